From an optimization exercise on the open Yosys and OpenROAD flow, aimed at small area; shortcuts taken in it are not production practice. Function was checked by simulation only, so behaviour that the tests miss may differ from the original. Order is by start time. A run may have started before the one above it ended, and the first run may already hold edits. Not every run is shown, and edits may drop behaviour that the tests do not exercise. In runs 9, 10, 12 and 13 the design's own scripts or RTL, not TritonCTS, make the clock network. The clock input has no modelled driver; a real chip could not lean on it and would need a root buffer or a full tree. Power is estimated from default activity; no workload was simulated.

## design/flow/config.mk

```make
export PLATFORM = sky130hd
export DESIGN_NAME = bist_link
export DESIGN_NICKNAME = bist_link
export VERILOG_FILES = /design/flow/design.v
export SDC_FILE = /design/flow/constraint.sdc
export NUM_CORES = 4
export LEC_CHECK = 0
export CAP_MARGIN = 20
export CORE_AREA = 5 5 165 165
export DIE_AREA = 0 0 170 170
export SLEW_MARGIN = 20
```

## design/flow/constraint.sdc

```tcl
create_clock -name core_clock -period 5.0 [get_ports {clk}]
set_input_delay 1.0000 -clock core_clock [delete_from_list [all_inputs] [get_ports {clk}]]
set_output_delay 1.0000 -clock core_clock [all_outputs]
set_load 0.01 [all_outputs]
```

## design/flow/design.v

```verilog
module lfsr32#(
    parameter SEED = 32'hdeadbeef
) (
    input  logic        clk,
    input  logic        reset,
    output logic [31:0] n
);
logic new_bit;
assign new_bit = n[7] ^ n[6] ^ n[2] ^ n[0];
always_ff @(posedge reset or posedge clk) begin
    if (reset) begin
        n <= SEED;
    end else begin
        n <= (n >> 1) | {new_bit, 31'b0};         
    end
end
endmodule
module bist_sender#(
    parameter int TEST_CHANNELS = 70,
    parameter SEED = 32'hdeadbeef,
    parameter int TEST_CASES = 1000
) (
    input  logic clk,
    input  logic reset,
    input  logic [TEST_CHANNELS-1:0] input_channels,
    output logic busy,
    output logic [TEST_CHANNELS-1:0] output_channels
);
logic [31:0] cases;
logic [31:0] rng_out;
logic [TEST_CHANNELS-1:0] test_output;
assign busy = cases != TEST_CASES;
lfsr32#(
    .SEED(SEED)
) rng (
    .clk(clk),
    .reset(reset),
    .n(rng_out)
);
always_ff @(posedge clk or posedge reset) begin
    if (reset) begin
        cases <= '0;
        test_output <= '0;
    end else begin
        if (busy) begin
            cases <= cases + 32'b1;
            test_output <= (test_output << 32) | rng_out;
        end
    end
end
always_comb begin
    if (busy)
        output_channels = test_output;
    else
        output_channels = input_channels;
end
endmodule
module bist_receiver#(
    parameter int TEST_CHANNELS = 70,
    parameter SEED = 32'hdeadbeef,
    parameter int TEST_CASES = 1000
) (
    input  logic clk,
    input  logic reset,
    input  logic [TEST_CHANNELS-1:0] input_channels,
    output logic busy,
    output logic failed
);
logic [31:0] cases;
logic [31:0] rng_out;
logic [TEST_CHANNELS-1:0] expected_input;
assign busy = cases != TEST_CASES;
lfsr32#(
    .SEED(SEED)
) rng (
    .clk(clk),
    .reset(reset),
    .n(rng_out)
);
always_ff @(posedge clk or posedge reset) begin
    if (reset) begin
        cases <= '0;
        expected_input <= '0;
        failed <= '0;
    end else begin
        if (busy) begin
            cases <= cases + 32'b1;
            expected_input <= (expected_input << 32) | rng_out;
            failed <= failed | (input_channels != expected_input);
        end
    end
end
endmodule
module bist_link (
    input  logic        clk,
    input  logic        reset,
    input  logic [69:0] sender_in,
    output logic        sender_busy,
    output logic [69:0] sender_out,
    input  logic [69:0] receiver_in,
    output logic        receiver_busy,
    output logic        receiver_failed
);
bist_sender#(
    .TEST_CHANNELS(70),
    .SEED(32'hdeadbeef),
    .TEST_CASES(1000)
) sender (
    .clk(clk),
    .reset(reset),
    .input_channels(sender_in),
    .busy(sender_busy),
    .output_channels(sender_out)
);
bist_receiver#(
    .TEST_CHANNELS(70),
    .SEED(32'hdeadbeef),
    .TEST_CASES(1000)
) receiver (
    .clk(clk),
    .reset(reset),
    .input_channels(receiver_in),
    .busy(receiver_busy),
    .failed(receiver_failed)
);
endmodule
```

## design/flow/run.sh

```bash
#!/bin/bash
# synth_recipe.tcl (not shown) runs the flow's synth.tcl, then flattens the netlist and writes it again
# the make line also repeats each setting of config.mk as NAME=value (left out here)
make -C /OpenROAD-flow-scripts/flow DESIGN_CONFIG=/design/flow/config.mk WORK_HOME=/design/flow/orfs CLKGATE_MAP_FILE= SYNTH_SCRIPT=/design/flow/synth_recipe.tcl finish
```

==> flow_summary.yaml, run 1 <==
worst_hold_path:
  min_to: "sender.rng.n[30]$_DFF_PP1_"
  worstHoldPathType: "flop to flop"
  worstHoldPathCells: 0
  min_from: "sender.rng.n[31]$_DFF_PP1_"
global_route:
  grt_first_pass_wirelength_um: 42100
  global_route_usage_sum: 0.179
  grt_overflow: 0
  vias_in_the_first_global_route: 7995
  grt_antenna_before_repair: 0
  pin_count_of_the_biggest_net_entering_global_routing: 142
  gr-usage-met3: 0.0386
  grtUsageMet2: 0.288
  grt_busiest_layer: "met2"
  grt_use_met1: 0.246
synth:
  post_synth_num_cell_types: 38
  synth_flop_type: "sky130_fd_sc_hd__dfrtp_1"
  synth_top_family_by_area: "simple AND/OR/NAND/NOR gates"
  synth-compound-area-share: 0.00416
  xor_xnor_portion_of_the_synthesized_cell_area: 0.102
  synth-seq-cells: 269
  synthCells: 1074
  post_synth_mux_area_share: 0.0707
  synthesis.yosys.warnings: 3
  fraction_of_the_mapped_netlist_area_in_adder_cells: 0.00438
  synthArstFlopShare: 1.00
  synth-simple-area-share: 0.202
  synthesis.nets: 1220
  synth.cell_area_um2: 11400
  postSynthAreaPerCell_um2: 10.6
  synth-seq-area-share: 0.594
  synth_enable_flop_cells: 0
clock_tree:
  post-cts-setup-buffer-count: 0
  cts_repair_resize_count: 0
  cts_max_path_buffers: 3
  cts_inserted_buffers: 28
  clk-insertion-delay-late_ns: 0.53
  cts_tree: "yes"
  cts.sink_count: 269
  cts-root-buf: "sky130_fd_sc_hd__clkbuf_16"
  cts_hold_buf: 0
  clk_pin_slew_ns: 0.06
  htreeDepth: 1
detailed_routing:
  vias_per_cell: 4.81
  routed_wl_per_cell_um: 15.8
  drt_pre_antenna_iters: 4
  drc: 0
  vias: 7889
  detailed_route_iter0_violations: 431
  postRouteWirelength_um: 25900
  route.antenna.remaining_nets: 0
timing:
  finalHoldViolCount: 0
  timing.setup.tns_ns: 0
  grt_setup_unrepaired: "false"
  timing_worst_slew_pin_value_ns: 0.988
  fmax_ghz: 0.238
  period_share: 0.842
  report.final.setup_viol: 0
  layout_min_cycle_time_ns: 4.21
  drv_slew: 0
  worst_max_slew_margin_expressed_relative_to_the_limit: 0.341
  clock-skew-final_ns: 0.00797
layout:
  finish.net_count: 1434
  drive_above_1_share: 0.101
  area_growth_syn_to_layout_pct: 30.6
  insertedDiodeCount: 0
  layout_common_cells: "sky130_fd_sc_hd__nand2_1, sky130_fd_sc_hd__dfrtp_1, sky130_fd_sc_hd__clkdlybuf4s50_1"
  layout_commonest_cell: "sky130_fd_sc_hd__nand2_1"
setup_path:
  reg2reg_path_depth: 7
  timing.critical_path.fanout_max: 141
  max_stage_delay_ns: 0.57
  timing.setup.critical_path_class: "flop to output port"
  critical_path_required_ns: 4.00
  timing.reg2reg.setup_slack_ns: 2.18
  worstPathArrival_ns: 3.21
  reg2reg_to: "receiver.expected_input[46]$_DFFE_PP0P_"
  timing.rr.start: "receiver.cases[0]$_DFFE_PP0P_"
  crit_path_frequent_cell: "sky130_fd_sc_hd__nand2_1"
  timing.critical_path.from: "sender.cases[0]$_DFFE_PP0N_"
  cell_chain_critical_path: "inv_1, ha_1, nor4b_1, nand3_1, nor3_4, buf_12, nand2_1, nand2_1, clkdlybuf4s50_1"
  critPathLaunchType: "flop"
  worst_path_max_delay_cell: "sky130_fd_sc_hd__clkdlybuf4s50_1"
  setup.worst_path.end_class: "output port"
power:
  total_power_per_unit_cell_area_nw_per_um2: 308
  internal_power_uw: 3690
  totalPowerFinal_uw: 4600
  p_seq_frac: 0.474
  power.combinational.fraction: 0.041
  netSwitchingFraction: 0.198
  net-switching-power_uw: 910
  ir_drop_mv: 0.260
  p_clk_frac: 0.485
  p_leak_uw: 0.00746
place:
  place.port_buffers: 214
  hpwlAfterDp_um: 18200
  gpl.final_weighted_congestion: 0.804
floorplan:
  die_width_um: 170
  floorplan.core_area_um2: 25200
  rows: 58
  total_die_area_um2: 28900
  die_h_um: 170
  ios: 215
  initial_utilization: 0.454
flow_run:
  max_capacitance_violation_count: 0
run_status:
  run_status: "complete, no violations"
-- critical path, delay by kind of cell (launching register included) --
family	cells	cell delay, ns
buffers and inverters	3	1.10
AND/OR/NAND/NOR	5	0.93
adder cells (fa/ha/maj)	1	0.13
flip-flops	1	0.43
-- power groups by stage --
stage / registers (µW) / clock network [µW] / logic [µW]
after floorplan: 2220 / 0 / 52.7
after global placement: 2220 / 0 / 193
after detailed placement: 2220 / 0 / 194
after CTS: 2180 / 2290 / 195
after global routing: 2180 / 2390 / 208
final: 2180 / 2230 / 190
-- routing by layer --
layer | share of wire | vias to the layer above
li1 | - | 3908
met1 | 0.45 | 3754
met2 | 0.47 | 177
met3 | 0.052 | 50
met4 | 0.031 | 0
met5 | 0 | -
-- worst max-delay path by stage --
stage	end	depth (start not counted)
2_1_floorplan	receiver.cases[0]$_DFFE_PP0P_	1
3_3_place_gp	sender_out[68]	9
3_5_place_dp	sender_out[68]	9
4_1_cts	sender_out[68]	9
5_1_grt	sender_out[68]	9
6_report	sender_out[68]	9
-- stage by stage --
stage                      util  setup WS [ns]  instances  hold slack [ns]  instance area (µm²)
after floorplan               -          0.486       1074            0.348                11400
after global placement    0.553           1.29       1588            0.353                13900
after detailed placement  0.553           1.32       1588            0.354                13900
after CTS                 0.593          0.735       1640            0.360                14900
after global routing      0.593          0.478       1640            0.363                14900
final                     0.593          0.790       1640            0.361                14900
-- synth_stat cells, types with 2 or more instances --
cell type | number | share of area
sky130_fd_sc_hd__nor4_1 | 24 | 0.013
sky130_fd_sc_hd__ha_1 | 4 | 0.0044
sky130_fd_sc_hd__dfstp_2 | 48 | 0.11
sky130_fd_sc_hd__clkbuf_1 | 15 | 0.0049
sky130_fd_sc_hd__and4_1 | 6 | 0.0046
sky130_fd_sc_hd__xor2_1 | 82 | 0.063
sky130_fd_sc_hd__inv_1 | 16 | 0.0053
sky130_fd_sc_hd__buf_6 | 5 | 0.0049
sky130_fd_sc_hd__nand2b_1 | 4 | 0.0022
sky130_fd_sc_hd__nand3_1 | 27 | 0.012
sky130_fd_sc_hd__nor2_1 | 19 | 0.0062
sky130_fd_sc_hd__o21ai_0 | 2 | 0.00088
sky130_fd_sc_hd__mux2_2 | 24 | 0.024
sky130_fd_sc_hd__nor4_2 | 3 | 0.0033
sky130_fd_sc_hd__xnor2_1 | 51 | 0.039
sky130_fd_sc_hd__buf_2 | 16 | 0.0070
sky130_fd_sc_hd__nor4b_1 | 3 | 0.0023
sky130_fd_sc_hd__dfrtp_1 | 221 | 0.48
sky130_fd_sc_hd__mux2_1 | 46 | 0.045
sky130_fd_sc_hd__nand4_1 | 15 | 0.0082
sky130_fd_sc_hd__nand2_1 | 411 | 0.13
sky130_fd_sc_hd__nor3_1 | 8 | 0.0035
sky130_fd_sc_hd__and3_1 | 8 | 0.0044
sky130_fd_sc_hd__mux2i_1 | 2 | 0.0018
-- flip-flops by register name (all words and copies together), names as in the netlist --
signal,cells
receiver.failed,1
sender.cases,32
sender.rng.n,32
sender.test_output,70
receiver.rng.n,32
receiver.cases,32
receiver.expected_input,70
-- area by class of cell --
class / count / area [µm²]
Timing Repair Buffer: 221 / 2260
Clock buffer: 42 / 825
Tap cell: 330 / 413
Multi-Input combinational cell: 751 / 4390
Clock inverter: 10 / 179
Inverter: 17 / 68.8
Fill cell: 2115 / 10300
Sequential cell: 269 / 6790
-- cells by family (layout without fill, tap and decap cells) --
group / Yosys count / after routing
flip-flops: 269 / 269
AO/OA/AOI/OAI: 6 / 6
buffers and inverters: 54 / 290
multiplexers: 72 / 72
adder cells (fa/ha/maj): 4 / 4
AND/OR/NAND/NOR: 536 / 536
XOR/XNOR: 133 / 133
==> run 2: changes to the inputs <==
==> design/flow/design.v (replaced) <==
module lfsr32#(
    parameter logic [31:0] RESET_WINDOW = 32'hf56df77b
) (
    input  logic        clk,
    input  logic        reset,
    output logic [31:0] r,       
    output logic [1:0]  next     
);
assign next[0] = r[7] ^ r[6] ^ r[2] ^ r[0];
assign next[1] = r[8] ^ r[7] ^ r[3] ^ r[1];
always_ff @(posedge reset or posedge clk) begin
    if (reset)
        r <= RESET_WINDOW;
    else
        r <= {next[0], r[31:1]};
end
endmodule
module bist_sender (
    input  logic [33:0] w,       
    input  logic [2:0]  en,      
    input  logic        busy,
    input  logic [69:0] input_channels,
    output logic [69:0] output_channels
);
logic [69:0] pattern;
assign pattern = {w[5:0]  & {6{en[2]}},
                  w[32:1] & {32{en[1]}},
                  w[33:2] & {32{en[0]}}};
assign output_channels = busy ? pattern : input_channels;
endmodule
module bist_receiver (
    input  logic        clk,
    input  logic        reset,
    input  logic        busy,
    input  logic [69:0] expected,
    input  logic [69:0] input_channels,
    output logic        failed
);
always_ff @(posedge clk or posedge reset) begin
    if (reset)
        failed <= 1'b0;
    else if (busy)
        failed <= failed | (input_channels != expected);
end
endmodule
module bist_link (
    input  logic        clk,
    input  logic        reset,
    input  logic [69:0] sender_in,
    output logic        sender_busy,
    output logic [69:0] sender_out,
    input  logic [69:0] receiver_in,
    output logic        receiver_busy,
    output logic        receiver_failed
);
logic [31:0] r;
logic [1:0]  next;
logic        done;
logic        busy;
logic [2:0]  en;
lfsr32 stream (
    .clk(clk),
    .reset(reset),
    .r(r),
    .next(next)
);
localparam logic [31:0] M_LAST = 32'h0020cd01, V_LAST = 32'h0000c401;  
localparam logic [31:0] M_S0   = 32'h04404089, V_S0   = 32'h04404009;  
localparam logic [31:0] M_S1   = 32'h22020c08, V_S1   = 32'h22020808;  
localparam logic [31:0] M_S2   = 32'h15010204, V_S2   = 32'h15010004;  
logic at_last, at0, at1, at2;
assign at_last = (r & M_LAST) == V_LAST;
assign at0     = (r & M_S0) == V_S0;
assign at1     = (r & M_S1) == V_S1;
assign at2     = (r & M_S2) == V_S2;
always_ff @(posedge clk or posedge reset) begin
    if (reset)
        done <= 1'b0;
    else if (at_last)
        done <= 1'b1;
end
assign busy = !done;
assign en[0] = !at0;
assign en[1] = !(at0 | at1);
assign en[2] = !(at0 | at1 | at2);
bist_sender sender (
    .w({next, r}),
    .en(en),
    .busy(busy),
    .input_channels(sender_in),
    .output_channels(sender_out)
);
bist_receiver receiver (
    .clk(clk),
    .reset(reset),
    .busy(busy),
    .expected(sender_out),
    .input_channels(receiver_in),
    .failed(receiver_failed)
);
assign sender_busy = busy;
assign receiver_busy = busy;
endmodule
==> run 2 against run 1 <==
  * Via count decreased by 47%
  * Count of clock-buffer cells in the layout shrank 37
  * Cell area down 59%
  * Synthesized cell count is 61% lower
  * Clock power fell by 82%
  * Hold slack improved by 0.032 ns
  * Final cell count is 41% lower
  * Clock skew decreased by 0.0037 ns
  * Routed wire length fell by 22%
  * Critical endpoint is now sender_out[69]
  * Setup slack improved by 0.38 ns
  * Register-to-register slack worse by 0.78 ns
==> flow_summary.yaml, run 2 <==
run_status:
  run_status: "complete, no violations"
layout:
  layout_common_cells: "sky130_fd_sc_hd__clkdlybuf4s50_1, sky130_fd_sc_hd__xnor2_1, sky130_fd_sc_hd__inv_1, sky130_fd_sc_hd__nand2_1, sky130_fd_sc_hd__nor2_1"
  design_area_um2: 6150
  finish.net_count: 768
  largest-register: "stream.r"
  fillCellCount: 2750
  number_of_non_filler_instances_in_the_completed_layout: 960
  layout.area.seq_um2: 885
  max_ffs_per_register: 32
  area_growth_syn_to_layout_pct: 76.7
  top_regs: "stream.r: 32 flops, done: 1 flops, receiver.failed: 1 flops"
  multi_input_area_um2: 2340
  drive_above_1_share: 0.0861
  layout_commonest_cell: "sky130_fd_sc_hd__clkdlybuf4s50_1"
detailed_routing:
  detailed_route_iter0_violations: 306
  route.antenna.remaining_nets: 0
  drc: 0
  routed_wl_per_cell_um: 20.9
  postRouteWirelength_um: 20100
  vias_per_cell: 4.38
  vias: 4202
  drt_pre_antenna_iters: 4
timing:
  finalHoldViolCount: 0
  layout_min_cycle_time_ns: 3.83
  report.final.setup_viol: 0
  worst_max_slew_margin_expressed_relative_to_the_limit: 0.455
  drv_slew: 0
  period_share: 0.767
  timing.setup.tns_ns: 0
  timing_worst_slew_pin_value_ns: 0.817
  clock-skew-final_ns: 0.00425
  fmax_ghz: 0.261
  grt_setup_unrepaired: "false"
floorplan:
  total_die_area_um2: 28900
  rows: 58
  floorplan.core_area_um2: 25200
  die_h_um: 170
  die_width_um: 170
  ios: 215
  initial_utilization: 0.138
synth:
  synth_largest_area_cell: "sky130_fd_sc_hd__dfstp_2"
  synth_enable_flop_cells: 0
  synthesis.nets: 563
  synth.cells.most_frequent: "sky130_fd_sc_hd__xnor2_1, sky130_fd_sc_hd__inv_1, sky130_fd_sc_hd__nand2_1, sky130_fd_sc_hd__nor2_1, sky130_fd_sc_hd__a22o_1"
  synthArstFlopShare: 1.00
  yosysTopAreaCellShare: 0.181
  postSynthAreaPerCell_um2: 8.27
  most_used_standard_cell_by_instance_count_after_synthesis: "sky130_fd_sc_hd__xnor2_1"
  synth-seq-area-share: 0.253
  synth_flop_type: "sky130_fd_sc_hd__dfstp_2"
  synth.cell_area_um2: 3480
  post_synth_num_cell_types: 63
  synth.top_cells.by_area: "sky130_fd_sc_hd__dfstp_2, sky130_fd_sc_hd__xnor2_1, sky130_fd_sc_hd__dfrtp_1"
  synthesis.yosys.warnings: 3
  synthCells: 421
  synth-seq-cells: 34
place:
  hpwlAfterDp_um: 17200
  gpl.final_weighted_congestion: 0.871
  postPlaceCellArea_um2: 5950
  cell_count_after_placement: 949
  place.port_buffers: 214
global_route:
  pin_count_of_the_biggest_net_entering_global_routing: 63
  grt_overflow: 0
  grt_first_pass_wirelength_um: 28000
  global_route_usage_sum: 0.131
  grt_antenna_before_repair: 4
  vias_in_the_first_global_route: 4246
clock_tree:
  cts.sink_count: 34
  cts_repair_resize_count: 0
  cts_tree: "yes"
  clk-insertion-delay-late_ns: 0.28
  clk_pin_slew_ns: 0.05
  cts_hold_buf: 0
  post-cts-setup-buffer-count: 0
  cts_max_path_buffers: 2
  cts_inserted_buffers: 5
  htreeDepth: 2
  cts-root-buf: "sky130_fd_sc_hd__clkbuf_16"
setup_path:
  timing.reg2reg.setup_slack_ns: 1.40
  reg2reg_path_depth: 9
  timing.critical_path.to: "sender_out[69]"
  worstPathArrival_ns: 2.83
  critical_path_required_ns: 4.00
  reg2reg_to: "receiver.failed$_DFFE_PP0N_"
  timing.rr.start: "done$_DFFE_PP0N_"
  timing.critical_path.from: "stream.r[7]$_DFF_PP0_"
  setup.worst_path.end_class: "output port"
  timing.setup.critical_path_class: "flop to output port"
  timing.critical_path.fanout_max: 7
  critPathLaunchType: "flop"
power:
  totalPowerFinal_uw: 859
  ir_drop_mv: 0.169
  p_leak_uw: 0.00217
  total_power_per_unit_cell_area_nw_per_um2: 140
flow_run:
  max_capacitance_violation_count: 0
worst_hold_path:
  worstHoldPathType: "flop to flop"
==> run 2: changes by cell type after synthesis, sizes merged, moves of 20 or more <==
cell	before	now
mux2i	2	23
dfrtp	221	10
nand2	411	35
a21oi	0	20
a22o	0	27
xor2	82	8
dfstp	48	24
nor4	28	4
mux2	70	1
==> run 2: how the worst min path moves through the flow <==
stage               cells after the start                endpoint              startpoint
finish                                  0  stream.r[29]$_DFF_PP1_  stream.r[30]$_DFF_PP1_
global route                            0  stream.r[18]$_DFF_PP1_  stream.r[19]$_DFF_PP1_
detailed placement                      0  stream.r[18]$_DFF_PP1_  stream.r[19]$_DFF_PP1_
CTS                                     0  stream.r[18]$_DFF_PP1_  stream.r[19]$_DFF_PP1_
global placement                        0  stream.r[18]$_DFF_PP1_  stream.r[19]$_DFF_PP1_
floorplan                               0   stream.r[1]$_DFF_PP1_   stream.r[2]$_DFF_PP0_
==> run 2: layer usage <==
layer  GRT usage  vias up  routed length [µm]
li1            -     1968                   -
met1       0.163     1989                8030
met2       0.219      212                9520
met3      0.0411       29                1990
met4      0.0340        4                 527
met5           0        -                  26
==> run 2: stage by stage <==
| step | utilization | hold WS, ns | setup slack [ns] |
|---|---|---|---|
| after floorplan | - | 0.353 | 2.21 |
| after global placement | 0.236 | 0.381 | 1.40 |
| after detailed placement | 0.236 | 0.383 | 1.36 |
| after CTS | 0.244 | 0.391 | 1.19 |
| after global routing | 0.244 | 0.397 | 1.04 |
| final | 0.244 | 0.393 | 1.17 |
==> run 2: cells by family after synthesis <==
group,count (synthesis),synth area share
AO/OA/AOI/OAI,126,0.264
XOR/XNOR,49,0.123
buffers and inverters,57,0.0779
flip-flops,34,0.253
multiplexers,24,0.0891
AND/OR/NAND/NOR,131,0.193
==> run 2: cell type report <==
cell class | instances | area share
well taps | 330 | 0.0671
inverters | 35 | 0.0214
flip-flops and latches | 34 | 0.144
diodes | 3 | 0.00122
clock buffers | 5 | 0.0203
clock inverters | 3 | 0.0112
repair buffers | 220 | 0.355
multi-input cells | 330 | 0.380
==> run 2: critical path, cell delays in order (launching register included) <==
cell                              delay [ns]
sky130_fd_sc_hd__dfrtp_1                0.47
sky130_fd_sc_hd__and3b_1                0.26
sky130_fd_sc_hd__and2_1                 0.19
sky130_fd_sc_hd__nor2_1                 0.53
sky130_fd_sc_hd__and3_1                 0.36
sky130_fd_sc_hd__a22o_1                 0.20
sky130_fd_sc_hd__clkdlybuf4s50_1        0.55
==> run 2: report_power, final <==
part	leakage [µW]	internal, µW	switching, µW	total [µW]
sequential	0.000380	276	0	276
combinational	0.00170	122	61.9	184
clock	0.0000940	286	113	399
total	0.00217	684	175	859
==> run 3: changes to the inputs <==
--- a/design/flow/design.v
+++ b/design/flow/design.v
@@ -17,16 +17,15 @@
 endmodule
 module bist_sender (
     input  logic [33:0] w,       
-    input  logic [2:0]  en,      
-    input  logic        busy,
+    input  logic [2:0]  sel,     
+    input  logic        idle,    
     input  logic [69:0] input_channels,
     output logic [69:0] output_channels
 );
-logic [69:0] pattern;
-assign pattern = {w[5:0]  & {6{en[2]}},
-                  w[32:1] & {32{en[1]}},
-                  w[33:2] & {32{en[0]}}};
-assign output_channels = busy ? pattern : input_channels;
+logic [69:0] pattern_sel;
+assign pattern_sel = {{6{sel[2]}}, {32{sel[1]}}, {32{sel[0]}}};
+assign output_channels = ({w[5:0], w[32:1], w[33:2]} & pattern_sel)
+                       | (input_channels & {70{idle}});
 endmodule
 module bist_receiver (
     input  logic        clk,
@@ -57,7 +56,7 @@
 logic [1:0]  next;
 logic        done;
 logic        busy;
-logic [2:0]  en;
+logic [2:0]  sel;
 lfsr32 stream (
     .clk(clk),
     .reset(reset),
@@ -80,13 +79,13 @@
         done <= 1'b1;
 end
 assign busy = !done;
-assign en[0] = !at0;
-assign en[1] = !(at0 | at1);
-assign en[2] = !(at0 | at1 | at2);
+assign sel[0] = busy & !at0;
+assign sel[1] = busy & !(at0 | at1);
+assign sel[2] = busy & !(at0 | at1 | at2);
 bist_sender sender (
     .w({next, r}),
-    .en(en),
-    .busy(busy),
+    .sel(sel),
+    .idle(done),
     .input_channels(sender_in),
     .output_channels(sender_out)
 );
==> design/flow/flow/run.sh (new file) <==
#!/bin/bash
# The standard layout (standard.sh: the standard flow's synthesis, floorplan, power grid,
# placement, CTS and routing), with the port buffers inserted at placement
# made from the smallest buffer cell.
set -euo pipefail
export BUFFER_PORTS_ARGS="-buffer_cell sky130_fd_sc_hd__buf_1"
bash standard.sh finish > standard_flow.log 2>&1
==> design/flow/standard.sh (new file) <==
#!/bin/bash
# synth_recipe.tcl (not shown) runs the flow's synth.tcl, then flattens the netlist and writes it again
# the make line also repeats each setting of config.mk as NAME=value (left out here)
make -C /OpenROAD-flow-scripts/flow DESIGN_CONFIG=/design/flow/config.mk WORK_HOME=/design/flow/orfs CLKGATE_MAP_FILE= SYNTH_SCRIPT=/design/flow/synth_recipe.tcl "${@:-finish}"
--- a/design/flow/config.mk
+++ b/design/flow/config.mk
@@ -6,6 +6,9 @@
 export NUM_CORES = 4
 export LEC_CHECK = 0
 export CAP_MARGIN = 20
-export CORE_AREA = 5 5 165 165
-export DIE_AREA = 0 0 170 170
+export CORE_MARGIN = 2
+export CORE_UTILIZATION = 60
+export PLACE_DENSITY = 0.75
 export SLEW_MARGIN = 20
+export SYNTH_HIERARCHICAL = 1
+export SYNTH_MINIMUM_KEEP_SIZE = 0
removed: design/flow/run.sh
==> run 3 against run 2 <==
  * Still clean on timing, DRC and antenna
  * Core utilization rose by 56 points
  * Setup slack improved by 0.47 ns
  * Power fell by 34%
  * Die area fell by 83%
  * Register-to-register slack improved by 0.24 ns
  * Clock power fell by 48%
  * Critical endpoint is now receiver.failed$_DFFE_PP0P_
  * Largest power group is now registers
  * Highest routed layer is now met4
==> flow_summary.yaml, run 3 <==
timing:
  report.final.setup_viol: 0
  clock-skew-final_ns: 0.00588
  finalHoldViolCount: 0
  layout_min_cycle_time_ns: 3.36
  drv_slew: 0
  grt_setup_unrepaired: "false"
  worst_max_slew_margin_expressed_relative_to_the_limit: 0.272
  fmax_ghz: 0.297
  period_share: 0.673
  timing_worst_slew_pin_value_ns: 1.09
  timing.setup.tns_ns: 0
layout:
  area_growth_syn_to_layout_pct: 30.9
  top_regs: "stream.r: 32 flops, done: 1 flops, receiver.failed: 1 flops"
  insertedDiodeCount: 0
  finish.net_count: 598
  layout_commonest_cell: "sky130_fd_sc_hd__buf_1"
  largest-register: "stream.r"
  max_ffs_per_register: 32
  layout_common_cells: "sky130_fd_sc_hd__buf_1, sky130_fd_sc_hd__a22o_1, sky130_fd_sc_hd__xnor2_1"
  postLayoutCoreUtil: 0.802
  drive_above_1_share: 0.0875
run_status:
  run_status: "complete, no violations"
synth:
  xor_xnor_portion_of_the_synthesized_cell_area: 0.223
  synth_largest_area_cell: "sky130_fd_sc_hd__dfstp_2"
  synthArstFlopShare: 1.00
  synthesis.yosys.warnings: 9
  fraction_of_the_mapped_netlist_area_in_adder_cells: 0
  postSynthAreaPerCell_um2: 10.6
  post_synth_mux_area_share: 0
  most_used_standard_cell_by_instance_count_after_synthesis: "sky130_fd_sc_hd__a22o_1"
  synth.top_cells.by_area: "sky130_fd_sc_hd__dfstp_2, sky130_fd_sc_hd__a22o_1, sky130_fd_sc_hd__xnor2_1"
  synth-seq-cells: 34
  synth-seq-area-share: 0.335
  synth.cell_area_um2: 2630
  synth-compound-area-share: 0.272
  synth_flop_type: "sky130_fd_sc_hd__dfstp_2"
  synth_top_family_by_area: "compound AO/OA/AOI/OAI gates"
  synth.cells.most_frequent: "sky130_fd_sc_hd__a22o_1, sky130_fd_sc_hd__xnor2_1, sky130_fd_sc_hd__xor2_1, sky130_fd_sc_hd__dfstp_2"
  synthCells: 248
  synth-simple-area-share: 0.0871
  yosysTopAreaCellShare: 0.240
  synth_enable_flop_cells: 0
  synthesis.nets: 390
  post_synth_num_cell_types: 26
setup_path:
  cp_top_family: "compound AO/OA/AOI/OAI gates"
  worst_path_max_delay_cell: "sky130_fd_sc_hd__a2111oi_0"
  crit_path_frequent_cell: "sky130_fd_sc_hd__inv_1"
  critPathLaunchType: "flop"
  critical_path_required_ns: 5.17
  max_stage_delay_ns: 0.69
  timing.setup.critical_path_class: "flop to flop"
  critical_path.n_buffers_inverters: 2
  setup.worst_path.end_class: "flop"
  timing.critical_path.fanout_max: 32
  cell_chain_critical_path: "nand4b_1, o21ai_2, inv_1, a22o_1, inv_1, o2111ai_1, a2111oi_0, nand3_1, o32a_1"
  worstPathArrival_ns: 3.54
place:
  gpl.final_weighted_congestion: 1.00
  hpwlAfterDp_um: 7720
  place.port_buffers: 214
floorplan:
  total_die_area_um2: 4930
  rows: 24
  initial_utilization: 0.612
  die_h_um: 70.2
  ios: 215
  floorplan.core_area_um2: 4290
  die_width_um: 70.2
global_route:
  vias_in_the_first_global_route: 2890
  grt_first_pass_wirelength_um: 14500
  grt_overflow: 0
  grt_antenna_before_repair: 0
  global_route_usage_sum: 0.383
  pin_count_of_the_biggest_net_entering_global_routing: 71
clock_tree:
  clk-insertion-delay-late_ns: 0.29
  cts_tree: "yes"
  post-cts-setup-buffer-count: 0
  cts_inserted_buffers: 5
  clk_pin_slew_ns: 0.07
  cts-root-buf: "sky130_fd_sc_hd__clkbuf_8"
  htreeDepth: 2
  cts_hold_buf: 0
  cts_repair_resize_count: 0
  cts.sink_count: 34
  cts_max_path_buffers: 2
power:
  p_leak_uw: 0.00125
  ir_drop_mv: 0.195
  totalPowerFinal_uw: 568
  total_power_per_unit_cell_area_nw_per_um2: 165
detailed_routing:
  routed_wl_per_cell_um: 18.9
  route.antenna.remaining_nets: 0
  drt_pre_antenna_iters: 5
  drc: 0
  postRouteWirelength_um: 9630
  detailed_route_iter0_violations: 198
  vias: 3034
  vias_per_cell: 5.96
flow_run:
  max_capacitance_violation_count: 0
worst_hold_path:
  worstHoldPathType: "flop to flop"
## run 3: cell types whose count changed in the layout (fill, tap and decap cells not counted), sizes merged, moves of 6 or more
cell and delta:
nand2 -32, a211oi -6, o32ai -9, inv -21, a22o +44, clkdlybuf4s50 -214
xor2 +17, o21ai -17, buf +210, a21oi -20, nor3 -9, nand3 -11
mux2i -23, nor2 -28
## run 3: cell families after synthesis
logic type / after synthesis
simple gates: 37
compound gates: 81
xor+xnor: 67
buf+inv: 29
flops: 34
## run 3: layout make-up
| cell class | instances | area (µm²) |
|---|---|---|
| Inverter | 14 | 52.6 |
| Clock inverter | 1 | 5.00 |
| Tap cell | 52 | 65.1 |
| Clock buffer | 7 | 86.3 |
| Multi-Input combinational cell | 185 | 1530 |
| Timing Repair Buffer | 216 | 818 |
| Fill cell | 336 | 852 |
| Sequential cell | 34 | 882 |
## run 3: worst paths after layout
check	startpoint	end	slack, ns	cells after the start
worst max-delay path	stream.r[3]$_DFF_PP1_	receiver.failed$_DFFE_PP0P_	1.64	9
worst min-delay path	stream.r[31]$_DFF_PP1_	stream.r[30]$_DFF_PP1_	0.38	0
worst max register to register	stream.r[3]$_DFF_PP1_	receiver.failed$_DFFE_PP0P_	1.64	9
worst min register to register	stream.r[31]$_DFF_PP1_	stream.r[30]$_DFF_PP1_	0.38	0
max in group asynchronous	reset	stream.r[23]$_DFF_PP0_	3.71	2
min in group asynchronous	reset	done$_DFFE_PP0N_	0.60	2
## run 3: Yosys stat by module (local to each module, per instance)
module	cells inside	cell area, µm²
lfsr32	39	887
bist_receiver	108	838
bist_sender	84	771
bist_link	17	133
## run 3: worst reg2reg max path: stages, from the launching register on
cell and delay (ns):
sky130_fd_sc_hd__dfstp_2 0.60, sky130_fd_sc_hd__nand4b_1 0.14, sky130_fd_sc_hd__o21ai_2 0.19, sky130_fd_sc_hd__inv_1 0.49
sky130_fd_sc_hd__a22o_1 0.44, sky130_fd_sc_hd__inv_1 0.09, sky130_fd_sc_hd__o2111ai_1 0.12, sky130_fd_sc_hd__a2111oi_0 0.69
sky130_fd_sc_hd__nand3_1 0.15, sky130_fd_sc_hd__o32a_1 0.32
## run 3: per-stage QoR
step	cell area (µm²)	worst slack, ns	hold slack, ns	instances
global placement	3350	1.76	0.368	501
finish	3440	1.64	0.379	509
CTS	3440	1.70	0.378	509
global route	3440	1.51	0.383	509
floorplan	2630	2.52	0.361	248
detailed placement	3350	1.72	0.368	501
## run 3: where the power goes
group          total (µW)  switching (µW)  internal (µW)  leakage, µW
Clock                 209            97.9            111    0.0000482
Combinational        83.5            41.7           41.8     0.000825
Sequential            276               0            276     0.000380
Total                 568             140            429      0.00125
## run 3: metal layers
layer  wire, µm  global-route usage  vias up
met5          0                   0        -
met4        246               0.118        0
li1           -                   -     1355
met1       3650               0.478     1448
met3        804              0.0707       29
met2       4930               0.671      202
==> run 4: changes to the inputs <==
==> design/flow/run.sh (new file) <==
#!/bin/bash
# synth_recipe.tcl (not shown) runs the flow's synth.tcl, then flattens the netlist and writes it again
# the make line also repeats each setting of config.mk as NAME=value (left out here)
make -C /OpenROAD-flow-scripts/flow DESIGN_CONFIG=/design/flow/config.mk WORK_HOME=/design/flow/orfs CLKGATE_MAP_FILE= SYNTH_SCRIPT=/design/flow/synth_recipe.tcl finish
removed: design/flow/flow/run.sh
removed: design/flow/standard.sh
==> run 4 against run 3 <==
  * The run now fails in global placement (3_3_place_gp)
  * Synthesized cell count unchanged
  * Synthesized area unchanged
==> flow_summary.yaml, run 4 <==
run_status:
  run_status: "stopped before the end"
  stage_at_which_the_flow_ended: "global placement (3_3_place_gp)"
  error: "[ERROR GPL-0301] Utilization 118.657 % exceeds 100%."
synth:
  synthesis.nets: 390
  synth_enable_flop_cells: 0
  synth-seq-cells: 34
  synth-seq-area-share: 0.335
  synthesis.yosys.warnings: 9
  yosysTopAreaCellShare: 0.240
  synthArstFlopShare: 1.00
  synthCells: 248
  synth_largest_area_cell: "sky130_fd_sc_hd__dfstp_2"
  synth.cell_area_um2: 2630
  post_synth_num_cell_types: 26
  postSynthAreaPerCell_um2: 10.6
  synth.cells.most_frequent: "sky130_fd_sc_hd__a22o_1, sky130_fd_sc_hd__xnor2_1, sky130_fd_sc_hd__xor2_1, sky130_fd_sc_hd__dfstp_2"
  synth_flop_type: "sky130_fd_sc_hd__dfstp_2"
  synth.top_cells.by_area: "sky130_fd_sc_hd__dfstp_2, sky130_fd_sc_hd__a22o_1, sky130_fd_sc_hd__xnor2_1"
  most_used_standard_cell_by_instance_count_after_synthesis: "sky130_fd_sc_hd__a22o_1"
floorplan:
  rows: 24
  ios: 215
  die_h_um: 70.2
  die_width_um: 70.2
  initial_utilization: 0.612
place:
  place.port_buffers: 214
-- run 4: cell counts after synthesis --
Identical to the previous run, type by type.
-- run 4: modules after synthesis (local to each module, per instance) --
module         times used  cell area [µm²]  flops+latches
bist_sender             1              771              0
bist_receiver           1              838              1
lfsr32                  1              887             32
bist_link               1              133              1
-- run 4: cells by family after synthesis --
logic type      after synthesis  synth area share
compound gates               81             0.272
xor+xnor                     67             0.223
buf+inv                      29            0.0828
flops                        34             0.335
simple gates                 37            0.0871
==> run 5: changes to the inputs <==
==> design/flow/flow/run.sh (new file) <==
#!/bin/bash
# The standard layout (standard.sh: the standard flow's synthesis, floorplan, power grid,
# placement, CTS and routing), with the port buffers inserted at placement
# made from the smallest buffer cell.
set -euo pipefail
export BUFFER_PORTS_ARGS="-buffer_cell sky130_fd_sc_hd__buf_1"
bash standard.sh finish > standard_flow.log 2>&1
==> design/flow/standard.sh (new file) <==
#!/bin/bash
# synth_recipe.tcl (not shown) runs the flow's synth.tcl, then flattens the netlist and writes it again
# the make line also repeats each setting of config.mk as NAME=value (left out here)
make -C /OpenROAD-flow-scripts/flow DESIGN_CONFIG=/design/flow/config.mk WORK_HOME=/design/flow/orfs CLKGATE_MAP_FILE= SYNTH_SCRIPT=/design/flow/synth_recipe.tcl "${@:-finish}"
--- a/design/flow/config.mk
+++ b/design/flow/config.mk
@@ -8,6 +8,9 @@
 export CAP_MARGIN = 20
 export CORE_MARGIN = 2
 export CORE_UTILIZATION = 60
+export CTS_BUF_LIST = sky130_fd_sc_hd__clkbuf_4
+export CTS_CLUSTER_DIAMETER = 200
+export CTS_CLUSTER_SIZE = 40
 export PLACE_DENSITY = 0.75
 export SLEW_MARGIN = 20
 export SYNTH_HIERARCHICAL = 1
removed: design/flow/run.sh
==> run 5 against run 4 <==
  * Now clean on timing, DRC and antenna
  * Synthesized cell count stayed put
  * Synthesized area is the same
==> flow_summary.yaml, run 5 <==
clock_tree:
  htreeDepth: 2
  cts.sink_count: 34
  cts_hold_buf: 0
  cts_repair_resize_count: 0
  cts_max_path_buffers: 2
  clk_pin_slew_ns: 0.10
  cts_inserted_buffers: 5
  clk-insertion-delay-late_ns: 0.34
  post-cts-setup-buffer-count: 0
  cts-root-buf: "sky130_fd_sc_hd__clkbuf_4"
  cts_tree: "yes"
setup_path:
  reg2reg_path_depth: 9
  cp_top_family: "compound AO/OA/AOI/OAI gates"
  timing.reg2reg.setup_slack_ns: 1.54
  timing.setup.critical_path_class: "flop to flop"
  crit_path_frequent_cell: "sky130_fd_sc_hd__inv_1"
  timing.rr.start: "stream.r[3]$_DFF_PP1_"
  critical_path.n_buffers_inverters: 2
  timing.critical_path.fanout_max: 32
  critical_path_required_ns: 5.23
  setup.worst_path.end_class: "flop"
  cell_chain_critical_path: "nand4b_1, o21ai_2, inv_1, a22o_1, inv_1, o2111ai_1, a2111oi_0, nand3_1, o32a_1"
  reg2reg_to: "receiver.failed$_DFFE_PP0P_"
  worstPathArrival_ns: 3.69
  max_stage_delay_ns: 0.74
  worst_path_max_delay_cell: "sky130_fd_sc_hd__a2111oi_0"
  critPathLaunchType: "flop"
synth:
  synth-simple-area-share: 0.0871
  synth.cell_area_um2: 2630
  synth_enable_flop_cells: 0
  synth_top_family_by_area: "compound AO/OA/AOI/OAI gates"
  synth_flop_type: "sky130_fd_sc_hd__dfstp_2"
  synthArstFlopShare: 1.00
  synth.top_cells.by_area: "sky130_fd_sc_hd__dfstp_2, sky130_fd_sc_hd__a22o_1, sky130_fd_sc_hd__xnor2_1"
  synthesis.yosys.warnings: 9
  post_synth_mux_area_share: 0
  synth_largest_area_cell: "sky130_fd_sc_hd__dfstp_2"
  post_synth_num_cell_types: 26
  xor_xnor_portion_of_the_synthesized_cell_area: 0.223
  most_used_standard_cell_by_instance_count_after_synthesis: "sky130_fd_sc_hd__a22o_1"
  synth-seq-cells: 34
  synthCells: 248
  synth-seq-area-share: 0.335
  synth.cells.most_frequent: "sky130_fd_sc_hd__a22o_1, sky130_fd_sc_hd__xnor2_1, sky130_fd_sc_hd__xor2_1, sky130_fd_sc_hd__dfstp_2"
  yosysTopAreaCellShare: 0.240
  synth-compound-area-share: 0.272
  fraction_of_the_mapped_netlist_area_in_adder_cells: 0
  postSynthAreaPerCell_um2: 10.6
  synthesis.nets: 390
detailed_routing:
  drt_pre_antenna_iters: 5
  vias: 3050
  vias_per_cell: 5.99
  detailed_route_iter0_violations: 202
  route.antenna.remaining_nets: 0
  routed_wl_per_cell_um: 18.8
  postRouteWirelength_um: 9570
  drc: 0
timing:
  report.final.setup_viol: 0
  finalHoldViolCount: 0
  grt_setup_unrepaired: "false"
  period_share: 0.691
  worst_max_slew_margin_expressed_relative_to_the_limit: 0.266
  layout_min_cycle_time_ns: 3.46
  drv_slew: 0
  hold-worst-slack_ns: 0.383
  timing.setup.tns_ns: 0
  fmax_ghz: 0.289
  final_critical_path_setup_slack_ns: 1.54
  timing_worst_slew_pin_value_ns: 1.10
  clock-skew-final_ns: 0.0108
worst_hold_path:
  min_to: "stream.r[30]$_DFF_PP1_"
  worstHoldPathCells: 0
  min_from: "stream.r[31]$_DFF_PP1_"
  worstHoldPathType: "flop to flop"
global_route:
  grt_first_pass_wirelength_um: 14400
  grt_overflow: 0
  pin_count_of_the_biggest_net_entering_global_routing: 71
  global_route_usage_sum: 0.380
  grt_antenna_before_repair: 0
  vias_in_the_first_global_route: 2896
floorplan:
  die_h_um: 70.2
  rows: 24
  floorplan.core_area_um2: 4290
  ios: 215
  die_width_um: 70.2
  total_die_area_um2: 4930
  initial_utilization: 0.612
place:
  place.port_buffers: 214
  gpl.final_weighted_congestion: 1.00
  hpwlAfterDp_um: 7720
  post-place-ws_ns: 1.72
layout:
  layout_commonest_cell: "sky130_fd_sc_hd__buf_1"
  max_ffs_per_register: 32
  drive_above_1_share: 0.0875
  layout_common_cells: "sky130_fd_sc_hd__buf_1, sky130_fd_sc_hd__a22o_1, sky130_fd_sc_hd__xnor2_1"
  area_growth_syn_to_layout_pct: 29.5
  finish.net_count: 598
  insertedDiodeCount: 0
  largest-register: "stream.r"
  top_regs: "stream.r: 32 flops, done: 1 flops, receiver.failed: 1 flops"
run_status:
  run_status: "complete, no violations"
power:
  ir_drop_mv: 0.190
  p_leak_uw: 0.00124
  totalPowerFinal_uw: 506
  total_power_per_unit_cell_area_nw_per_um2: 148
flow_run:
  max_capacitance_violation_count: 0
## run 5: cell counts after synthesis
Identical to the previous run, type by type.
## run 5: routing by layer
metal / vias to the layer above / global-route usage / share of wire
met3: 30 / 0.0736 / 0.094
li1: 1353 / - / -
met4: 0 / 0.141 / 0.032
met5: - / 0 / 0
met1: 1447 / 0.473 / 0.37
met2: 220 / 0.655 / 0.50
## run 5: logic make-up after synthesis
group | after synthesis
AO/OA/AOI/OAI | 81
XOR/XNOR | 67
buffers and inverters | 29
flip-flops | 34
AND/OR/NAND/NOR | 37
## run 5: worst reg2reg max path, stage by stage (launching register included)
cell                        delay (ns)
sky130_fd_sc_hd__dfstp_2          0.62
sky130_fd_sc_hd__nand4b_1         0.15
sky130_fd_sc_hd__o21ai_2          0.19
sky130_fd_sc_hd__inv_1            0.49
sky130_fd_sc_hd__a22o_1           0.45
sky130_fd_sc_hd__inv_1            0.09
sky130_fd_sc_hd__o2111ai_1        0.12
sky130_fd_sc_hd__a2111oi_0        0.74
sky130_fd_sc_hd__nand3_1          0.17
sky130_fd_sc_hd__o32a_1           0.33
## run 5: stage by stage
stage          utilization  area [µm²]  std cells
6_report             0.793        3400        509
5_1_grt              0.793        3400        509
4_1_cts              0.793        3400        509
3_5_place_dp         0.780        3350        501
3_3_place_gp         0.780        3350        501
2_1_floorplan            -        2630        248
## run 5: per-module statistics from Yosys, one instance, submodules excluded
module,area [µm²],copies in the design
bist_sender,771,1
bist_link,133,1
bist_receiver,838,1
lfsr32,887,1
## run 5: how the worst max path moves through the flow
stage	start	depth (start not counted)	slack, ns	end
floorplan	stream.r[3]$_DFF_PP1_	10	2.52	receiver.failed$_DFFE_PP0P_
global placement	stream.r[3]$_DFF_PP1_	9	1.76	receiver.failed$_DFFE_PP0P_
detailed placement	stream.r[3]$_DFF_PP1_	9	1.72	receiver.failed$_DFFE_PP0P_
CTS	stream.r[3]$_DFF_PP1_	5	1.64	sender_out[7]
global route	stream.r[7]$_DFF_PP0_	5	1.45	sender_out[20]
finish	stream.r[3]$_DFF_PP1_	9	1.54	receiver.failed$_DFFE_PP0P_
## run 5: layout make-up
cell class,count,area (µm²)
Tap cell,52,65.1
Fill cell,330,890
Multi-Input combinational cell,185,1530
Clock inverter,2,8.76
Clock buffer,6,45.0
Inverter,14,52.6
Sequential cell,34,882
Timing Repair Buffer,216,818
## run 5: power by group
part           switching [µW]  internal, µW
logic                    41.6          41.8
clock network            88.1          58.2
registers                   0           276
total                     130           376
==> run 6: changes to the inputs <==
--- a/design/flow/config.mk
+++ b/design/flow/config.mk
@@ -8,9 +8,9 @@
 export CAP_MARGIN = 20
 export CORE_MARGIN = 2
 export CORE_UTILIZATION = 60
-export CTS_BUF_LIST = sky130_fd_sc_hd__clkbuf_4
-export CTS_CLUSTER_DIAMETER = 200
-export CTS_CLUSTER_SIZE = 40
+export CTS_BUF_LIST = sky130_fd_sc_hd__clkbuf_2 sky130_fd_sc_hd__clkbuf_4
+export CTS_CLUSTER_DIAMETER = 100
+export CTS_CLUSTER_SIZE = 20
 export PLACE_DENSITY = 0.75
 export SLEW_MARGIN = 20
 export SYNTH_HIERARCHICAL = 1
==> run 6 against run 5 <==
  * Largest power group unchanged
  * Sequential power about the same
  * Power unchanged
  * Routed wire length unchanged
  * Core utilization unchanged
  * Global-route usage unchanged
  * Clock skew unchanged
  * Highest routed layer unchanged
==> flow_summary.yaml, run 6 <==
run_status:
  run_status: "complete, no violations"
setup_path:
  critPathLaunchType: "flop"
  worstPathArrival_ns: 3.69
  timing.critical_path.fanout_max: 32
  timing.rr.start: "stream.r[3]$_DFF_PP1_"
  critical_path_required_ns: 5.23
  timing.setup.critical_path_class: "flop to flop"
  setup.worst_path.end_class: "flop"
  timing.critical_path.from: "stream.r[3]$_DFF_PP1_"
synth:
  synth_largest_area_cell: "sky130_fd_sc_hd__dfstp_2"
  synth-simple-area-share: 0.0871
  synth_top_family_by_area: "compound AO/OA/AOI/OAI gates"
  yosysTopAreaCellShare: 0.240
  synth.top_cells.by_area: "sky130_fd_sc_hd__dfstp_2, sky130_fd_sc_hd__a22o_1, sky130_fd_sc_hd__xnor2_1"
  synthCells: 248
  synth-seq-cells: 34
  xor_xnor_portion_of_the_synthesized_cell_area: 0.223
  synthesis.nets: 390
  post_synth_mux_area_share: 0
  synth_enable_flop_cells: 0
  synth.cells.most_frequent: "sky130_fd_sc_hd__a22o_1, sky130_fd_sc_hd__xnor2_1, sky130_fd_sc_hd__xor2_1, sky130_fd_sc_hd__dfstp_2"
  synthesis.yosys.warnings: 9
  synth_flop_type: "sky130_fd_sc_hd__dfstp_2"
  fraction_of_the_mapped_netlist_area_in_adder_cells: 0
  synth-compound-area-share: 0.272
  post_synth_num_cell_types: 26
  most_used_standard_cell_by_instance_count_after_synthesis: "sky130_fd_sc_hd__a22o_1"
  synth-seq-area-share: 0.335
  postSynthAreaPerCell_um2: 10.6
  synthArstFlopShare: 1.00
  synth.cell_area_um2: 2630
layout:
  layout_commonest_cell: "sky130_fd_sc_hd__buf_1"
  layout_common_cells: "sky130_fd_sc_hd__buf_1, sky130_fd_sc_hd__a22o_1, sky130_fd_sc_hd__xnor2_1"
  area_growth_syn_to_layout_pct: 29.5
  top_regs: "stream.r: 32 flops, done: 1 flops, receiver.failed: 1 flops"
  max_ffs_per_register: 32
  drive_above_1_share: 0.0875
  postLayoutCoreUtil: 0.793
  finish.net_count: 598
  fillCellCount: 330
  insertedDiodeCount: 0
  largest-register: "stream.r"
detailed_routing:
  routed_wl_per_cell_um: 18.8
  drt_pre_antenna_iters: 5
  route.antenna.remaining_nets: 0
  drc: 0
  postRouteWirelength_um: 9570
  vias: 3050
  detailed_route_iter0_violations: 202
  vias_per_cell: 5.99
flow_run:
  max_capacitance_violation_count: 0
place:
  place.port_buffers: 214
  gpl.final_weighted_congestion: 1.00
  hpwlAfterDp_um: 7720
worst_hold_path:
  worstHoldPathType: "flop to flop"
  min_from: "stream.r[31]$_DFF_PP1_"
clock_tree:
  cts_inserted_buffers: 5
  cts_tree: "yes"
  cts_max_path_buffers: 2
  cts-root-buf: "sky130_fd_sc_hd__clkbuf_4"
  htreeDepth: 2
  cts_repair_resize_count: 0
  cts.sink_count: 34
  clk-insertion-delay-late_ns: 0.34
  cts_hold_buf: 0
  clk_pin_slew_ns: 0.10
  post-cts-setup-buffer-count: 0
global_route:
  grt_antenna_before_repair: 0
  vias_in_the_first_global_route: 2896
  global_route_usage_sum: 0.380
  grt_first_pass_wirelength_um: 14400
  pin_count_of_the_biggest_net_entering_global_routing: 71
  grt_overflow: 0
power:
  p_leak_uw: 0.00124
  ir_drop_mv: 0.190
  total_power_per_unit_cell_area_nw_per_um2: 148
timing:
  finalHoldViolCount: 0
  layout_min_cycle_time_ns: 3.46
  drv_slew: 0
  clock-skew-final_ns: 0.0108
  grt_setup_unrepaired: "false"
  report.final.setup_viol: 0
  worst_max_slew_margin_expressed_relative_to_the_limit: 0.266
  timing.setup.tns_ns: 0
  timing_worst_slew_pin_value_ns: 1.10
  fmax_ghz: 0.289
  period_share: 0.691
floorplan:
  die_h_um: 70.2
  initial_utilization: 0.612
  total_die_area_um2: 4930
  die_width_um: 70.2
  ios: 215
  floorplan.core_area_um2: 4290
  rows: 24
==> run 6: final cells by class <==
cell class                      count  area (µm²)  share of cell area
Multi-Input combinational cell    185        1530               0.450
Sequential cell                    34         882               0.259
Timing Repair Buffer              216         818               0.240
Tap cell                           52        65.1              0.0191
Inverter                           14        52.6              0.0154
Clock buffer                        6        45.0              0.0132
Clock inverter                      2        8.76             0.00257
==> run 6: power by group <==
part	total, µW	leakage (µW)	switching, µW	internal [µW]
combinational	83.4	0.000825	41.6	41.8
clock	146	0.0000331	88.1	58.2
sequential	276	0.000380	0	276
total	506	0.00124	130	376
==> run 6: metal layers <==
| metal | part of all wire | vias up | global-route usage |
|---|---|---|---|
| met3 | 0.094 | 30 | 0.0736 |
| met2 | 0.50 | 220 | 0.655 |
| li1 | - | 1353 | - |
| met5 | 0 | - | 0 |
| met1 | 0.37 | 1447 | 0.473 |
| met4 | 0.032 | 0 | 0.141 |
==> run 6: path summary, 6_finish.rpt <==
path,slack [ns],cells past startpoint,to
min,0.38,0,stream.r[30]$_DFF_PP1_
min in group asynchronous,0.53,2,done$_DFFE_PP0N_
max in group asynchronous,3.79,2,stream.r[17]$_DFF_PP0_
min reg2reg,0.38,0,stream.r[30]$_DFF_PP1_
max,1.54,9,receiver.failed$_DFFE_PP0P_
max reg2reg,1.54,9,receiver.failed$_DFFE_PP0P_
==> run 6: per-module statistics from Yosys (local to each module, per instance) <==
module | cells inside | area (µm²)
lfsr32 | 39 | 887
bist_link | 17 | 133
bist_sender | 84 | 771
bist_receiver | 108 | 838
==> run 6: cells by family (layout without fill, tap and decap cells) <==
kind of cell | count (synthesis) | count (layout)
buffers and inverters | 29 | 238
AO/OA/AOI/OAI | 81 | 81
AND/OR/NAND/NOR | 37 | 37
flip-flops | 34 | 34
XOR/XNOR | 67 | 67
==> run 6: per-stage QoR <==
step                total power (µW)  setup WS, ns  instances  hold WS [ns]  cell area (µm²)
floorplan                        310          2.52        248         0.361             2630
finish                           506          1.54        509         0.383             3400
global route                     531          1.45        509         0.389             3400
global placement                 363          1.76        501         0.368             3350
detailed placement               363          1.72        501         0.368             3350
CTS                              507          1.64        509         0.383             3400
==> run 6: critical path: stages (launching register included) <==
cell and delay [ns]:
sky130_fd_sc_hd__dfstp_2 0.62, sky130_fd_sc_hd__nand4b_1 0.14, sky130_fd_sc_hd__o21ai_2 0.19, sky130_fd_sc_hd__inv_1 0.49, sky130_fd_sc_hd__a22o_1 0.43, sky130_fd_sc_hd__inv_1 0.09
sky130_fd_sc_hd__o2111ai_1 0.12, sky130_fd_sc_hd__a2111oi_0 0.74, sky130_fd_sc_hd__nand3_1 0.17, sky130_fd_sc_hd__o32a_1 0.33
==> run 7: changes to the inputs <==
--- a/design/flow/design.v
+++ b/design/flow/design.v
@@ -20,26 +20,50 @@
     input  logic [2:0]  sel,     
     input  logic        idle,    
     input  logic [69:0] input_channels,
-    output logic [69:0] output_channels
+    output logic [69:0] output_channels,
+    input  logic [69:0] check_channels,
+    output logic [69:0] mismatch
 );
+logic [69:0] pattern;
 logic [69:0] pattern_sel;
+assign pattern     = {w[5:0], w[32:1], w[33:2]};
 assign pattern_sel = {{6{sel[2]}}, {32{sel[1]}}, {32{sel[0]}}};
-assign output_channels = ({w[5:0], w[32:1], w[33:2]} & pattern_sel)
-                       | (input_channels & {70{idle}});
+for (genvar i = 0; i < 70; i++) begin : lane
+    bist_lane u (
+        .pattern(pattern[i]),
+        .sel(pattern_sel[i]),
+        .idle(idle),
+        .data_in(input_channels[i]),
+        .data_out(output_channels[i]),
+        .check_in(check_channels[i]),
+        .mismatch(mismatch[i])
+    );
+end
+endmodule
+module bist_lane (
+    input  logic pattern,
+    input  logic sel,
+    input  logic idle,
+    input  logic data_in,
+    output logic data_out,
+    input  logic check_in,
+    output logic mismatch
+);
+assign data_out = (pattern & sel) | (data_in & idle);
+assign mismatch = check_in ^ data_out;
 endmodule
 module bist_receiver (
     input  logic        clk,
     input  logic        reset,
     input  logic        busy,
-    input  logic [69:0] expected,
-    input  logic [69:0] input_channels,
+    input  logic [69:0] mismatch,
     output logic        failed
 );
 always_ff @(posedge clk or posedge reset) begin
     if (reset)
         failed <= 1'b0;
     else if (busy)
-        failed <= failed | (input_channels != expected);
+        failed <= failed | (|mismatch);
 end
 endmodule
 module bist_link (
@@ -57,6 +81,7 @@
 logic        done;
 logic        busy;
 logic [2:0]  sel;
+logic [69:0] mismatch;
 lfsr32 stream (
     .clk(clk),
     .reset(reset),
@@ -87,14 +112,15 @@
     .sel(sel),
     .idle(done),
     .input_channels(sender_in),
-    .output_channels(sender_out)
+    .output_channels(sender_out),
+    .check_channels(receiver_in),
+    .mismatch(mismatch)
 );
 bist_receiver receiver (
     .clk(clk),
     .reset(reset),
     .busy(busy),
-    .expected(sender_out),
-    .input_channels(receiver_in),
+    .mismatch(mismatch),
     .failed(receiver_failed)
 );
 assign sender_busy = busy;
--- a/design/flow/config.mk
+++ b/design/flow/config.mk
@@ -8,9 +8,9 @@
 export CAP_MARGIN = 20
 export CORE_MARGIN = 2
 export CORE_UTILIZATION = 60
-export CTS_BUF_LIST = sky130_fd_sc_hd__clkbuf_2 sky130_fd_sc_hd__clkbuf_4
-export CTS_CLUSTER_DIAMETER = 100
-export CTS_CLUSTER_SIZE = 20
+export CTS_BUF_LIST = sky130_fd_sc_hd__clkbuf_4
+export CTS_CLUSTER_DIAMETER = 200
+export CTS_CLUSTER_SIZE = 40
 export PLACE_DENSITY = 0.75
 export SLEW_MARGIN = 20
 export SYNTH_HIERARCHICAL = 1
==> run 7 against run 6 <==
  * Flip-flop and latch count did not move
  * Largest cell class unchanged
  * Clock skew fell by 0.0049 ns
  * Critical path depth fell by 4
  * Final cell count fell by 2.9%
  * Fmax rose by 2.7%
  * Critical endpoint is now sender_out[12]
  * Die area fell by 6.9%
  * Cell area fell by 1.4%
  * Power fell by 3.9%
  * Routed wire length fell by 6.6%
  * Critical path type is now flop to output port
==> flow_summary.yaml, run 7 <==
run_status:
  run_status: "complete, no violations"
synth:
  synth-seq-area-share: 0.361
  synth.cells.most_frequent: "sky130_fd_sc_hd__xor2_1, sky130_fd_sc_hd__a22o_1, sky130_fd_sc_hd__dfstp_2, sky130_fd_sc_hd__nor4_1, sky130_fd_sc_hd__dfrtp_1"
  synthesis.yosys.warnings: 9
  synthCells: 223
  synth_enable_flop_cells: 0
  postSynthAreaPerCell_um2: 10.9
  synthArstFlopShare: 1.00
  synth_largest_area_cell: "sky130_fd_sc_hd__dfstp_2"
  synth.top_cells.by_area: "sky130_fd_sc_hd__dfstp_2, sky130_fd_sc_hd__xor2_1, sky130_fd_sc_hd__a22o_1"
  synth_flop_type: "sky130_fd_sc_hd__dfstp_2"
  most_used_standard_cell_by_instance_count_after_synthesis: "sky130_fd_sc_hd__xor2_1"
  synth.cell_area_um2: 2440
  synthesis.nets: 365
  post_synth_num_cell_types: 20
  yosysTopAreaCellShare: 0.259
  synth-seq-cells: 34
layout:
  number_of_non_filler_instances_in_the_completed_layout: 494
  largest-register: "stream.r"
  max_ffs_per_register: 32
  finish.net_count: 587
  top_regs: "stream.r: 32 flops, done: 1 flops, receiver.failed: 1 flops"
  area_growth_syn_to_layout_pct: 37.7
  layout_common_cells: "sky130_fd_sc_hd__buf_1, sky130_fd_sc_hd__xor2_1, sky130_fd_sc_hd__a22o_1"
  fillCellCount: 264
  layout_commonest_cell: "sky130_fd_sc_hd__buf_1"
  postLayoutCoreUtil: 0.851
  insertedDiodeCount: 0
  drive_above_1_share: 0.0856
global_route:
  vias_in_the_first_global_route: 2630
  grtUsageMet2: 0.652
  gr-usage-met3: 0.120
  grt_first_pass_wirelength_um: 12600
  grt_antenna_before_repair: 0
  grt_use_met1: 0.437
  pin_count_of_the_biggest_net_entering_global_routing: 71
  global_route_usage_sum: 0.383
  grt_overflow: 0
  grt_busiest_layer: "met2"
floorplan:
  die_h_um: 67.7
  floorplan.core_area_um2: 3940
  total_die_area_um2: 4590
  initial_utilization: 0.618
  die_width_um: 67.7
  ios: 215
  rows: 23
clock_tree:
  htreeDepth: 2
  cts-root-buf: "sky130_fd_sc_hd__clkbuf_4"
  cts_inserted_buffers: 5
  clk_pin_slew_ns: 0.09
  cts_max_path_buffers: 2
  cts.sink_count: 34
  post-cts-setup-buffer-count: 0
  cts_tree: "yes"
  cts_hold_buf: 0
  cts_repair_resize_count: 0
  clk-insertion-delay-late_ns: 0.33
setup_path:
  timing.setup.critical_path_class: "flop to output port"
  setup.worst_path.end_class: "output port"
  timing.critical_path.fanout_max: 32
  worstPathArrival_ns: 2.37
  critical_path_required_ns: 4.00
  critPathLaunchType: "flop"
timing:
  grt_setup_unrepaired: "false"
  timing_worst_slew_pin_value_ns: 1.03
  worst_max_slew_margin_expressed_relative_to_the_limit: 0.311
  fmax_ghz: 0.297
  clock-skew-final_ns: 0.00585
  report.final.setup_viol: 0
  layout_min_cycle_time_ns: 3.37
  period_share: 0.673
  drv_slew: 0
  timing.setup.tns_ns: 0
  finalHoldViolCount: 0
  hold-worst-slack_ns: 0.378
worst_hold_path:
  worstHoldPathType: "flop to flop"
power:
  total_power_per_unit_cell_area_nw_per_um2: 145
  ir_drop_mv: 0.138
  p_leak_uw: 0.00136
detailed_routing:
  drc: 0
  postRouteWirelength_um: 8940
  routed_wl_per_cell_um: 18.1
  vias_per_cell: 5.84
  drt_pre_antenna_iters: 4
  vias: 2885
  route.antenna.remaining_nets: 0
  detailed_route_iter0_violations: 180
place:
  hpwlAfterDp_um: 7100
  gpl.final_weighted_congestion: 0.847
  place.port_buffers: 214
  cell_count_after_placement: 488
flow_run:
  max_capacitance_violation_count: 0
run 7: modules after synthesis (local to each module, per instance), excerpt:
module	cells	copies in the design	area, µm²	flip-flops and latches
bist_lane	2	70	17.5	0
bist_receiver	27	1	191	1
lfsr32	39	1	887	32
bist_link	17	1	133	1
run 7: kinds of logic after synthesis:
group,share of synthesized area
XOR/XNOR,0.273
AO/OA/AOI/OAI,0.265
flip-flops,0.361
AND/OR/NAND/NOR,0.0893
buffers and inverters,0.0108
run 7: worst max-delay path, stage by stage, from the launching register on:
cell,delay [ns]
sky130_fd_sc_hd__dfrtp_1,0.51
sky130_fd_sc_hd__nand4b_1,0.17
sky130_fd_sc_hd__o21ai_2,0.08
sky130_fd_sc_hd__inv_1,0.76
sky130_fd_sc_hd__a22o_1,0.34
sky130_fd_sc_hd__buf_1,0.18
run 7: final timing paths:
path	start	to	slack [ns]	cells after the start
setup / recovery	stream.r[7]$_DFF_PP0_	sender_out[12]	1.63	5
hold / removal	stream.r[30]$_DFF_PP1_	stream.r[29]$_DFF_PP1_	0.38	0
setup reg to reg	stream.r[3]$_DFF_PP1_	receiver.failed$_DFFE_PP0P_	1.63	9
hold reg to reg	stream.r[30]$_DFF_PP1_	stream.r[29]$_DFF_PP1_	0.38	0
max in group asynchronous	reset	stream.r[2]$_DFF_PP0_	3.79	2
min in group asynchronous	reset	done$_DFFE_PP0N_	0.53	2
run 7: per-layer routing:
layer | wire [µm] | part of all wire | up-vias
met5 | 0 | 0 | -
met4 | 253 | 0.028 | 0
met3 | 913 | 0.10 | 26
met2 | 4560 | 0.51 | 202
met1 | 3210 | 0.36 | 1341
li1 | - | - | 1316
run 7: cell type report:
| cell class | instances | area (µm²) | share of cell area |
|---|---|---|---|
| clock buffers | 5 | 37.5 | 0.0112 |
| clock inverters | 1 | 3.75 | 0.00112 |
| inverters | 5 | 18.8 | 0.00559 |
| multi-input cells | 183 | 1530 | 0.457 |
| flip-flops and latches | 34 | 882 | 0.263 |
| well taps | 50 | 62.6 | 0.0186 |
| repair buffers | 216 | 818 | 0.244 |
run 7: metrics by stage:
stage	setup WS (ns)	total power, µW	instance area, µm²
4_1_cts	1.67	485	3360
3_5_place_dp	1.68	357	3310
6_report	1.63	486	3360
2_1_floorplan	0.959	305	2440
3_3_place_gp	1.80	354	3310
5_1_grt	1.50	511	3360
run 7: power by group:
group	switching (µW)	leakage (µW)	internal [µW]
Sequential	0	0.000380	276
Clock	85.1	0.0000246	48.0
Combinational	38.7	0.000955	38.2
==> run 8: changes to the inputs <==
==> design/flow/flow/run.sh (replaced) <==
#!/bin/bash
# The standard layout (standard.sh: the standard flow's synthesis, floorplan, power grid,
# placement, CTS and routing), with the port buffers inserted at placement
# made from the smallest buffer cell, and a clock tree with few buffers.
set -euo pipefail
export BUFFER_PORTS_ARGS="-buffer_cell sky130_fd_sc_hd__buf_1"
export CTS_ARGS="-sink_clustering_enable -sink_clustering_size 40 -sink_clustering_max_diameter 500 -buf_list sky130_fd_sc_hd__clkbuf_8 -root_buf sky130_fd_sc_hd__clkbuf_8 -dont_use_dummy_load -repair_clock_nets"
bash standard.sh finish > standard_flow.log 2>&1
==> run 8 against run 7 <==
  * Still clean on timing, DRC and antenna
  * Clock power increased by 33%
  * Sequential share of layout area decreased by 0.21 points
  * Synthesized cell count unchanged
  * Via count up 2.8%
  * Clock skew about the same
  * First-iteration DRC count down 8.3%
  * Highest routed layer unchanged
==> flow_summary.yaml, run 8 <==
synth:
  synth_flop_type: "sky130_fd_sc_hd__dfstp_2"
  synth-seq-cells: 34
  most_used_standard_cell_by_instance_count_after_synthesis: "sky130_fd_sc_hd__xor2_1"
  synthesis.nets: 365
  synthArstFlopShare: 1.00
  synth.top_cells.by_area: "sky130_fd_sc_hd__dfstp_2, sky130_fd_sc_hd__xor2_1, sky130_fd_sc_hd__a22o_1"
  synth_largest_area_cell: "sky130_fd_sc_hd__dfstp_2"
  yosysTopAreaCellShare: 0.259
  synth_enable_flop_cells: 0
  synth-seq-area-share: 0.361
  synth.cells.most_frequent: "sky130_fd_sc_hd__xor2_1, sky130_fd_sc_hd__a22o_1, sky130_fd_sc_hd__dfstp_2, sky130_fd_sc_hd__nor4_1, sky130_fd_sc_hd__dfrtp_1"
  post_synth_num_cell_types: 20
  synthesis.yosys.warnings: 9
  postSynthAreaPerCell_um2: 10.9
  synthCells: 223
  synth.cell_area_um2: 2440
global_route:
  global_route_usage_sum: 0.389
  pin_count_of_the_biggest_net_entering_global_routing: 71
  grt_overflow: 0
  vias_in_the_first_global_route: 2680
  grt_first_pass_wirelength_um: 12800
  grt_antenna_before_repair: 0
place:
  hpwlAfterDp_um: 7100
  cell_count_after_placement: 488
  postPlaceCellArea_um2: 3310
  place.port_buffers: 214
  gpl.final_weighted_congestion: 0.847
clock_tree:
  clk-insertion-delay-late_ns: 0.28
  clk_pin_slew_ns: 0.06
  cts_repair_resize_count: 0
  cts_hold_buf: 0
  cts_max_path_buffers: 2
  cts_inserted_buffers: 5
  htreeDepth: 2
  cts.sink_count: 34
  cts-root-buf: "sky130_fd_sc_hd__clkbuf_8"
  cts_tree: "yes"
  post-cts-setup-buffer-count: 0
layout:
  finish.net_count: 587
  layout_common_cells: "sky130_fd_sc_hd__buf_1, sky130_fd_sc_hd__xor2_1, sky130_fd_sc_hd__a22o_1"
  fillCellCount: 253
  max_ffs_per_register: 32
  insertedDiodeCount: 0
  number_of_non_filler_instances_in_the_completed_layout: 493
  largest-register: "stream.r"
  design_area_um2: 3380
  drive_above_1_share: 0.0858
  top_regs: "stream.r: 32 flops, done: 1 flops, receiver.failed: 1 flops"
  layout_commonest_cell: "sky130_fd_sc_hd__buf_1"
  area_growth_syn_to_layout_pct: 38.8
flow_run:
  max_capacitance_violation_count: 0
power:
  ir_drop_mv: 0.130
  p_leak_uw: 0.00137
  power.combinational.fraction: 0.146
  total_power_per_unit_cell_area_nw_per_um2: 157
  netSwitchingFraction: 0.238
  internal_power_uw: 404
  net-switching-power_uw: 126
  p_clk_frac: 0.333
  p_seq_frac: 0.521
detailed_routing:
  detailed_route_iter0_violations: 165
  vias: 2967
  routed_wl_per_cell_um: 18.4
  route.antenna.remaining_nets: 0
  vias_per_cell: 6.02
  drc: 0
  postRouteWirelength_um: 9080
  drt_pre_antenna_iters: 5
setup_path:
  critPathLaunchType: "flop"
  max_stage_delay_ns: 0.59
  timing.setup.critical_path_class: "flop to flop"
  timing.critical_path.fanout_max: 32
  worstPathArrival_ns: 3.54
  cell_chain_critical_path: "nand4b_1, o21ai_2, inv_1, a22o_1, xor2_1, nor4_1, nand4_1, or4_1, o22a_1"
  worst_path_max_delay_cell: "sky130_fd_sc_hd__dfstp_2"
  setup.worst_path.end_class: "flop"
  critical_path_required_ns: 5.17
floorplan:
  die_width_um: 67.7
  floorplan.core_area_um2: 3940
  initial_utilization: 0.618
  ios: 215
  rows: 23
  total_die_area_um2: 4590
  die_h_um: 67.7
timing:
  timing.setup.tns_ns: 0
  clock-skew-final_ns: 0.00566
  layout_min_cycle_time_ns: 3.38
  period_share: 0.675
  drv_slew: 0
  report.final.setup_viol: 0
  worst_max_slew_margin_expressed_relative_to_the_limit: 0.324
  finalHoldViolCount: 0
  timing_worst_slew_pin_value_ns: 1.01
  grt_setup_unrepaired: "false"
  fmax_ghz: 0.296
run_status:
  run_status: "complete, no violations"
worst_hold_path:
  worstHoldPathType: "flop to flop"
==> run 8: cell counts after synthesis <==
Identical to the previous run, type by type.
==> run 8: cells by family (layout without fill, tap and decap cells) <==
group	count (synthesis)	in the layout	synth area share
DFF	34	34	0.361
buffers and inverters	6	226	0.0108
AOI/OAI and AO/OA	73	73	0.265
and+or+nand+nor	34	34	0.0893
xor gates and xnor gates	76	76	0.273
==> run 8: metal layers <==
layer	part of all wire	wire length (µm)	GRT usage
met5	0	0	0
met4	0.032	290	0.189
met3	0.091	825	0.108
met2	0.51	4620	0.659
met1	0.37	3340	0.450
==> run 8: cell type report <==
class,count,area [µm²],area share
timing repair buffer,216,818,0.242
tap,50,62.6,0.0185
multi-input combinational,183,1530,0.453
inverter,5,18.8,0.00555
clock buffer,5,68.8,0.0203
sequential,34,882,0.261
==> run 8: path summary, 6_finish.rpt <==
check | to | cells after the start | slack (ns) | start
worst max-delay path | receiver.failed$_DFFE_PP0P_ | 9 | 1.62 | stream.r[3]$_DFF_PP1_
worst min-delay path | stream.r[30]$_DFF_PP1_ | 0 | 0.38 | stream.r[31]$_DFF_PP1_
worst max register to register | receiver.failed$_DFFE_PP0P_ | 9 | 1.62 | stream.r[3]$_DFF_PP1_
worst min register to register | stream.r[30]$_DFF_PP1_ | 0 | 0.38 | stream.r[31]$_DFF_PP1_
max in group asynchronous | stream.r[23]$_DFF_PP0_ | 2 | 3.73 | reset
min in group asynchronous | receiver.failed$_DFFE_PP0P_ | 2 | 0.59 | reset
==> run 8: through the flow <==
| step | power [µW] | hold WS (ns) | worst slack, ns | util |
|---|---|---|---|---|
| 2_1_floorplan | 305 | 0.361 | 0.959 | - |
| 3_3_place_gp | 354 | 0.366 | 1.80 | 0.841 |
| 3_5_place_dp | 357 | 0.366 | 1.68 | 0.841 |
| 4_1_cts | 530 | 0.379 | 1.67 | 0.858 |
| 5_1_grt | 552 | 0.387 | 1.52 | 0.858 |
| 6_report | 530 | 0.381 | 1.62 | 0.858 |
==> run 8: modules after synthesis (local to each module, per instance), excerpt <==
module | times used | cells | flops+latches
lfsr32 | 1 | 39 | 32
bist_lane | 70 | 2 | 0
bist_receiver | 1 | 27 | 1
bist_link | 1 | 17 | 1
==> run 8: power groups by stage <==
stage	combinational [µW]	clock, µW	sequential, µW
floorplan	24.9	0	280
global placement	73.8	0	280
CTS	77.2	177	276
finish	77.4	177	276
detailed placement	76.1	0	280
global route	85.6	191	276
==> run 8: critical path, delay by kind of cell (launching register included) <==
family                    cells  cell delay [ns]
and+or+nand+nor               4             1.29
AOI/OAI and AO/OA             3             0.76
DFF                           1             0.59
buffers and inverters         1             0.47
xor gates and xnor gates      1             0.14
==> run 9: changes to the inputs <==
==> design/flow/design.v (replaced) <==
module lfsr32#(
    parameter logic [31:0] RESET_WINDOW = 32'hf56df77b
) (
    input  logic        clk,
    input  logic        reset,
    output logic [31:0] r,       
    output logic [1:0]  next,    
    input  logic        last,    
    output logic        done,
    input  logic        busy,
    input  logic        mismatch,
    output logic        failed
);
assign next[0] = r[7] ^ r[6] ^ r[2] ^ r[0];
assign next[1] = r[8] ^ r[7] ^ r[3] ^ r[1];
always_ff @(posedge reset or posedge clk) begin
    if (reset) begin
        r <= RESET_WINDOW;
        done <= 1'b0;
        failed <= 1'b0;
    end else begin
        r <= {next[0], r[31:1]};
        if (last)
            done <= 1'b1;
        if (busy && mismatch)
            failed <= 1'b1;
    end
end
endmodule
module bist_sender (
    input  logic [33:0] w,       
    input  logic [2:0]  sel,     
    input  logic        idle,    
    input  logic [69:0] input_channels,
    output logic [69:0] output_channels,
    input  logic [69:0] check_channels,
    output logic [69:0] mismatch
);
logic [69:0] pattern;
logic [69:0] pattern_sel;
assign pattern     = {w[5:0], w[32:1], w[33:2]};
assign pattern_sel = {{6{sel[2]}}, {32{sel[1]}}, {32{sel[0]}}};
for (genvar i = 0; i < 70; i++) begin : lane
    bist_lane u (
        .pattern(pattern[i]),
        .sel(pattern_sel[i]),
        .idle(idle),
        .data_in(input_channels[i]),
        .data_out(output_channels[i]),
        .check_in(check_channels[i]),
        .mismatch(mismatch[i])
    );
end
endmodule
module bist_lane (
    input  logic pattern,
    input  logic sel,
    input  logic idle,
    input  logic data_in,
    output logic data_out,
    input  logic check_in,
    output logic mismatch
);
assign data_out = (pattern & sel) | (data_in & idle);
assign mismatch = check_in ^ data_out;
endmodule
module bist_receiver (
    input  logic [69:0] mismatch,
    output logic        any_mismatch
);
assign any_mismatch = |mismatch;
endmodule
module bist_link (
    input  logic        clk,
    input  logic        reset,
    input  logic [69:0] sender_in,
    output logic        sender_busy,
    output logic [69:0] sender_out,
    input  logic [69:0] receiver_in,
    output logic        receiver_busy,
    output logic        receiver_failed
);
logic [31:0] r;
logic [1:0]  next;
logic        last;
logic        done;
logic        busy;
logic        any_mismatch;
logic [2:0]  sel;
logic [69:0] mismatch;
lfsr32 regs (
    .clk(clk),
    .reset(reset),
    .r(r),
    .next(next),
    .last(last),
    .done(done),
    .busy(busy),
    .mismatch(any_mismatch),
    .failed(receiver_failed)
);
bist_phase phase (
    .r(r),
    .done(done),
    .last(last),
    .sel(sel)
);
bist_sender sender (
    .w({next, r}),
    .sel(sel),
    .idle(done),
    .input_channels(sender_in),
    .output_channels(sender_out),
    .check_channels(receiver_in),
    .mismatch(mismatch)
);
bist_receiver receiver (
    .mismatch(mismatch),
    .any_mismatch(any_mismatch)
);
assign busy = !done;
assign sender_busy = busy;
assign receiver_busy = busy;
endmodule
module bist_phase (
    input  logic [31:0] r,
    input  logic        done,
    output logic        last,    
    output logic [2:0]  sel      
);
localparam logic [31:0] M_LAST = 32'h0020cd01, V_LAST = 32'h0000c401;  
localparam logic [31:0] M_S0   = 32'h04404089, V_S0   = 32'h04404009;  
localparam logic [31:0] M_S1   = 32'h22020c08, V_S1   = 32'h22020808;  
localparam logic [31:0] M_S2   = 32'h15010204, V_S2   = 32'h15010004;  
logic at0, at1, at2;
assign last = (r & M_LAST) == V_LAST;
assign at0  = (r & M_S0) == V_S0;
assign at1  = (r & M_S1) == V_S1;
assign at2  = (r & M_S2) == V_S2;
assign sel[0] = !(done | at0);
assign sel[1] = !(done | at0 | at1);
assign sel[2] = !(done | at0 | at1 | at2);
endmodule
==> design/flow/flow/run.sh (replaced) <==
#!/bin/bash
# The standard layout (standard.sh: the standard flow's synthesis, floorplan, power grid,
# placement, CTS and routing) with two changes: the port buffers inserted at
# placement are the smallest buffer cell, and the clock tree is the single
# clock buffer that flow/cts_pre.tcl inserts before CTS.
set -euo pipefail
export BUFFER_PORTS_ARGS="-buffer_cell sky130_fd_sc_hd__buf_1"
export PRE_CTS_TCL="$PWD/flow/cts_pre.tcl"
bash standard.sh finish > standard_flow.log 2>&1
==> design/flow/flow/cts_pre.tcl (new file) <==
# Clock distribution: one clock buffer, placed at the centre of the
# flip-flops, drives every flip-flop clock pin; the clock port drives only
# that buffer. It takes the place of TritonCTS's tree, which for this
# handful of flip-flops builds a two-level tree of five buffers.
set block [ord::get_db_block]
set clk_port_net [$block findNet clk]
set master [[ord::get_db] findMaster sky130_fd_sc_hd__clkbuf_16]
set root [odb::dbInst_create $block $master clkbuf_root]
set leaf [odb::dbNet_create $block clknet_root]
$clk_port_net setSigType CLOCK
$leaf setSigType CLOCK
set sx 0
set sy 0
set n 0
foreach it [$clk_port_net getITerms] {
  set inst [$it getInst]
  if { [$inst getName] eq "clkbuf_root" } { continue }
  set loc [$inst getLocation]
  set sx [expr { $sx + [lindex $loc 0] }]
  set sy [expr { $sy + [lindex $loc 1] }]
  incr n
  $it disconnect
  $it connect $leaf
}
[$root findITerm A] connect $clk_port_net
[$root findITerm X] connect $leaf
$root setLocation [expr { $sx / $n }] [expr { $sy / $n }]
$root setPlacementStatus PLACED
puts "clock buffer clkbuf_root drives $n clock pins"
set_propagated_clock [all_clocks]
proc clock_tree_synthesis { args } {
  puts "clock_tree_synthesis skipped: the clock tree is clkbuf_root"
}
--- a/design/flow/config.mk
+++ b/design/flow/config.mk
@@ -8,9 +8,6 @@
 export CAP_MARGIN = 20
 export CORE_MARGIN = 2
 export CORE_UTILIZATION = 60
-export CTS_BUF_LIST = sky130_fd_sc_hd__clkbuf_4
-export CTS_CLUSTER_DIAMETER = 200
-export CTS_CLUSTER_SIZE = 40
 export PLACE_DENSITY = 0.75
 export SLEW_MARGIN = 20
 export SYNTH_HIERARCHICAL = 1
==> run 9 against run 8 <==
  * Highest routed layer unchanged
  * Fmax decreased by 1.9%
  * Final cell count decreased by 1.0%
  * Synthesized cell count decreased by 0.90%
  * Largest cell class unchanged
  * Sequential share of layout area increased by 0.38 points
  * Combinational power decreased by 2%
  * Flip-flop and latch count unchanged
  * Register-to-register slack got worse by 0.02 ns
  * Cell area decreased by 1.4%
  * Critical path type is now flop to output port
  * Die area decreased by 0.49%
  * Clock power decreased by 42%
==> flow_summary.yaml, run 9 <==
run_status:
  run_status: "complete, no violations"
timing:
  grt_setup_unrepaired: "false"
  finalHoldViolCount: 0
  drv_slew: 0
  worst_max_slew_margin_expressed_relative_to_the_limit: 0.327
  clock-skew-final_ns: 0.0125
  period_share: 0.688
  layout_min_cycle_time_ns: 3.44
  timing.setup.tns_ns: 0
  hold-worst-slack_ns: 0.387
  report.final.setup_viol: 0
  fmax_ghz: 0.291
  timing_worst_slew_pin_value_ns: 1.01
clock_tree:
  clk-insertion-delay-late_ns: 0.18
  post-cts-setup-buffer-count: 0
  clk_pin_slew_ns: 0.12
  cts_repair_resize_count: 0
  cts_hold_buf: 0
synth:
  synth.cells.most_frequent: "sky130_fd_sc_hd__xor2_1, sky130_fd_sc_hd__a22o_1, sky130_fd_sc_hd__dfstp_2, sky130_fd_sc_hd__nor4_1, sky130_fd_sc_hd__dfrtp_1"
  synth-seq-cells: 34
  synth_flop_type: "sky130_fd_sc_hd__dfstp_2"
  postSynthAreaPerCell_um2: 11.0
  synth_enable_flop_cells: 0
  post_synth_num_cell_types: 21
  synthesis.nets: 363
  synthArstFlopShare: 1.00
  synth.top_cells.by_area: "sky130_fd_sc_hd__dfstp_2, sky130_fd_sc_hd__xor2_1, sky130_fd_sc_hd__a22o_1"
  yosysTopAreaCellShare: 0.260
  synth_largest_area_cell: "sky130_fd_sc_hd__dfstp_2"
  synth.cell_area_um2: 2420
  synth-seq-area-share: 0.363
  most_used_standard_cell_by_instance_count_after_synthesis: "sky130_fd_sc_hd__xor2_1"
  synthCells: 221
  synthesis.yosys.warnings: 7
flow_run:
  max_capacitance_violation_count: 0
place:
  hpwlAfterDp_um: 6760
  place.port_buffers: 214
  gpl.final_weighted_congestion: 0.964
  cell_count_after_placement: 487
  postPlaceCellArea_um2: 3310
detailed_routing:
  vias_per_cell: 5.84
  postRouteWirelength_um: 8550
  drc: 0
  drt_pre_antenna_iters: 4
  routed_wl_per_cell_um: 17.5
  vias: 2849
  detailed_route_iter0_violations: 198
  route.antenna.remaining_nets: 0
power:
  total_power_per_unit_cell_area_nw_per_um2: 136
  ir_drop_mv: 0.146
  net-switching-power_uw: 103
  p_leak_uw: 0.00135
  p_clk_frac: 0.225
  internal_power_uw: 352
  p_seq_frac: 0.607
  netSwitchingFraction: 0.226
  power.combinational.fraction: 0.168
setup_path:
  worstPathArrival_ns: 2.44
  timing.critical_path.fanout_max: 32
  cell_chain_critical_path: "and4b_1, a31o_1, inv_1, a22o_1, buf_1"
  setup.worst_path.end_class: "output port"
  timing.reg2reg.setup_slack_ns: 1.60
  timing.setup.critical_path_class: "flop to output port"
  critical_path.n_buffers_inverters: 2
  worst_path_max_delay_cell: "sky130_fd_sc_hd__inv_1"
  critPathLaunchType: "flop"
  critical_path_cell_count: 5
  reg2reg_path_depth: 10
  cp_top_family: "buffers and inverters"
  max_stage_delay_ns: 0.74
  critical_path_required_ns: 4.00
floorplan:
  total_die_area_um2: 4570
  die_h_um: 67.6
  die_width_um: 67.6
  rows: 23
  ios: 215
  initial_utilization: 0.615
  floorplan.core_area_um2: 3940
layout:
  finish.net_count: 582
  area_growth_syn_to_layout_pct: 37.5
  design_area_um2: 3330
  number_of_non_filler_instances_in_the_completed_layout: 488
  top_regs: "regs.r: 32 flops, regs.done: 1 flops, regs.failed: 1 flops"
  insertedDiodeCount: 0
  layout_common_cells: "sky130_fd_sc_hd__buf_1, sky130_fd_sc_hd__xor2_1, sky130_fd_sc_hd__a22o_1"
  postLayoutCoreUtil: 0.846
  layout_commonest_cell: "sky130_fd_sc_hd__buf_1"
  drive_above_1_share: 0.0753
  max_ffs_per_register: 32
  largest-register: "regs.r"
global_route:
  vias_in_the_first_global_route: 2605
  global_route_usage_sum: 0.351
  grt_first_pass_wirelength_um: 12100
  pin_count_of_the_biggest_net_entering_global_routing: 73
  grt_overflow: 0
  grt_antenna_before_repair: 0
worst_hold_path:
  worstHoldPathType: "flop to flop"
  worstHoldPathCells: 0
[run 9: modules after synthesis (local to each module, per instance), excerpt]
module         area [µm²]  cells  flops+latches  times used
bist_link            11.3      2              0           1
bist_receiver         153     24              0           1
bist_lane            17.5      2              0          70
bist_phase           83.8     12              0           1
lfsr32                951     43             34           1
[run 9: logic make-up after synthesis]
group,after synthesis,share of synthesized area
xor+xnor,76,0.275
compound gates,72,0.260
simple gates,35,0.0949
flops,34,0.363
buf+inv,4,0.00774
[run 9: power groups by stage]
stage	Clock [µW]	Sequential, µW	Combinational (µW)
finish	103	276	76.2
global route	109	276	84.5
CTS	104	276	76.2
detailed placement	0	280	75.4
global placement	0	280	74.4
floorplan	0	280	24.8
[run 9: final timing paths]
path	endpoint	start
min	regs.r[18]$_DFF_PP1_	regs.r[19]$_DFF_PP1_
max	sender_out[28]	regs.r[7]$_DFF_PP0_
max in group asynchronous	regs.r[28]$_DFF_PP1_	reset
min in group asynchronous	regs.r[11]$_DFF_PP0_	reset
min reg2reg	regs.r[18]$_DFF_PP1_	regs.r[19]$_DFF_PP1_
max reg2reg	regs.failed$_DFFE_PP0P_	regs.r[7]$_DFF_PP0_
[run 9: area by class of cell]
| class | instances | area, µm² |
|---|---|---|
| Sequential cell | 34 | 882 |
| Buffer | 1 | 25.0 |
| Multi-Input combinational cell | 183 | 1530 |
| Fill cell | 272 | 608 |
| Tap cell | 50 | 62.6 |
| Inverter | 3 | 11.3 |
| Timing Repair Buffer | 217 | 826 |
[run 9: per-stage QoR]
step	worst slack (ns)	power [µW]
2_1_floorplan	1.16	305
3_5_place_dp	1.70	356
5_1_grt	1.40	469
3_3_place_gp	1.82	355
6_report	1.56	455
4_1_cts	1.60	456
[run 9: worst register-to-register path, cell delays in order, from the launching register on]
cell                      delay, ns
sky130_fd_sc_hd__dfrtp_1       0.48
sky130_fd_sc_hd__and4b_1       0.23
sky130_fd_sc_hd__a31o_1        0.26
sky130_fd_sc_hd__inv_1         0.74
sky130_fd_sc_hd__a22o_1        0.33
sky130_fd_sc_hd__xor2_1        0.08
sky130_fd_sc_hd__nor4_1        0.42
sky130_fd_sc_hd__nand4_1       0.14
sky130_fd_sc_hd__nor4_1        0.31
sky130_fd_sc_hd__nand3_1       0.12
sky130_fd_sc_hd__a21o_1        0.18
[run 9: per-layer routing]
metal,GRT usage,share of wire
met5,0,0
met4,0.161,0.037
met3,0.0550,0.090
met2,0.618,0.50
met1,0.418,0.37
==> run 10: changes to the inputs <==
--- a/design/flow/config.mk
+++ b/design/flow/config.mk
@@ -5,10 +5,11 @@
 export SDC_FILE = /design/flow/constraint.sdc
 export NUM_CORES = 4
 export LEC_CHECK = 0
-export CAP_MARGIN = 20
+export CAP_MARGIN = 0
 export CORE_MARGIN = 2
 export CORE_UTILIZATION = 60
+export GPL_TIMING_DRIVEN = 0
 export PLACE_DENSITY = 0.75
-export SLEW_MARGIN = 20
+export SLEW_MARGIN = 0
 export SYNTH_HIERARCHICAL = 1
 export SYNTH_MINIMUM_KEEP_SIZE = 0
==> run 10 against run 9 <==
  * Final cell count rose by 0.20%
  * Cell area rose by 1.4%
  * Sequential power barely moved
  * Core utilization rose by 1.2 points
  * Sequential share of layout area fell by 0.37 points
  * Hold slack got worse by 0.0025 ns
  * Register-to-register slack got worse by 0.20 ns
  * Die area did not move
  * Critical path depth rose by 5
  * Critical path type is now flop to flop
  * Largest cell class unchanged
==> flow_summary.yaml, run 10 <==
setup_path:
  cp_top_family: "buffers and inverters"
  setup.worst_path.end_class: "flop"
  timing.rr.start: "regs.done$_DFFE_PP0P_"
  worst_path_max_delay_cell: "sky130_fd_sc_hd__inv_1"
  critical_path_required_ns: 5.08
  cell_chain_critical_path: "buf_12, a31o_1, inv_1, a22o_1, xor2_1, nor4_1, nand4_1, nor4_1, nand3_1, a21o_1"
  timing.critical_path.from: "regs.done$_DFFE_PP0P_"
  reg2reg_to: "regs.failed$_DFFE_PP0P_"
  critPathLaunchType: "flop"
  worstPathArrival_ns: 3.68
  timing.reg2reg.setup_slack_ns: 1.40
  timing.critical_path.fanout_max: 54
  max_stage_delay_ns: 0.80
  timing.setup.critical_path_class: "flop to flop"
  reg2reg_path_depth: 10
  critical_path.n_buffers_inverters: 2
  crit_path_frequent_cell: "sky130_fd_sc_hd__nor4_1"
layout:
  largest-register: "regs.r"
  design_area_um2: 3380
  top_regs: "regs.r: 32 flops, regs.done: 1 flops, regs.failed: 1 flops"
  finish.net_count: 583
  insertedDiodeCount: 0
  layout_commonest_cell: "sky130_fd_sc_hd__buf_1"
  postLayoutCoreUtil: 0.858
  fillCellCount: 258
  number_of_non_filler_instances_in_the_completed_layout: 489
  max_ffs_per_register: 32
  drive_above_1_share: 0.0774
  area_growth_syn_to_layout_pct: 39.5
  layout_common_cells: "sky130_fd_sc_hd__buf_1, sky130_fd_sc_hd__xor2_1, sky130_fd_sc_hd__a22o_1"
global_route:
  grt_first_pass_wirelength_um: 11600
  grt_overflow: 0
  vias_in_the_first_global_route: 2458
  global_route_usage_sum: 0.340
  grt_antenna_before_repair: 0
  pin_count_of_the_biggest_net_entering_global_routing: 55
timing:
  period_share: 0.720
  layout_min_cycle_time_ns: 3.60
  grt_setup_unrepaired: "false"
  drv_slew: 0
  report.final.setup_viol: 0
  fmax_ghz: 0.278
  finalHoldViolCount: 0
  worst_max_slew_margin_expressed_relative_to_the_limit: 0.276
  clock-skew-final_ns: 0.00463
  timing_worst_slew_pin_value_ns: 1.09
clock_tree:
  clk-insertion-delay-late_ns: 0.18
  post-cts-setup-buffer-count: 0
  clk_pin_slew_ns: 0.12
  cts_hold_buf: 0
  cts_repair_resize_count: 0
floorplan:
  floorplan.core_area_um2: 3940
  ios: 215
  initial_utilization: 0.615
  total_die_area_um2: 4570
  die_h_um: 67.6
  die_width_um: 67.6
  rows: 23
detailed_routing:
  routed_wl_per_cell_um: 17.6
  postRouteWirelength_um: 8590
  route.antenna.remaining_nets: 0
  drt_pre_antenna_iters: 5
  vias_per_cell: 5.89
  vias: 2878
  detailed_route_iter0_violations: 148
  drc: 0
power:
  total_power_per_unit_cell_area_nw_per_um2: 135
  ir_drop_mv: 0.175
  p_leak_uw: 0.00137
  totalPowerFinal_uw: 458
synth:
  synthesis.nets: 363
  synth.top_cells.by_area: "sky130_fd_sc_hd__dfstp_2, sky130_fd_sc_hd__xor2_1, sky130_fd_sc_hd__a22o_1"
  postSynthAreaPerCell_um2: 11.0
  synthArstFlopShare: 1.00
  synth-seq-area-share: 0.363
  most_used_standard_cell_by_instance_count_after_synthesis: "sky130_fd_sc_hd__xor2_1"
  synth_enable_flop_cells: 0
  synth_flop_type: "sky130_fd_sc_hd__dfstp_2"
  yosysTopAreaCellShare: 0.260
  synth.cell_area_um2: 2420
  synthCells: 221
  post_synth_num_cell_types: 21
  synth_largest_area_cell: "sky130_fd_sc_hd__dfstp_2"
  synthesis.yosys.warnings: 7
  synth.cells.most_frequent: "sky130_fd_sc_hd__xor2_1, sky130_fd_sc_hd__a22o_1, sky130_fd_sc_hd__dfstp_2, sky130_fd_sc_hd__nor4_1, sky130_fd_sc_hd__dfrtp_1"
  synth-seq-cells: 34
place:
  postPlaceCellArea_um2: 3330
  place.port_buffers: 214
  cell_count_after_placement: 487
  hpwlAfterDp_um: 6710
  gpl.final_weighted_congestion: 0.798
worst_hold_path:
  worstHoldPathCells: 0
  min_to: "regs.r[30]$_DFF_PP1_"
  min_from: "regs.r[31]$_DFF_PP1_"
  worstHoldPathType: "flop to flop"
flow_run:
  max_capacitance_violation_count: 0
run_status:
  run_status: "complete, no violations"
-- run 10: cell counts after synthesis --
Identical to the previous run, type by type.
-- run 10: kinds of logic after synthesis --
kind of cell | share of synthesized area
simple gates | 0.0949
flops | 0.363
compound gates | 0.260
buf+inv | 0.00774
xor+xnor | 0.275
-- run 10: cell type report --
class	instances	area, µm²	area share
plain buffers	2	32.5	0.00962
well taps	50	62.6	0.0185
inverters	3	11.3	0.00333
flip-flops and latches	34	882	0.261
multi-input cells	183	1530	0.452
repair buffers	217	866	0.256
-- run 10: worst reg2reg max path, cell delays in order (launching register included) --
cell and delay [ns]:
sky130_fd_sc_hd__dfrtp_2 0.56, sky130_fd_sc_hd__buf_12 0.25, sky130_fd_sc_hd__a31o_1 0.27, sky130_fd_sc_hd__inv_1 0.80, sky130_fd_sc_hd__a22o_1 0.33, sky130_fd_sc_hd__xor2_1 0.08, sky130_fd_sc_hd__nor4_1 0.38, sky130_fd_sc_hd__nand4_1 0.17
sky130_fd_sc_hd__nor4_1 0.34, sky130_fd_sc_hd__nand3_1 0.14, sky130_fd_sc_hd__a21o_1 0.17
-- run 10: worst max path at each step --
stage	endpoint	slack, ns	depth (start not counted)
finish	regs.failed$_DFFE_PP0P_	1.40	10
global route	regs.failed$_DFFE_PP0P_	1.09	10
CTS	regs.failed$_DFFE_PP0P_	1.46	10
detailed placement	regs.failed$_DFFE_PP0P_	1.48	10
global placement	regs.failed$_DFFE_PP0P_	-0.05	9
floorplan	regs.failed$_DFFE_PP0P_	1.16	9
-- run 10: per-module statistics from Yosys, one instance, submodules excluded, a selection --
module,cell area [µm²],copies in the design,cells inside
lfsr32,951,1,43
bist_receiver,153,1,24
bist_phase,83.8,1,12
bist_lane,17.5,70,2
bist_link,11.3,1,2
-- run 10: metrics by stage --
step | TNS, ns | worst slack [ns] | hold WS [ns]
final | 0 | 1.40 | 0.384
after global routing | 0 | 1.09 | 0.390
after CTS | 0 | 1.46 | 0.386
after detailed placement | 0 | 1.48 | 0.369
after global placement | -0.0538 | -0.0538 | 0.371
after floorplan | 0 | 1.16 | 0.361
-- run 10: per-layer routing --
layer	up-vias	track usage	wire length, µm
met3	16	0.0350	726
met2	185	0.630	4490
met1	1373	0.428	3220
li1	1304	-	-
met5	-	0	0
met4	0	0.0638	145
-- run 10: report_power, final --
group          switching, µW  leakage, µW  total [µW]  internal, µW
Sequential                 0     0.000380         276           276
Clock                   66.0    0.0000123         104          37.5
Combinational           38.2     0.000974        78.5          40.3
==> run 11: changes to the inputs <==
==> design/flow/config.mk (replaced) <==
export PLATFORM = sky130hd
export DESIGN_NAME = bist_link
export DESIGN_NICKNAME = bist_link
export VERILOG_FILES = /design/flow/design.v
export SDC_FILE = /design/flow/constraint.sdc
export NUM_CORES = 4
export LEC_CHECK = 0
export CAP_MARGIN = 20
export CORE_MARGIN = 2
export CORE_UTILIZATION = 70
export PLACE_DENSITY = 0.85
export SLEW_MARGIN = 20
export SYNTH_HIERARCHICAL = 1
export SYNTH_MINIMUM_KEEP_SIZE = 0
==> run 11 against run 10 <==
  * The run now fails in global placement (3_3_place_gp)
  * Synthesized area unchanged
  * Synthesized cell count unchanged
==> flow_summary.yaml, run 11 <==
floorplan:
  ios: 215
  initial_utilization: 0.727
  die_width_um: 62.9
  die_h_um: 62.9
  rows: 21
synth:
  synthArstFlopShare: 1.00
  synth-seq-cells: 34
  post_synth_num_cell_types: 21
  synth_flop_type: "sky130_fd_sc_hd__dfstp_2"
  synth_largest_area_cell: "sky130_fd_sc_hd__dfstp_2"
  synthesis.nets: 363
  synth.cells.most_frequent: "sky130_fd_sc_hd__xor2_1, sky130_fd_sc_hd__a22o_1, sky130_fd_sc_hd__dfstp_2, sky130_fd_sc_hd__nor4_1, sky130_fd_sc_hd__dfrtp_1"
  synth.cell_area_um2: 2420
  synthCells: 221
  synth.top_cells.by_area: "sky130_fd_sc_hd__dfstp_2, sky130_fd_sc_hd__xor2_1, sky130_fd_sc_hd__a22o_1"
  yosysTopAreaCellShare: 0.260
  most_used_standard_cell_by_instance_count_after_synthesis: "sky130_fd_sc_hd__xor2_1"
  postSynthAreaPerCell_um2: 11.0
  synth_enable_flop_cells: 0
  synthesis.yosys.warnings: 7
  synth-seq-area-share: 0.363
run_status:
  run_status: "stopped before the end"
  stage_at_which_the_flow_ended: "global placement (3_3_place_gp)"
  error: "[ERROR GPL-0301] Utilization 103.698 % exceeds 100%."
place:
  place.port_buffers: 214
run 11: cell counts after synthesis:
No cell type changed its count.
run 11: modules after synthesis (local to each module, per instance), a selection:
module	cells inside	flip-flops and latches	copies in the design	cell area (µm²)
lfsr32	43	34	1	951
bist_receiver	24	0	1	153
bist_phase	12	0	1	83.8
bist_lane	2	0	70	17.5
bist_link	2	0	1	11.3
run 11: logic make-up after synthesis:
logic type             after synthesis  synth area share
XOR/XNOR                            76             0.275
AO/OA/AOI/OAI                       72             0.260
AND/OR/NAND/NOR                     35            0.0949
flip-flops                          34             0.363
buffers and inverters                4           0.00774
==> run 12: changes to the inputs <==
==> design/flow/config.mk (replaced) <==
export PLATFORM = sky130hd
export DESIGN_NAME = bist_link
export DESIGN_NICKNAME = bist_link
export VERILOG_FILES = /design/flow/design.v
export SDC_FILE = /design/flow/constraint.sdc
export NUM_CORES = 4
export LEC_CHECK = 0
export CAP_MARGIN = 0
export CORE_MARGIN = 2
export CORE_UTILIZATION = 60
export PLACE_DENSITY = 0.75
export SLEW_MARGIN = 0
export SYNTH_HIERARCHICAL = 1
export SYNTH_MINIMUM_KEEP_SIZE = 0
==> run 12 against run 11 <==
  * Synthesized cell count unchanged
  * The run now finishes clean
  * Synthesized area unchanged
==> flow_summary.yaml, run 12 <==
synth:
  synthesis.nets: 363
  synth.cells.most_frequent: "sky130_fd_sc_hd__xor2_1, sky130_fd_sc_hd__a22o_1, sky130_fd_sc_hd__dfstp_2, sky130_fd_sc_hd__nor4_1, sky130_fd_sc_hd__dfrtp_1"
  yosysTopAreaCellShare: 0.260
  synth-seq-cells: 34
  synth.top_cells.by_area: "sky130_fd_sc_hd__dfstp_2, sky130_fd_sc_hd__xor2_1, sky130_fd_sc_hd__a22o_1"
  post_synth_num_cell_types: 21
  synthCells: 221
  synth-seq-area-share: 0.363
  synth_flop_type: "sky130_fd_sc_hd__dfstp_2"
  synth.cell_area_um2: 2420
  synth_enable_flop_cells: 0
  most_used_standard_cell_by_instance_count_after_synthesis: "sky130_fd_sc_hd__xor2_1"
  synthesis.yosys.warnings: 7
  synth_largest_area_cell: "sky130_fd_sc_hd__dfstp_2"
  synthArstFlopShare: 1.00
  postSynthAreaPerCell_um2: 11.0
timing:
  grt_setup_unrepaired: "false"
  timing.setup.tns_ns: 0
  worst_max_slew_margin_expressed_relative_to_the_limit: 0.327
  final_critical_path_setup_slack_ns: 1.56
  clock-skew-final_ns: 0.0125
  layout_min_cycle_time_ns: 3.44
  timing_worst_slew_pin_value_ns: 1.01
  report.final.setup_viol: 0
  drv_slew: 0
  finalHoldViolCount: 0
  fmax_ghz: 0.291
  hold-worst-slack_ns: 0.387
  period_share: 0.688
flow_run:
  max_capacitance_violation_count: 0
layout:
  design_area_um2: 3330
  insertedDiodeCount: 0
  fillCellCount: 272
  area_growth_syn_to_layout_pct: 37.5
  layout.area.seq_um2: 882
  top_regs: "regs.r: 32 flops, regs.done: 1 flops, regs.failed: 1 flops"
  layout_commonest_cell: "sky130_fd_sc_hd__buf_1"
  number_of_non_filler_instances_in_the_completed_layout: 488
  max_ffs_per_register: 32
  largest-register: "regs.r"
  drive_above_1_share: 0.0753
  multi_input_area_um2: 1530
  layout_common_cells: "sky130_fd_sc_hd__buf_1, sky130_fd_sc_hd__xor2_1, sky130_fd_sc_hd__a22o_1"
  finish.net_count: 582
setup_path:
  setup.worst_path.end_class: "output port"
  critical_path_required_ns: 4.00
  timing.critical_path.fanout_max: 32
  timing.setup.critical_path_class: "flop to output port"
  critPathLaunchType: "flop"
  worstPathArrival_ns: 2.44
  timing.reg2reg.setup_slack_ns: 1.60
place:
  place.port_buffers: 214
  cell_count_after_placement: 487
  hpwlAfterDp_um: 6760
  postPlaceCellArea_um2: 3310
  gpl.final_weighted_congestion: 0.964
  post-place-ws_ns: 1.70
global_route:
  global_route_usage_sum: 0.351
  vias_in_the_first_global_route: 2605
  grt_first_pass_wirelength_um: 12100
  grt_antenna_before_repair: 0
  pin_count_of_the_biggest_net_entering_global_routing: 73
  grt_overflow: 0
floorplan:
  rows: 23
  initial_utilization: 0.615
  floorplan.core_area_um2: 3940
  ios: 215
  total_die_area_um2: 4570
  die_width_um: 67.6
  die_h_um: 67.6
clock_tree:
  post-cts-setup-buffer-count: 0
  clk-insertion-delay-late_ns: 0.18
  clk_pin_slew_ns: 0.12
  cts_hold_buf: 0
  cts_repair_resize_count: 0
detailed_routing:
  drt_pre_antenna_iters: 4
  routed_wl_per_cell_um: 17.5
  drc: 0
  detailed_route_iter0_violations: 198
  postRouteWirelength_um: 8550
  route.antenna.remaining_nets: 0
  vias: 2849
  vias_per_cell: 5.84
power:
  p_leak_uw: 0.00135
  power.combinational.fraction: 0.168
  net-switching-power_uw: 103
  netSwitchingFraction: 0.226
  ir_drop_mv: 0.146
  p_seq_frac: 0.607
  p_clk_frac: 0.225
  internal_power_uw: 352
  total_power_per_unit_cell_area_nw_per_um2: 136
run_status:
  run_status: "complete, no violations"
worst_hold_path:
  worstHoldPathType: "flop to flop"
[run 12: cell counts after synthesis]
Identical to the previous run, type by type.
[run 12: metrics by stage]
| stage | total power, µW | utilization |
|---|---|---|
| 3_5_place_dp | 356 | 0.839 |
| 4_1_cts | 456 | 0.846 |
| 3_3_place_gp | 355 | 0.839 |
| 6_report | 455 | 0.846 |
| 5_1_grt | 469 | 0.846 |
| 2_1_floorplan | 305 | - |
[run 12: final timing paths]
path                                           endpoint  depth (start not counted)                 start
worst max-delay path                     sender_out[28]                          5   regs.r[7]$_DFF_PP0_
worst min-delay path               regs.r[18]$_DFF_PP1_                          0  regs.r[19]$_DFF_PP1_
worst max register to register  regs.failed$_DFFE_PP0P_                         10   regs.r[7]$_DFF_PP0_
worst min register to register     regs.r[18]$_DFF_PP1_                          0  regs.r[19]$_DFF_PP1_
max in group asynchronous          regs.r[28]$_DFF_PP1_                          3                 reset
min in group asynchronous          regs.r[11]$_DFF_PP0_                          3                 reset
[run 12: cell type report]
cell class              count  area share
plain buffers               1     0.00750
well taps                  50      0.0188
repair buffers            217       0.248
flip-flops and latches     34       0.265
inverters                   3     0.00338
multi-input cells         183       0.458
[run 12: power groups by stage]
stage	clock network [µW]	registers, µW	logic (µW)
after floorplan	0	280	24.8
after global placement	0	280	74.4
after detailed placement	0	280	75.4
after CTS	104	276	76.2
after global routing	109	276	84.5
final	103	276	76.2
[run 12: kinds of logic (layout without fill, tap and decap cells)]
group	after synthesis	after routing	synth area share
xor+xnor	76	76	0.275
compound gates	72	72	0.260
simple gates	35	35	0.0949
flops	34	34	0.363
buf+inv	4	221	0.00774
[run 12: layer usage]
layer	GRT usage	part of all wire	wire, µm
met5	0	0	0
met4	0.161	0.037	318
met3	0.0550	0.090	767
met2	0.618	0.50	4300
met1	0.418	0.37	3160
[run 12: critical path, cell delays in order (launching register included)]
cell                      delay (ns)
sky130_fd_sc_hd__dfrtp_1        0.48
sky130_fd_sc_hd__and4b_1        0.23
sky130_fd_sc_hd__a31o_1         0.26
sky130_fd_sc_hd__inv_1          0.74
sky130_fd_sc_hd__a22o_1         0.35
sky130_fd_sc_hd__buf_1          0.18
[run 12: Yosys stat by module (local to each module, per instance), a selection]
module         cells  cell area, µm²  flip-flops and latches
lfsr32            43             951                      34
bist_receiver     24             153                       0
bist_lane          2            17.5                       0
bist_phase        12            83.8                       0
bist_link          2            11.3                       0
==> run 13: changes to the inputs <==
==> design/flow/config.mk (replaced) <==
export PLATFORM = sky130hd
export DESIGN_NAME = bist_link
export DESIGN_NICKNAME = bist_link
export VERILOG_FILES = /design/flow/design.v
export SDC_FILE = /design/flow/constraint.sdc
export NUM_CORES = 4
export LEC_CHECK = 0
export CAP_MARGIN = 20
export CORE_MARGIN = 2
export CORE_UTILIZATION = 62
export PLACE_DENSITY = 0.92
export SLEW_MARGIN = 20
export SYNTH_HIERARCHICAL = 1
export SYNTH_MINIMUM_KEEP_SIZE = 0
==> run 13 against run 12 <==
  * First-iteration DRC count increased by 16%
  * Register-to-register slack got worse by 0.03 ns
  * Fmax about the same
  * Die area decreased by 3.0%
  * Power increased by 0.13%
  * Combinational power increased by 2%
  * Sequential share of layout area about the same
  * Via count increased by 3.9%
  * Critical path depth unchanged
  * Final cell count decreased by 0.41%
  * Setup slack got worse by 0.0031 ns
==> flow_summary.yaml, run 13 <==
timing:
  period_share: 0.689
  report.final.setup_viol: 0
  worst_max_slew_margin_expressed_relative_to_the_limit: 0.320
  layout_min_cycle_time_ns: 3.45
  final_critical_path_setup_slack_ns: 1.55
  finalHoldViolCount: 0
  timing_worst_slew_pin_value_ns: 1.02
  hold-worst-slack_ns: 0.390
  clock-skew-final_ns: 0.00639
  fmax_ghz: 0.290
  drv_slew: 0
  grt_setup_unrepaired: "false"
  timing.setup.tns_ns: 0
setup_path:
  worstPathArrival_ns: 2.45
  reg2reg_path_depth: 10
  setup.worst_path.end_class: "output port"
  critPathLaunchType: "flop"
  timing.reg2reg.setup_slack_ns: 1.57
  timing.setup.critical_path_class: "flop to output port"
  timing.critical_path.fanout_max: 32
  critical_path_required_ns: 4.00
clock_tree:
  post-cts-setup-buffer-count: 0
  clk_pin_slew_ns: 0.12
  clk-insertion-delay-late_ns: 0.18
  cts_repair_resize_count: 0
  cts_hold_buf: 0
floorplan:
  die_width_um: 66.5
  ios: 215
  total_die_area_um2: 4430
  floorplan.core_area_um2: 3720
  initial_utilization: 0.653
  rows: 22
  die_h_um: 66.5
layout:
  largest-register: "regs.r"
  insertedDiodeCount: 0
  design_area_um2: 3330
  drive_above_1_share: 0.0753
  layout_commonest_cell: "sky130_fd_sc_hd__buf_1"
  max_ffs_per_register: 32
  top_regs: "regs.r: 32 flops, regs.done: 1 flops, regs.failed: 1 flops"
  layout_common_cells: "sky130_fd_sc_hd__buf_1, sky130_fd_sc_hd__xor2_1, sky130_fd_sc_hd__a22o_1"
  finish.net_count: 582
  area_growth_syn_to_layout_pct: 37.4
synth:
  synth.cells.most_frequent: "sky130_fd_sc_hd__xor2_1, sky130_fd_sc_hd__a22o_1, sky130_fd_sc_hd__dfstp_2, sky130_fd_sc_hd__nor4_1, sky130_fd_sc_hd__dfrtp_1"
  synth-seq-cells: 34
  synth.top_cells.by_area: "sky130_fd_sc_hd__dfstp_2, sky130_fd_sc_hd__xor2_1, sky130_fd_sc_hd__a22o_1"
  synth-seq-area-share: 0.363
  synthesis.yosys.warnings: 7
  synth_enable_flop_cells: 0
  synth_flop_type: "sky130_fd_sc_hd__dfstp_2"
  synthArstFlopShare: 1.00
  synth_largest_area_cell: "sky130_fd_sc_hd__dfstp_2"
  synth.cell_area_um2: 2420
  synthesis.nets: 363
  post_synth_num_cell_types: 21
  most_used_standard_cell_by_instance_count_after_synthesis: "sky130_fd_sc_hd__xor2_1"
  synthCells: 221
  yosysTopAreaCellShare: 0.260
  postSynthAreaPerCell_um2: 11.0
global_route:
  pin_count_of_the_biggest_net_entering_global_routing: 73
  grt_first_pass_wirelength_um: 12900
  vias_in_the_first_global_route: 2722
  global_route_usage_sum: 0.386
  grt_overflow: 0
  grt_antenna_before_repair: 0
detailed_routing:
  detailed_route_iter0_violations: 230
  postRouteWirelength_um: 8960
  routed_wl_per_cell_um: 18.4
  vias: 2959
  vias_per_cell: 6.09
  route.antenna.remaining_nets: 0
  drt_pre_antenna_iters: 5
  drc: 0
place:
  gpl.final_weighted_congestion: 0.928
  hpwlAfterDp_um: 7220
  postPlaceCellArea_um2: 3310
  place.port_buffers: 214
  post-place-ws_ns: 1.66
worst_hold_path:
  worstHoldPathType: "flop to flop"
  worstHoldPathCells: 0
power:
  total_power_per_unit_cell_area_nw_per_um2: 137
  p_leak_uw: 0.00135
  totalPowerFinal_uw: 455
  ir_drop_mv: 0.138
flow_run:
  max_capacitance_violation_count: 0
run_status:
  run_status: "complete, no violations"
==> run 13: cell counts after synthesis <==
No cell type changed its count.
==> run 13: Yosys stat by module, one instance, submodules excluded, excerpt <==
module,flip-flops and latches,cell area [µm²],times used,cells
lfsr32,34,951,1,43
bist_link,0,11.3,1,2
bist_receiver,0,153,1,24
bist_phase,0,83.8,1,12
bist_lane,0,17.5,70,2
==> run 13: worst paths after layout <==
| check | from | endpoint |
|---|---|---|
| min in group asynchronous | reset | regs.r[23]$_DFF_PP0_ |
| worst max-delay path | regs.r[7]$_DFF_PP0_ | sender_out[1] |
| worst min register to register | regs.r[19]$_DFF_PP1_ | regs.r[18]$_DFF_PP1_ |
| worst max register to register | regs.r[7]$_DFF_PP0_ | regs.failed$_DFFE_PP0P_ |
| max in group asynchronous | reset | regs.r[29]$_DFF_PP1_ |
| worst min-delay path | regs.r[19]$_DFF_PP1_ | regs.r[18]$_DFF_PP1_ |
==> run 13: final cells by class <==
class                      count  area [µm²]
tap                           48        60.1
fill                         194         384
sequential                    34         882
timing repair buffer         217         826
buffer                         1        25.0
inverter                       3        11.3
multi-input combinational    183        1530
==> run 13: cell families (layout without fill, tap and decap cells) <==
| kind of cell | Yosys count | after routing | synth area share |
|---|---|---|---|
| buffers and inverters | 4 | 221 | 0.00774 |
| AND/OR/NAND/NOR | 35 | 35 | 0.0949 |
| flip-flops | 34 | 34 | 0.363 |
| XOR/XNOR | 76 | 76 | 0.275 |
| AO/OA/AOI/OAI | 72 | 72 | 0.260 |
==> run 13: critical path, stage by stage, from the launching register on <==
cell and delay (ns):
sky130_fd_sc_hd__dfrtp_1 0.47, sky130_fd_sc_hd__and4b_1 0.22, sky130_fd_sc_hd__a31o_1 0.26, sky130_fd_sc_hd__inv_1 0.76, sky130_fd_sc_hd__a22o_1 0.34, sky130_fd_sc_hd__buf_1 0.21
==> run 13: metal layers <==
metal	track usage	up-vias	routed length, µm
li1	-	1302	-
met1	0.452	1402	3140
met2	0.700	215	4580
met3	0.0608	40	824
met4	0.156	0	414
met5	0	-	0
==> run 13: metrics by stage <==
stage / util / cells
after floorplan: - / 221
after global placement: 0.890 / 485
after detailed placement: 0.890 / 485
after CTS: 0.897 / 486
after global routing: 0.897 / 486
final: 0.897 / 486
==> run 13: report_power, final <==
group | total, µW | switching [µW] | internal (µW)
logic | 77.9 | 39.2 | 38.6
clock network | 102 | 64.1 | 37.4
registers | 276 | 0 | 276

## port drivers added, routing unchanged
Ports are ideal in the flow. The routed layouts listed here were re-timed in OpenROAD.
Step 1: set_driving_cell puts a clkbuf_16 on clk and a buf_2 on each other input, an assumption about the parent block.
Step 2 also shifts input and output timing later by t, the mid clock arrival at the registers, as if the neighbouring blocks saw the same clock.
Three values: no drivers, after step 1, after step 2; two values: the first two.
run | shift t [ns] | slack for setup (ns) | worst hold slack (ns)
run 1 | 0.569 | 0.790 / 0.743 / 1.312 | 0.361 / 0.361 / 0.361
run 2 | 0.311 | 1.165 / 1.128 / 1.235 | 0.393 / 0.393 / 0.393
run 3 | 0.308 | 1.636 / 1.612 / 1.636 | 0.379 / 0.379 / 0.379
run 5 | 0.356 | 1.543 / 1.543 / 1.543 | 0.383 / 0.383 / 0.383
run 6 | 0.356 | 1.543 / 1.543 / 1.543 | 0.383 / 0.383 / 0.383
run 7 | 0.350 | 1.634 / 1.608 / 1.634 | 0.378 / 0.378 / 0.378
run 8 | 0.303 | 1.623 / 1.623 / 1.623 | 0.381 / 0.381 / 0.381
run 9 | 0.207 | 1.558 / 1.524 / 1.602 | 0.387 / 0.387 / 0.387
run 10 | 0.205 | 1.401 / 1.386 / 1.401 | 0.384 / 0.384 / 0.384
run 12 | 0.207 | 1.558 / 1.524 / 1.602 | 0.387 / 0.387 / 0.387
run 13 | 0.206 | 1.555 / 1.521 / 1.567 | 0.390 / 0.390 / 0.390
After both steps every run listed still meets setup and hold.
